Background: an optimization exercise with open tools, aiming at small area. Do not read the settings as production practice. Where RTL was checked, it was by simulation tests only, not by an equivalence proof against the original. The runs stand in the order in which they began. Some may have run side by side, so a run need not build on the results above it, and the first need not be the original design. Not every run is shown, and edits may drop behaviour that the tests do not exercise. For run 6, only the layout was checked, not whether the RTL still works. The clock cells of runs 7 to 12 come from the design's own scripts or RTL, not from TritonCTS. No driver is modelled on the clock port, so clock power and skew are understated where the tree is cut down; a real chip needs a root buffer or a tree. No activity file was given, so power comes from the tool's default toggle rates.

<file path="design/flow/run.sh">
#!/bin/bash
# synth_recipe.tcl (not shown) runs the flow's synth.tcl, then flattens the netlist and writes it again
# the make line also repeats each setting of config.mk as NAME=value (left out here)
make -C /OpenROAD-flow-scripts/flow DESIGN_CONFIG=/design/flow/config.mk WORK_HOME=/design/flow/orfs CLKGATE_MAP_FILE= SYNTH_SCRIPT=/design/flow/synth_recipe.tcl finish
</file>
<file path="design/flow/config.mk">
export PLATFORM = sky130hd
export DESIGN_NAME = memory_game
export DESIGN_NICKNAME = memory_game
export VERILOG_FILES = /design/flow/design.v
export SDC_FILE = /design/flow/constraint.sdc
export NUM_CORES = 4
export LEC_CHECK = 0
export CAP_MARGIN = 20
export CORE_MARGIN = 2
export CORE_UTILIZATION = 40
export SLEW_MARGIN = 20
</file>
<file path="design/flow/constraint.sdc">
create_clock -name core_clock -period 10.0 [get_ports {clk}]
set_input_delay 2.0000 -clock core_clock [delete_from_list [all_inputs] [get_ports {clk}]]
set_output_delay 2.0000 -clock core_clock [all_outputs]
set_load 0.01 [all_outputs]
</file>
<file path="design/flow/design.v">
`timescale 1ns / 1ps
module clk_gen #(
	parameter W = 28
)(
	input clock,
	input reset,
	input [W-1:0] counter,
	output reg clk_out,
	output rise
	);
reg [W-1:0] count_to;
assign rise = (~reset) & (count_to == counter) & (~clk_out);
always @ (posedge clock)
begin
	if (reset)
	begin
		clk_out <= 1'b0;
		count_to <= {W{1'b0}};
	end
	else if (count_to == counter)
	begin
		clk_out <= ~clk_out;
		count_to <= {W{1'b0}};
	end
	else
	begin
		count_to <= count_to + 1'b1;
	end
end
endmodule
`timescale 1ns / 1ps
module game_speed(
	input clock,
	input reset,
	input [7:0] p_score,
	output reg [9:0] count_value
	);
always @ (posedge clock)
begin
	if (reset)
		count_value <= 10'd1023;
	else
	count_value <= (
		(p_score < 1 ) ? 10'd1023 :  
		(p_score < 2 ) ? 10'd946  :  
		(p_score < 3 ) ? 10'd839  :  
		(p_score < 4 ) ? 10'd762  :  
		(p_score < 5 ) ? 10'd648  :  
		(p_score < 6 ) ? 10'd572  :  
		(p_score < 7 ) ? 10'd457  :  
		(p_score < 8 ) ? 10'd381  :  
		(p_score < 9 ) ? 10'd286  :  
		(p_score < 10) ? 10'd190  :  
		                 10'd95);    
end
endmodule
`timescale 1ns / 1ps
module lfsr(
clock,    
reset,    
out       
);
output [7:0] out;
input clock, reset;
reg [7:0] out;
wire linear_feedback;
assign linear_feedback = ~(out[7] ^ out[3] ^ out[2]);
always @(posedge clock)
begin
	if (reset)
	begin
		out <= 8'b0 ;
	end
	else
	begin
		out <= {out[6],out[5],
				out[4],out[3],
				out[2],out[1],
				out[0], linear_feedback};
	end
end
endmodule
`timescale 1ns / 1ps
module pulse(
	input clock,
	input set,
	input clear,
	output reg out
	);
always @ (posedge clock)
begin
	if (set)
		out <= 1'b1;
	else if (clear)
		out <= 1'b0;
end
endmodule
`timescale 1ns / 1ps
module PushButton_Debouncer(
	input clock,
	input reset,
	input tick,  
	input PB,   
	output reg PB_state   
);
reg PB_sync_0;
reg PB_sync_1;
reg [3:0] PB_cnt;
wire PB_idle = (PB_state==PB_sync_1);
wire PB_cnt_max = &PB_cnt;	 
always @(posedge clock)
if (reset)
begin
	PB_sync_0 <= 1'b0;
	PB_sync_1 <= 1'b0;
	PB_cnt <= 4'd0;
	PB_state <= 1'b0;
end
else if (tick)
begin
	PB_sync_0 <= ~PB;   
	PB_sync_1 <= PB_sync_0;
	if(PB_idle)
		PB_cnt <= 4'd0;   
	else
	begin
		PB_cnt <= PB_cnt + 4'd1;   
		if(PB_cnt_max) PB_state <= ~PB_state;   
	end
end
endmodule
`timescale 1ns / 1ps
module scoreCounter(
		input clock,
		input reset,
		input inc,
		output reg [7:0] count
	);
reg inc_prev;
always @ (posedge clock)
begin
		inc_prev <= inc;
		if (reset)
		begin
			count <= 8'b0;
			inc_prev <= 1'b0;
		end
		else if (inc & ~inc_prev)
		begin
			count <= (count + 1'b1);
		end
end
endmodule
`timescale 1ns / 1ps
module BCDconverter(
	input [7:0] binary,
	output reg [3:0] Hundreds,
	output reg [3:0] Tens,
	output reg [3:0] Ones
    );
reg [19:0] a;
integer i;
always @ (binary)
begin
a[19:8] = 0;
a[7:0] = binary;
for(i=0; i<8; i = i+1)
begin
if(a[19:16] >= 5)
	a[19:16] = a[19:16] + 4'b0011;
if(a[15:12] >= 5)
	a[15:12] = a[15:12] + 4'b0011;
if(a[11:8] >=5)
	a[11:8] = a[11:8] + 4'b0011;
a = a << 1;
end
Hundreds = a[19:16];
Tens = a[15:12];
Ones = a[11:8];
end
endmodule
`timescale 1ns / 1ps
module seven_segment(input [1:0] select,
	input [3:0] digit_val,
	input dp,
	input src_clk,
	input reset,
	input en,
	output reg [3:0]anode,
	output reg [7:0]segment
	);
	always @ (posedge src_clk)
	begin
		if (reset)
		begin
			anode <= 4'b1111;
			segment <= 8'b11111111;
		end
		else if (en)
		begin
		case(select)
			0:	anode <= 4'b1110;
			1: anode <= 4'b1101;
			2: anode <= 4'b1011;
			default: anode <= 4'b0111;
		endcase
		case(digit_val)
			0:	segment <= 8'b11000000; 
			1:	segment <= 8'b11111001;
			2:	segment <= 8'b10100100;
			3:	segment <= 8'b10110000;
			4:	segment <= 8'b10011001;
			5:	segment <= 8'b10010010;
			6:	segment <= 8'b10000010;
			7:	segment <= 8'b11111000;
			8:	segment <= 8'b10000000;
			default: segment <= 8'b10011000;
		endcase
		segment[7] <= ~dp;
		end
	end
endmodule
`timescale 1ns / 1ps
module memory_game(
	input clk,
	input reset,
	input rst,
	input btnTM,
	input [7:0] sw,
	output reg [7:0] LED,
	output reg [7:0] seg,
	output reg [2:0] an
	);
wire [9:0] game_speed;    
reg  [7:0] gen_level;     
reg  inc_score;           
reg  [1:0] digPos;        
reg  enter;               
wire [7:0] score;         
wire [3:0] units;         
wire [3:0] tens;          
wire [3:0] hnds;          
wire [7:0] rng_val;       
wire pulse;               
wire rng_pulse;           
wire speed_rise;          
wire mux_rise;            
wire deb_rise;            
wire rst_db;
wire btnTM_db;
game_speed game_clock_setter(
	.clock(clk),
	.reset(reset),
	.p_score(score),
	.count_value(game_speed)
);
lfsr level_generation(
	.clock(clk),
	.reset(reset),
	.out(rng_val)
);
clk_gen #(.W(10)) generate_clock(
	.clock(clk),
	.reset(reset | enter),
	.counter(game_speed),
	.clk_out(),
	.rise(speed_rise)
);
clk_gen #(.W(4)) generate_clock_mux(
	.clock(clk),
	.reset(reset),
	.counter(4'd15),
	.clk_out(),
	.rise(mux_rise)
);
pulse genLEDs(
	.clock(clk),
	.set(reset | enter),
	.clear(speed_rise),
	.out(pulse)
);
pulse rngPulse(
	.clock(clk),
	.set(reset | enter),
	.clear(1'b1),
	.out(rng_pulse)
);
clk_gen #(.W(4)) generate_debck(
	.clock(clk),
	.reset(reset),
	.counter(4'd10),
	.clk_out(),
	.rise(deb_rise)
);
PushButton_Debouncer debRst(
	.clock(clk),
	.reset(reset),
	.tick(deb_rise),
	.PB(rst),
	.PB_state(rst_db)
);
PushButton_Debouncer debBtnTM(
	.clock(clk),
	.reset(reset),
	.tick(deb_rise),
	.PB(btnTM),
	.PB_state(btnTM_db)
);
scoreCounter sct(
	.clock(clk),
	.reset(reset | rst_db),
	.inc(inc_score),
	.count(score)
);
always @ (posedge clk)
begin
	if (reset)
		gen_level <= 8'b0;
	else
		gen_level <= (rng_pulse) ? rng_val : gen_level;
end
always @ ( posedge clk )
begin
	if (reset)
		LED <= 8'b00000000;
	else if (pulse)
	begin
		LED[0] <= (~rng_pulse) & (gen_level[0]);
		LED[1] <= (~rng_pulse) & (gen_level[1]);
		LED[2] <= (~rng_pulse) & (gen_level[2]);
		LED[3] <= (~rng_pulse) & (gen_level[3]);
		LED[4] <= (~rng_pulse) & (gen_level[4]);
		LED[5] <= (~rng_pulse) & (gen_level[5]);
		LED[6] <= (~rng_pulse) & (gen_level[6]);
		LED[7] <= (~rng_pulse) & (gen_level[7]);
	end
	else
	begin
		LED <= 8'b00000000;
	end
end
always @ (posedge clk)
begin
	if (reset | rst_db)
	begin
		enter <= 1'b1;
		inc_score <= 1'b0;
	end
	else if(btnTM_db)
	begin
		inc_score <= ((gen_level == sw) & (~pulse)) ? 1'b1:1'b0;
		enter <= 1'b1;
	end
	else
	begin
		inc_score <= 1'b0;
		enter <= 1'b0;
	end
end
BCDconverter bcd(
	.binary(score),
	.Hundreds(hnds),
	.Tens(tens),
	.Ones(units)
);
reg [3:0] digit_value [0:3];
always @ (posedge clk)
begin
	if(reset | rst_db)
	begin
		digit_value[0] <= 4'd0;
		digit_value[1] <= 4'd0;
		digit_value[2] <= 4'd0;
	end
	else
	begin
		digit_value[0] <= units;
		digit_value[1] <= tens;
		digit_value[2] <= hnds;
	end
	digit_value[3] <= 4'd0;
end
wire [3:0]an_val;
wire [7:0]seg_val;
always @ (posedge clk)
begin
	if (reset)
		digPos <= 2'b00;
	else if (mux_rise)
		digPos <= digPos + 2'b01;
end
seven_segment dispDig(
	.select(digPos),
	.dp(1'b0),
	.digit_val(digit_value[digPos]),
	.src_clk(clk),
	.reset(reset),
	.en(mux_rise),
	.anode(an_val),
	.segment(seg_val)
);
always @ (posedge clk)
begin
	if (reset)
	begin
		an[2:0] <= 3'b111;
		seg[7:0] <= 8'b11111111;
	end
	else if (mux_rise)
	begin
		an[2:0] <= an_val[2:0];
		seg[7:0] <= seg_val;
	end
end
endmodule
</file>
==> qor.csv, run 1 <==
metric,value,unit
most frequent CP cell,ha_1,
HP Start,debRst.PB_sync_0,
largest net degree at the start of global routing,74,
top cell type's share of synthesized area,0.422,
most common cell in the synthesized netlist,dfxtp_1,
Layout Skew,0.00997,ns
Period minus WS final,4.90,ns
Setup crit start kind,register,
TritonCTS Buffers,17,
Die Y,120,um
Post-Route WL,10.5,mm
Nets,674,
Final WS setup,5.10,ns
slowest CP cell,dfxtp_1,
Rows,42,
worst-path cell chain,inv_1 -> ha_1 -> o21ai_0 -> xnor2_1 -> inv_1 -> ha_1 -> nand2b_1 -> a32oi_2 -> xnor2_2 -> ha_1 -> nor2b_1 -> nand2b_1 -> mux2i_1 -> or2_2 -> ha_1 -> a21oi_1 -> mux2_2 -> or2_2 -> mux2i_1,
r2r setup slk,5.10,ns
Avg WL per Cell,12.7,um
Slew HR,0.452,
Reg2Reg Launch Point,sct.count[6],
mux contribution to synthesized area,0.0458,
die area,14500,um2
sequential fraction of design power,0.408,
internal power,921,uW
hold slack,0.454,ns
htree depth,4,
Crit path largest cell delay,0.55,ns
Clock transition at path regs,0.06,ns
RSZ-0062 raised after global routing,false,
synth top area cells,"dfxtp_1 42%, nor2_1 6.8%, ha_1 5.8%, xnor2_1 5.2%, a21oi_1 3.8%",
drt drc,0,
CTS tree,built,
first-pass GRT wire length,18.0,mm
CTS Root Cell,clkbuf_16,
WP data required,10.33,ns
CTS Sinks,114,
FMAX,204,MHz
Final setup violation count,0,
Total GRT Usage,0.153,
leakage power,2.44,nW
Resized Gates After CTS,0,
ys flop type,dfxtp_1,
TritonRoute pass-1 iters,5,
placed inst area,5800,um2
final hold vios,0,
Sw Ratio,0.192,
CP Class,reg -> reg,
number of synthesized flops with an enable pin,0,
CP Launch Point,sct.count[6],
Core ar.,13200,um2
vias in the first global route,3915,
Async SR Flop Fraction,0,
Yosys warnings,12,
CP Buf/Inv Count,2,
GPL Wtd Cong,0.880,
Cells after Synth,618,
Post-CTS Setup Bufs,0,
"CP delay by family, top",simple AND/OR/NAND/NOR gates,
complex-gate fraction of the synthesized area,0.142,
worst hold path class,reg -> reg,
Synth Area in Adders,0.0579,
Design Power,1.14,mW
Pins Over Slew Limit,0,
Post-Syn Area,5410,um2
fraction of layout cells with a size suffix above 1,0.0800,
Critical Path AT,5.23,ns
# IOs,31,
Clock power frac,0.572,
part of the cycle the worst path needs,0.490,
total grt overflow,0,
IO Port Bufs,29,
Synth top cells by count,"114 x dfxtp_1, 98 x nor2_1, 41 x a21oi_1",
DR vias,4156,
Antenna Violating Nets Remaining,0,
P_sw,219,uW
crit path capture type,register,
via/cell ratio,5.03,
Post-CTS Hold Buffers,0,
HPWL Detailed,7.19,mm
status,"complete, no violations",
starting density of the core,0.408,
#FFs+latches synth,114,
Synth cell types,65,
largest family of logic cells by synthesized area,simple AND/OR/NAND/NOR gates,
number of diodes,0,
post-synthesis simple-gate area fraction,0.211,
Final TNS setup,0,ns
FILL cells,1234,
peak fanout along the critical path,11,
clock latency on the worst-skew pair,0.40,ns
Comb pwr share,0.021,
Synth Area per Inst,8.75,um2
post-synth top area cell,dfxtp_1,
Power per Cell Area,177,nW/um2
initial antenna violation count,0,
initial DRC count,338,
XOR/XNOR share of the synthesized area,0.0824,
"Seq/Total Area, Yosys",0.422,
pre-CTS setup slack,5.13,ns
peak supply drop,0.145,mV
CTS max path bufs,2,
die width,120,um
"Design Area, Final",6450,um2
maxcap violations,0,
Slew @ Worst Pin,0.822,ns
area grow syn2layout,19.3,%
post-synth net total,655,
sequential cells by signal (all words and copies together) (netlist names), 7 cells and up:
| name | flops |
|---|---|
| digit_value | 10 |
| game_clock_setter.count_value | 10 |
| generate_clock.count_to | 10 |
| LED | 8 |
| gen_level | 8 |
| level_generation.out | 8 |
| sct.count | 8 |
| dispDig.segment | 7 |
| seg | 7 |
cells by family (layout without fill, tap and decap cells):
family,Yosys count,in the layout
buf+inv,51,83
xor+xnor,50,50
mux,23,23
compound gates,121,121
flops,114,114
fa+ha+maj,25,25
other cells,1,1
simple gates,233,233
metrics by stage:
stage / util / instances
final: 0.487 / 826
after global routing: 0.487 / 826
after CTS: 0.487 / 826
after detailed placement: 0.438 / 794
after global placement: 0.438 / 794
after floorplan: - / 618
worst reg2reg max path, delay by kind of cell, from the launching register on:
kind | cells | cell delay [ns]
and+or+nand+nor | 5 | 1.22
DFF | 1 | 0.55
adders and majority gates | 4 | 1.03
AOI/OAI and AO/OA | 3 | 0.61
buffers and inverters | 2 | 0.22
xor gates and xnor gates | 2 | 0.56
muxes | 3 | 0.66
worst paths after layout:
path	to	cells after the start
hold reg to reg	debRst.PB_sync_1	2
setup / recovery	digit_value[1][3]	19
setup reg to reg	digit_value[1][3]	19
hold / removal	debRst.PB_sync_1	2
final cells by class:
| type | instances | area [um2] | area share |
|---|---|---|---|
| sequential | 114 | 2280 | 0.354 |
| multi-input combinational | 453 | 2920 | 0.453 |
| timing repair buffer | 31 | 300 | 0.0466 |
| clock buffer | 24 | 502 | 0.0778 |
| inverter | 20 | 75.1 | 0.0116 |
| clock inverter | 8 | 148 | 0.0229 |
| tap | 176 | 220 | 0.0342 |
cells in the final DEF (no fill, tap or decap), drive strengths merged, types with 12 or more instances in the layout:
cell type	Yosys	final
nand2	32	32
dfxtp	114	114
nor2b	12	12
xnor2	33	33
o21ai	35	35
nand3	22	22
a21oi	41	41
xor2	17	17
ha	25	25
clkdlybuf4s50	0	28
mux2i	19	19
nor2	98	98
inv	19	19
clkbuf	27	24
power groups by stage:
stage	clock [mW]	sequential, mW	combinational [mW]
floorplan	0	0.472	0.0168
global placement	0	0.474	0.0233
detailed placement	0	0.474	0.0237
CTS	0.664	0.464	0.0241
global route	0.685	0.465	0.0268
finish	0.652	0.464	0.0236
routing by layer:
metal	GRT usage	vias up	part of all wire
met4	0.0603	0	0.011
met5	0	-	0
li1	-	2159	-
met2	0.254	61	0.48
met1	0.190	1927	0.48
met3	0.0420	9	0.032
==> run 2: changes to the inputs <==
==> design/flow/design.v (replaced) <==
`timescale 1ns / 1ps
module memory_game(
	input clk,
	input reset,
	input rst,
	input btnTM,
	input [7:0] sw,
	output [7:0] LED,
	output [7:0] seg,
	output [2:0] an
	);
reg [3:0] dcnt;
reg dhalf;
wire dwrap = (dcnt == 4'd10);
wire tick = dwrap & ~dhalf;
always @(posedge clk)
	if (reset) begin
		dcnt <= 4'd0;
		dhalf <= 1'b0;
	end else if (dwrap) begin
		dcnt <= 4'd0;
		dhalf <= ~dhalf;
	end else
		dcnt <= dcnt + 4'd1;
reg r_s0, r_s1, r_st;
reg [3:0] r_cnt;
always @(posedge clk)
	if (reset) begin
		r_s0 <= 1'b0; r_s1 <= 1'b0; r_cnt <= 4'd0; r_st <= 1'b0;
	end else if (tick) begin
		r_s0 <= ~rst;
		r_s1 <= r_s0;
		if (r_st == r_s1)
			r_cnt <= 4'd0;
		else begin
			r_cnt <= r_cnt + 4'd1;
			if (&r_cnt) r_st <= ~r_st;
		end
	end
reg b_s0, b_s1, b_st;
reg [3:0] b_cnt;
always @(posedge clk)
	if (reset) begin
		b_s0 <= 1'b0; b_s1 <= 1'b0; b_cnt <= 4'd0; b_st <= 1'b0;
	end else if (tick) begin
		b_s0 <= ~btnTM;
		b_s1 <= b_s0;
		if (b_st == b_s1)
			b_cnt <= 4'd0;
		else begin
			b_cnt <= b_cnt + 4'd1;
			if (&b_cnt) b_st <= ~b_st;
		end
	end
wire rr = reset | r_st;    
reg [7:0] lfsr;
always @(posedge clk)
	if (reset)
		lfsr <= 8'd0;
	else
		lfsr <= {lfsr[6:0], ~(lfsr[7] ^ lfsr[3] ^ lfsr[2])};
reg enter;        
reg rng_pulse;    
reg pulse;        
reg show;         
reg [7:0] gen_level;
always @(posedge clk)
	if (rng_pulse)
		gen_level <= lfsr;
assign LED = show ? gen_level : 8'd0;
reg inc, inc_prev, inc_d;
reg [1:0] s_h;
reg [3:0] s_t, s_o;
always @(posedge clk) begin
	enter <= rr | b_st;
	inc <= ~rr & b_st & (gen_level == sw) & ~pulse;
	inc_prev <= inc;
	inc_d <= ~rr & inc & ~inc_prev;
end
always @(posedge clk)
	if (rr) begin
		s_h <= 2'd0; s_t <= 4'd0; s_o <= 4'd0;
	end else if (inc_d) begin
		if (s_h == 2'd2 && s_t == 4'd5 && s_o == 4'd5) begin
			s_h <= 2'd0; s_t <= 4'd0; s_o <= 4'd0;
		end else if (s_o == 4'd9) begin
			s_o <= 4'd0;
			if (s_t == 4'd9) begin
				s_t <= 4'd0;
				s_h <= s_h + 2'd1;
			end else
				s_t <= s_t + 4'd1;
		end else
			s_o <= s_o + 4'd1;
	end
reg [9:0] nval;
always @(*)
	if (s_h != 2'd0 || s_t != 4'd0)
		nval = 10'd95;
	else case (s_o)
		4'd0: nval = 10'd1023;
		4'd1: nval = 10'd946;
		4'd2: nval = 10'd839;
		4'd3: nval = 10'd762;
		4'd4: nval = 10'd648;
		4'd5: nval = 10'd572;
		4'd6: nval = 10'd457;
		4'd7: nval = 10'd381;
		4'd8: nval = 10'd286;
		4'd9: nval = 10'd190;
		default: nval = 10'd95;
	endcase
reg [9:0] lcnt;
wire ldone = &lcnt;
always @(posedge clk) begin
	if (reset | enter)
		lcnt <= ~nval;
	else
		lcnt <= lcnt + 10'd1;
	rng_pulse <= reset | enter;
	pulse <= reset | enter | (pulse & ~ldone);
	show <= ~reset & pulse & ~rng_pulse;
end
reg [6:0] dpc;
reg dinit;                
reg [3:0] dig1, dig2;     
wire mstep = &dpc[4:0];
wire [1:0] pos = dpc[6:5];
reg [3:0] dsel;
always @(*)
	case (pos)
		2'd0: dsel = s_o;
		2'd1: dsel = s_t;
		2'd2: dsel = {2'b00, s_h};
		default: dsel = 4'd0;
	endcase
always @(posedge clk) begin
	if (reset)
		dpc <= 7'd16;
	else
		dpc <= dpc + 7'd1;
	if (reset)
		dinit <= 1'b1;
	else if (mstep && pos == 2'd1)
		dinit <= 1'b0;
	if (mstep) begin
		dig1 <= dsel;
		dig2 <= dig1;
	end
end
reg [6:0] sev;
always @(*)
	case (dig2)
		4'd0: sev = 7'b1000000;
		4'd1: sev = 7'b1111001;
		4'd2: sev = 7'b0100100;
		4'd3: sev = 7'b0110000;
		4'd4: sev = 7'b0011001;
		4'd5: sev = 7'b0010010;
		4'd6: sev = 7'b0000010;
		4'd7: sev = 7'b1111000;
		4'd8: sev = 7'b0000000;
		default: sev = 7'b0011000;
	endcase
assign seg = {1'b1, sev | {7{dinit}}};
assign an = {~(~dinit & pos == 2'd0), ~(~dinit & pos == 2'd3), ~(~dinit & pos == 2'd2)};
endmodule
==> run 2 against run 1 <==
Effect of this change:
- still clean
- die area decreased by 24%
- hold slack got worse by 0.094 ns
- routed wire length decreased by 29%
- largest power group is now sequential cells
==> qor.csv, run 2 <==
metric,value,unit,change
Power per Cell Area,140,nW/um2,-21%
Yosys warnings,1,,-11
TritonRoute pass-1 iters,4,,-1
Clock power frac,0.348,,-0.224
Pins Over Slew Limit,0,,unchanged
Post-Route WL,7.45,mm,-29%
post-synth net total,441,,-33%
# IOs,31,,unchanged
fraction of layout cells with a size suffix above 1,0.0799,,-0.0000913
Final TNS setup,0,ns,unchanged
peak supply drop,0.0606,mV,-58%
FMAX,248,MHz,+21%
IO Port Bufs,29,,unchanged
Comb pwr share,0.037,,+0.016
synth top area cells,"dfxtp_1 39%, edfxtp_1 12%, ha_1 6.4%, xnor2_1 3.9%, xor2_1 3.2%",,
Avg WL per Cell,13.0,um,+2.7%
number of diodes,0,,unchanged
P_sw,147,uW,-33%
final hold vios,0,,unchanged
area grow syn2layout,14.0,%,
slowest CP cell,clkdlybuf4s50_1,,
peak fanout along the critical path,39,,+28
starting density of the core,0.415,,+0.00688
initial antenna violation count,0,,unchanged
Setup crit start kind,input port,,
part of the cycle the worst path needs,0.403,,-0.0864
initial DRC count,67,,-80%
CP Class,in -> reg,,
CTS tree,built,,
die area,11000,um2,-24%
Post-CTS Setup Bufs,0,,unchanged
CTS Sinks,95,,-17%
Post-CTS Hold Buffers,0,,unchanged
die width,105,um,-13%
first-pass GRT wire length,12.8,mm,-29%
drt drc,0,,unchanged
Crit path largest cell delay,0.39,ns,-0.16 ns
leakage power,1.69,nW,-31%
worst hold path class,reg -> reg,,
CTS Root Cell,clkbuf_8,,
Final WS setup,5.97,ns,+0.864 ns
GPL Wtd Cong,0.836,,-5.0%
htree depth,3,,-1
top cell type's share of synthesized area,0.388,,-0.0342
internal power,504,uW,-45%
vias in the first global route,2749,,-30%
via/cell ratio,4.88,,-3.1%
Die Y,105,um,-13%
Antenna Violating Nets Remaining,0,,unchanged
Core ar.,9820,um2,-26%
DR vias,2785,,-33%
Slew @ Worst Pin,0.676,ns,-0.146 ns
Resized Gates After CTS,0,,unchanged
Critical Path AT,4.28,ns,-0.95 ns
Cells after Synth,408,,-34%
Nets,466,,-31%
HPWL Detailed,5.37,mm,-25%
status,"complete, no violations",,
Synth cell types,51,,-22%
maxcap violations,0,,unchanged
Synth Area per Inst,9.99,um2,+14%
number of synthesized flops with an enable pin,16,,+16
WP data required,10.25,ns,-0.08 ns
clock latency on the worst-skew pair,0.35,ns,-0.05 ns
most common cell in the synthesized netlist,dfxtp_1,,
post-synth top area cell,dfxtp_1,,
crit path capture type,register,,
ys flop type,dfxtp_1,,
sequential fraction of design power,0.616,,+0.208
Synth top cells by count,"79 x dfxtp_1, 33 x nor2_1, 31 x nand2_1",,
pre-CTS setup slack,5.49,ns,+0.357 ns
largest net degree at the start of global routing,40,,-46%
Total GRT Usage,0.144,,-0.00972
"most common cell after layout, fill and taps aside",dfxtp_1,,
TritonCTS Buffers,9,,-8
"Seq/Total Area, Yosys",0.506,,+0.0837
Post-Syn Area,4080,um2,-25%
CTS max path bufs,2,,unchanged
Slew HR,0.548,,+0.0954
Async SR Flop Fraction,0,,unchanged
Layout Skew,0.00634,ns,-0.00363 ns
Period minus WS final,4.03,ns,-0.864 ns
Clock transition at path regs,0.08,ns,+0.02 ns
Final setup violation count,0,,unchanged
Design Power,650,uW,-43%
Rows,36,,-14%
RSZ-0062 raised after global routing,false,,
#FFs+latches synth,95,,-17%
total grt overflow,0,,unchanged
"commonest non-fill, non-tap cells in the layout","79 x dfxtp_1, 33 x nor2_1, 31 x nand2_1",,
worst-path cell chain,clkdlybuf4s50_1 -> buf_4 -> nor2_1 -> o21ai_1 -> a21oi_1 -> inv_1 -> ha_1 -> or3_1 -> a21o_1,,
Sw Ratio,0.225,,+0.0334
run 2: final cells by class:
class                      instances  area (um2)
fill                             957        5170
sequential                        95        2060
multi-input combinational        285        1900
timing repair buffer              31         305
tap                              133         166
clock buffer                      10         138
inverter                          11        41.3
clock inverter                     6        35.0
run 2: worst paths after layout:
path,startpoint,depth (start not counted),slack [ns],to
setup reg to reg,dpc[0],9,7.26,sev[3]
setup / recovery,reset,9,5.97,register
hold / removal,inc,0,0.36,inc_prev
hold reg to reg,inc,0,0.36,inc_prev
run 2: cell families after synthesis:
logic type / share of synthesized area
mux: 0.0353
fa+ha+maj: 0.0645
flops: 0.506
other cells: 0.000920
xor+xnor: 0.0709
compound gates: 0.0823
simple gates: 0.211
buf+inv: 0.0295
run 2: layer usage:
metal	up-vias	share of wire	global-route usage
met4	0	0.011	0.0514
met1	1298	0.48	0.185
met5	-	0	0
met2	35	0.47	0.238
li1	1445	-	-
met3	7	0.034	0.0306
run 2: through the flow:
stage,instances,area [um2],utilization,hold slack [ns]
final,571,4650,0.473,0.360
after global routing,571,4650,0.473,0.383
after CTS,571,4640,0.473,0.366
after detailed placement,555,4470,0.455,0.351
after global placement,555,4470,0.455,0.339
after floorplan,408,4080,-,0.323
run 2: power groups by stage:
stage | sequential (mW) | clock [mW] | combinational (mW)
CTS | 0.401 | 0.236 | 0.0241
finish | 0.401 | 0.226 | 0.0238
global placement | 0.409 | 0 | 0.0237
floorplan | 0.408 | 0 | 0.0154
detailed placement | 0.410 | 0 | 0.0239
global route | 0.402 | 0.251 | 0.0269
run 2: worst max-delay path: cells and delay by family:
kind / cells / cell delay (ns)
AOI/OAI and AO/OA: 3 / 0.68
buffers and inverters: 3 / 0.78
adders and majority gates: 1 / 0.24
and+or+nand+nor: 2 / 0.59
==> run 3: changes to the inputs <==
--- a/design/flow/design.v
+++ b/design/flow/design.v
@@ -93,23 +93,19 @@
 		end else
 			s_o <= s_o + 4'd1;
 	end
-reg [9:0] nval;
-always @(*)
-	if (s_h != 2'd0 || s_t != 4'd0)
-		nval = 10'd95;
-	else case (s_o)
-		4'd0: nval = 10'd1023;
-		4'd1: nval = 10'd946;
-		4'd2: nval = 10'd839;
-		4'd3: nval = 10'd762;
-		4'd4: nval = 10'd648;
-		4'd5: nval = 10'd572;
-		4'd6: nval = 10'd457;
-		4'd7: nval = 10'd381;
-		4'd8: nval = 10'd286;
-		4'd9: nval = 10'd190;
-		default: nval = 10'd95;
-	endcase
+wire big = (s_h != 2'd0) | (s_t != 4'd0);
+wire [9:0] nval =
+	big             ? 10'd95   :
+	(s_o == 4'd0)   ? 10'd1023 :
+	(s_o == 4'd1)   ? 10'd946  :
+	(s_o == 4'd2)   ? 10'd839  :
+	(s_o == 4'd3)   ? 10'd762  :
+	(s_o == 4'd4)   ? 10'd648  :
+	(s_o == 4'd5)   ? 10'd572  :
+	(s_o == 4'd6)   ? 10'd457  :
+	(s_o == 4'd7)   ? 10'd381  :
+	(s_o == 4'd8)   ? 10'd286  :
+	                  10'd190;
 reg [9:0] lcnt;
 wire ldone = &lcnt;
 always @(posedge clk) begin
@@ -148,20 +144,15 @@
 		dig2 <= dig1;
 	end
 end
-reg [6:0] sev;
-always @(*)
-	case (dig2)
-		4'd0: sev = 7'b1000000;
-		4'd1: sev = 7'b1111001;
-		4'd2: sev = 7'b0100100;
-		4'd3: sev = 7'b0110000;
-		4'd4: sev = 7'b0011001;
-		4'd5: sev = 7'b0010010;
-		4'd6: sev = 7'b0000010;
-		4'd7: sev = 7'b1111000;
-		4'd8: sev = 7'b0000000;
-		default: sev = 7'b0011000;
-	endcase
+wire x3 = dig2[3], x2 = dig2[2], x1 = dig2[1], x0 = dig2[0];
+wire [6:0] sev;
+assign sev[0] = (~x3 & ~x2 & ~x1 & x0) | (x2 & ~x1 & ~x0);
+assign sev[1] = x2 & (x1 ^ x0);
+assign sev[2] = ~x2 & x1 & ~x0;
+assign sev[3] = (~x2 & ~x1 & x0) | (x2 & ~x1 & ~x0) | (x2 & x1 & x0);
+assign sev[4] = x0 | (x2 & ~x1);
+assign sev[5] = (~x3 & ~x2 & (x1 | x0)) | (x1 & x0);
+assign sev[6] = (~x3 & ~x2 & ~x1) | (x2 & x1 & x0);
 assign seg = {1'b1, sev | {7{dinit}}};
 assign an = {~(~dinit & pos == 2'd0), ~(~dinit & pos == 2'd3), ~(~dinit & pos == 2'd2)};
 endmodule
==> run 3 against run 2 <==
Effect of this change:
- sequential power decreased by 17%
- fmax grew 1.7%
- total power decreased by 5.3%
- non-clock buffer count fell by 1
- final cell count is 12% lower
- hold slack worse by 0.0060 ns
- combinational power up 2%
- clock power rose by 15%
- routed wire length fell by 13%
- first-iteration DRC count increased by 36%
- largest cell class unchanged
- largest power group unchanged
==> qor.csv, run 3 <==
metric,value,unit,change
Finished Layout Cells,504,,-12%
Post-CTS Setup Bufs,0,,unchanged
met3 usage,0.0367,,+0.00612
WP depth,5,,-4
Slew @ Worst Pin,0.672,ns,-0.00379 ns
Comb pwr share,0.039,,+0.002
Rows,34,,-5.6%
worst hold path class,reg -> reg,,
Synth top cells by count,"62 x dfxtp_1, 42 x nor2_1, 28 x nand2_1",,
CP Class,reg -> out,,
Antenna Violating Nets Remaining,0,,unchanged
crit path capture type,output pin,,
met1 Use GR,0.202,,+0.0166
Total GRT Usage,0.148,,+0.00452
#FFs+latches synth,78,,-18%
CTS max path bufs,2,,unchanged
CTS Root Cell,clkbuf_8,,
P_sw,127,uW,-13%
grt met2 use,0.220,,-0.0183
Power per Cell Area,151,nW/um2,+8.0%
Die Y,97.6,um,-7.0%
Final TNS setup,0,ns,unchanged
Resized Gates After CTS,0,,unchanged
starting density of the core,0.408,,-0.00760
leakage power,1.41,nW,-17%
internal power,489,uW,-3.0%
FMAX,252,MHz,+1.7%
CP Buf/Inv Count,2,,-1
sequential fraction of design power,0.541,,-0.075
Nets,414,,-11%
DR vias,2556,,-8.2%
first-pass GRT wire length,11.4,mm,-11%
initial antenna violation count,0,,unchanged
Crit path largest cell delay,0.48,ns,+0.09 ns
Reg2Reg Depth,3,,-6
Period minus WS final,3.97,ns,-0.0655 ns
via/cell ratio,5.07,,+4.0%
CTS tree,built,,
most common cell in the synthesized netlist,dfxtp_1,,
Avg WL per Cell,12.8,um,-1.9%
utilization after layout,0.474,,+0.00113
Post-CTS Hold Buffers,0,,unchanged
number of diodes,0,,unchanged
"commonest non-fill, non-tap cells in the layout","62 x dfxtp_1, 42 x nor2_1, 29 x clkdlybuf4s50_1",,
TritonCTS Buffers,9,,unchanged
TritonRoute pass-1 iters,4,,unchanged
vias in the first global route,2428,,-12%
ys flop type,dfxtp_1,,
top cell type's share of synthesized area,0.354,,-0.0336
largest register by flop count,lcnt,,
Synth Area per Inst,9.52,um2,-4.8%
Setup crit start kind,register,,
Cells after Synth,368,,-9.8%
"Most Used Layer, Global Route",met2,,
die width,97.6,um,-7.0%
Synth cell types,53,,+3.9%
GPL Wtd Cong,0.792,,-5.3%
Final setup violation count,0,,unchanged
biggest regs,"lcnt (10), gen_level (8), lfsr (8)",,
Clock power frac,0.420,,+0.072
peak fanout along the critical path,6,,-85%
HPWL Detailed,4.52,mm,-16%
part of the cycle the worst path needs,0.397,,-0.00655
clock latency on the worst-skew pair,0.35,ns,about the same
Async SR Flop Fraction,0,,unchanged
Critical Path AT,1.97,ns,-2.31 ns
slowest CP cell,clkdlybuf4s50_1,,
placed cell count,488,,-12%
"Seq/Total Area, Yosys",0.492,,-0.0142
number of flip-flops in the largest register,10,,
Yosys warnings,1,,unchanged
"most common cell after layout, fill and taps aside",dfxtp_1,,
initial DRC count,91,,+36%
status,"complete, no violations",,
WP data required,8.00,ns,-2.25 ns
largest net degree at the start of global routing,42,,+5.0%
Post-Route WL,6.45,mm,-13%
worst-path cell chain,inv_1 -> ha_1 -> nor3_1 -> or3_1 -> clkdlybuf4s50_1,,
Post-Syn Area,3500,um2,-14%
htree depth,3,,unchanged
maxcap violations,0,,unchanged
CTS Sinks,78,,-18%
Sw Ratio,0.207,,-0.0187
number of synthesized flops with an enable pin,16,,unchanged
RSZ-0062 raised after global routing,false,,
die area,9520,um2,-14%
r2r setup slk,8.03,ns,+0.77 ns
Clock transition at path regs,0.08,ns,about the same
# IOs,31,,unchanged
IO Port Bufs,29,,unchanged
Layout Skew,0.0119,ns,+0.00559 ns
hold depth,0,,unchanged
post-synth net total,391,,-11%
drt drc,0,,unchanged
Pins Over Slew Limit,0,,unchanged
final hold vios,0,,unchanged
post-synth top area cell,dfxtp_1,,
"CP delay by family, top",buffers and inverters,,
synth top area cells,"dfxtp_1 35%, edfxtp_1 14%, xnor2_1 6.5%, nor2_1 4.5%, ha_1 3.9%",,
FILL cells,830,,-13%
Core ar.,8590,um2,-12%
Slew HR,0.551,,+0.00358
peak supply drop,0.0799,mV,+32%
area grow syn2layout,16.4,%,
fraction of layout cells with a size suffix above 1,0.0581,,-0.0218
total grt overflow,0,,unchanged
==> run 3: cell types whose count changed in the layout (fill, tap and decap cells not counted), moves of 9 or more <==
cell and delta:
xor2_1 -9, or2_2 -9, ha_1 -10, dfxtp_1 -17, nor2_1 +9
==> run 3: logic make-up (layout without fill, tap and decap cells) <==
logic type      Yosys count  after routing  synth area share
simple gates            152            152             0.225
other cells               1              1           0.00107
buf+inv                  29             57            0.0336
flops                    78             78             0.492
mux                       8              8            0.0229
compound gates           57             57             0.106
fa+ha+maj                11             11            0.0393
xor+xnor                 32             32            0.0800
==> run 3: through the flow <==
| stage | setup WS [ns] | cell area (um2) | power [mW] | hold WS [ns] |
|---|---|---|---|---|
| final | 6.03 | 4080 | 0.616 | 0.354 |
| after global placement | 5.97 | 3860 | 0.365 | 0.340 |
| after detailed placement | 5.85 | 3860 | 0.365 | 0.338 |
| after floorplan | 6.91 | 3500 | 0.355 | 0.323 |
| after global routing | 5.88 | 4080 | 0.644 | 0.365 |
| after CTS | 6.02 | 4080 | 0.625 | 0.358 |
==> run 3: worst register-to-register path: stages, from the launching register on <==
cell and delay (ns):
dfxtp_1 0.76, or4b_4 0.57, o31ai_4 0.43, o22ai_2 0.10
==> run 3: area by class of cell <==
| cell class | count | area (um2) | share of cell area |
|---|---|---|---|
| well taps | 108 | 135 | 0.0331 |
| multi-input cells | 261 | 1660 | 0.408 |
| flip-flops and latches | 78 | 1720 | 0.422 |
| clock buffers | 13 | 149 | 0.0365 |
| repair buffers | 30 | 298 | 0.0731 |
| inverters | 11 | 41.3 | 0.0101 |
| clock inverters | 3 | 68.8 | 0.0169 |
==> run 3: path summary, 6_finish.rpt <==
| path | startpoint | endpoint |
|---|---|---|
| worst max-delay path | dig2[0] | seg[5] |
| worst min register to register | inc | inc_prev |
| worst min-delay path | inc | inc_prev |
| worst max register to register | s_o[2] | s_h[1] |
==> run 3: per-layer routing <==
metal / up-vias / share of wire
li1: 1322 / -
met1: 1195 / 0.51
met2: 28 / 0.44
met3: 11 / 0.027
met4: 0 / 0.021
met5: - / 0
==> run 3: power groups by stage <==
stage          logic [mW]  clock network, mW  registers [mW]
4_1_cts            0.0249              0.267           0.333
3_3_place_gp       0.0243                  0           0.341
2_1_floorplan      0.0158                  0           0.339
6_report           0.0243              0.259           0.333
3_5_place_dp       0.0247                  0           0.341
5_1_grt            0.0276              0.282           0.334
==> run 4: changes to the inputs <==
--- a/design/flow/config.mk
+++ b/design/flow/config.mk
@@ -8,4 +8,7 @@
 export CAP_MARGIN = 20
 export CORE_MARGIN = 2
 export CORE_UTILIZATION = 40
+export CTS_BUF_LIST = sky130_fd_sc_hd__clkbuf_16
+export CTS_CLUSTER_DIAMETER = 500
+export CTS_CLUSTER_SIZE = 100
 export SLEW_MARGIN = 20
==> run 4 against run 3 <==
Effect of this change:
- still clean
- sequential share of layout area down 0.93 points
- combinational power about the same
- first-iteration DRC count fell by 13%
- highest routed layer unchanged
==> qor.csv, run 4 <==
metric,value,unit,change
status,"complete, no violations",,
part of the cycle the worst path needs,0.394,,-0.00253
Nets,414,,unchanged
Synth Area per Inst,9.52,um2,unchanged
CTS Root Cell,clkbuf_16,,
CTS Sinks,78,,unchanged
peak supply drop,0.0970,mV,+22%
Core ar.,8590,um2,unchanged
worst-path cell chain,inv_1 -> ha_1 -> nor3_1 -> or3_1 -> clkdlybuf4s50_1,,
number of diodes,0,,unchanged
first-pass GRT wire length,11.6,mm,+1.5%
Final TNS setup,0,ns,unchanged
Total GRT Usage,0.150,,+0.00151
area grow syn2layout,19.0,%,
Async SR Flop Fraction,0,,unchanged
GPL Wtd Cong,0.792,,unchanged
FILL cells,812,,-2.2%
largest net degree at the start of global routing,42,,unchanged
ys flop type,dfxtp_1,,
# IOs,31,,unchanged
most common cell in the synthesized netlist,dfxtp_1,,
number of flip-flops in the largest register,10,,unchanged
Resized Gates After CTS,0,,unchanged
leakage power,1.46,nW,+3.8%
peak fanout along the critical path,6,,unchanged
FMAX,254,MHz,+0.64%
drt drc,0,,unchanged
largest register by flop count,lcnt,,
Pins Over Slew Limit,0,,unchanged
Post-CTS Setup Bufs,0,,unchanged
Crit path largest cell delay,0.48,ns,about the same
initial DRC count,79,,-13%
"most common cell after layout, fill and taps aside",dfxtp_1,,
Avg WL per Cell,13.0,um,+1.4%
post-synth top area cell,dfxtp_1,,
Setup crit start kind,register,,
htree depth,3,,unchanged
initial antenna violation count,0,,unchanged
final hold vios,0,,unchanged
Synth cell types,53,,unchanged
Antenna Violating Nets Remaining,0,,unchanged
worst hold path class,reg -> reg,,
Post-Syn Area,3500,um2,unchanged
"Seq/Total Area, Yosys",0.492,,unchanged
total grt overflow,0,,unchanged
CTS tree,built,,
placed cell count,488,,unchanged
number of synthesized flops with an enable pin,16,,unchanged
Clock transition at path regs,0.06,ns,-0.02 ns
die area,9520,um2,unchanged
synth top area cells,"dfxtp_1 35%, edfxtp_1 14%, xnor2_1 6.5%, nor2_1 4.5%, ha_1 3.9%",,
TritonRoute pass-1 iters,4,,unchanged
Yosys warnings,1,,unchanged
Post-Route WL,6.54,mm,+1.4%
HPWL Detailed,4.52,mm,unchanged
maxcap violations,0,,unchanged
Slew @ Worst Pin,0.674,ns,+0.00166 ns
"commonest non-fill, non-tap cells in the layout","62 x dfxtp_1, 42 x nor2_1, 29 x clkdlybuf4s50_1",,
Post-CTS Hold Buffers,0,,unchanged
DR vias,2564,,+0.31%
IO Port Bufs,29,,unchanged
Final setup violation count,0,,unchanged
slowest CP cell,clkdlybuf4s50_1,,
Synth top cells by count,"62 x dfxtp_1, 42 x nor2_1, 28 x nand2_1",,
Finished Layout Cells,504,,unchanged
CP Buf/Inv Count,2,,unchanged
Power per Cell Area,166,nW/um2,+10%
"CP delay by family, top",buffers and inverters,,
Critical Path AT,1.94,ns,-0.03 ns
#FFs+latches synth,78,,unchanged
crit path capture type,output pin,,
via/cell ratio,5.09,,+0.31%
CP Class,reg -> out,,
top cell type's share of synthesized area,0.354,,unchanged
TritonCTS Buffers,9,,unchanged
Period minus WS final,3.94,ns,-0.0253 ns
Rows,34,,unchanged
Layout Skew,0.00710,ns,-0.00483 ns
starting density of the core,0.408,,unchanged
Die Y,97.6,um,unchanged
WP data required,8.00,ns,about the same
fraction of layout cells with a size suffix above 1,0.0556,,-0.00253
CTS max path bufs,2,,unchanged
biggest regs,"lcnt (10), gen_level (8), lfsr (8)",,
post-synth net total,391,,unchanged
Cells after Synth,368,,unchanged
Slew HR,0.550,,-0.00111
vias in the first global route,2428,,unchanged
clock latency on the worst-skew pair,0.33,ns,-0.02 ns
die width,97.6,um,unchanged
RSZ-0062 raised after global routing,false,,
run 4: cell types whose count changed in the layout (fill, tap and decap cells not counted):
cell,before,now
clkbuf_8,10,0
clkinv_1,0,1
inv_1,10,13
clkbuf_1,3,0
clkbuf_16,0,9
run 4: metrics by stage:
step	power [mW]	hold slack [ns]	cell area, um2	worst slack (ns)	utilization
after floorplan	0.355	0.323	3500	6.91	-
after global placement	0.365	0.340	3860	5.97	0.449
after detailed placement	0.365	0.338	3860	5.85	0.449
after CTS	0.703	0.355	4170	6.06	0.485
after global routing	0.722	0.366	4170	5.92	0.485
final	0.693	0.348	4170	6.06	0.485
run 4: cell type report:
type                            instances  area, um2  area share
Multi-Input combinational cell        261       1660       0.399
Timing Repair Buffer                   30        298      0.0715
Clock buffer                            9        225      0.0540
Tap cell                              108        135      0.0324
Sequential cell                        78       1720       0.413
Clock inverter                          7       83.8      0.0201
Inverter                               11       41.3     0.00991
run 4: metal layers:
layer | vias up | GRT usage | wire, um
met5 | - | 0 | 0
met4 | 0 | 0.0630 | 110
met3 | 10 | 0.0367 | 236
met2 | 35 | 0.227 | 3030
met1 | 1196 | 0.204 | 3160
li1 | 1323 | - | -
run 4: report_power, final:
group	switching [mW]	internal (mW)
sequential	0.00599	0.328
combinational	0.0112	0.0133
clock	0.120	0.215
run 4: cell families after synthesis:
kind of cell	synth area share
adders and majority gates	0.0393
other	0.00107
and+or+nand+nor	0.225
DFF	0.492
muxes	0.0229
buffers and inverters	0.0336
AOI/OAI and AO/OA	0.106
xor gates and xnor gates	0.0800
run 4: worst paths after layout:
kind	start	end	slack, ns	cells past startpoint
worst min register to register	inc	inc_prev	0.35	0
worst min-delay path	inc	inc_prev	0.35	0
worst max-delay path	dig2[0]	seg[5]	6.06	5
worst max register to register	s_o[2]	s_h[1]	8.02	3
==> run 5: changes to the inputs <==
--- a/design/flow/config.mk
+++ b/design/flow/config.mk
@@ -8,7 +8,6 @@
 export CAP_MARGIN = 20
 export CORE_MARGIN = 2
 export CORE_UTILIZATION = 40
-export CTS_BUF_LIST = sky130_fd_sc_hd__clkbuf_16
 export CTS_CLUSTER_DIAMETER = 500
 export CTS_CLUSTER_SIZE = 100
 export SLEW_MARGIN = 20
==> run 5 against run 4 <==
Effect of this change:
- flip-flop and latch count stayed put
- synthesized cell count did not move
- critical endpoint unchanged
- fmax shrank 0.64%
- largest cell class unchanged
- global-route usage fell by 0.15 points
- largest power group is now sequential cells
- via count decreased by 0.31%
- routed wire length down 1.4%
- sequential power hardly changed
- utilization fell by 1.1 points
- die area stayed put
==> qor.csv, run 5 <==
metric,value,unit,change
status,"complete, no violations",,
htree depth,3,,unchanged
"commonest non-fill, non-tap cells in the layout","62 x dfxtp_1, 42 x nor2_1, 29 x clkdlybuf4s50_1",,
WP data required,8.00,ns,about the same
Synth Area per Inst,9.52,um2,unchanged
Final WS setup,6.03,ns,-0.0253 ns
Synth cell types,53,,unchanged
largest family of logic cells by synthesized area,simple AND/OR/NAND/NOR gates,,
Hold Crit Endpoint,inc_prev,,
GPL Wtd Cong,0.792,,unchanged
post-synth top area cell,dfxtp_1,,
Post-Route WL,6.45,mm,-1.4%
Period minus WS final,3.97,ns,+0.0253 ns
CTS tree,built,,
Yosys warnings,1,,unchanged
die area,9520,um2,unchanged
TritonRoute pass-1 iters,4,,unchanged
pre-CTS setup slack,5.85,ns,unchanged
ys flop type,dfxtp_1,,
"Design Area, Final",4080,um2,-2.2%
initial DRC count,91,,+15%
worst hold path class,reg -> reg,,
post-synthesis simple-gate area fraction,0.225,,unchanged
via/cell ratio,5.07,,-0.31%
FILL cells,830,,+2.2%
peak supply drop,0.0799,mV,-18%
leakage power,1.41,nW,-3.6%
drt drc,0,,unchanged
part of the cycle the worst path needs,0.397,,+0.00253
Post-CTS Hold Buffers,0,,unchanged
number of synthesized flops with an enable pin,16,,unchanged
synth top area cells,"dfxtp_1 35%, edfxtp_1 14%, xnor2_1 6.5%, nor2_1 4.5%, ha_1 3.9%",,
"Seq/Total Area, Yosys",0.492,,unchanged
Cells after Synth,368,,unchanged
DR vias,2556,,-0.31%
area grow syn2layout,16.4,%,
first-pass GRT wire length,11.4,mm,-1.4%
Final TNS setup,0,ns,unchanged
Final setup violation count,0,,unchanged
Nets,414,,unchanged
most common cell in the synthesized netlist,dfxtp_1,,
Post-Syn Area,3500,um2,unchanged
largest register by flop count,lcnt,,
IO Port Bufs,29,,unchanged
Power per Cell Area,151,nW/um2,-9.2%
Async SR Flop Fraction,0,,unchanged
clock latency on the worst-skew pair,0.35,ns,+0.02 ns
CTS Sinks,78,,unchanged
starting density of the core,0.408,,unchanged
Reg2Reg Launch Point,s_o[2],,
Clock transition at path regs,0.08,ns,+0.02 ns
utilization after layout,0.474,,-0.0106
Pins Over Slew Limit,0,,unchanged
CP Class,reg -> out,,
Layout Skew,0.0119,ns,+0.00483 ns
complex-gate fraction of the synthesized area,0.106,,unchanged
TritonCTS Buffers,9,,unchanged
Slew @ Worst Pin,0.672,ns,-0.00166 ns
number of diodes,0,,unchanged
top cell type's share of synthesized area,0.354,,unchanged
CTS Root Cell,clkbuf_8,,
Setup crit start kind,register,,
hold slack,0.354,ns,+0.00541 ns
Resized Gates After CTS,0,,unchanged
Total GRT Usage,0.148,,-0.00151
XOR/XNOR share of the synthesized area,0.0800,,unchanged
hold depth,0,,unchanged
"most common cell after layout, fill and taps aside",dfxtp_1,,
r2r setup slk,8.03,ns,about the same
vias in the first global route,2428,,unchanged
die width,97.6,um,unchanged
Antenna Violating Nets Remaining,0,,unchanged
peak fanout along the critical path,6,,unchanged
fraction of layout cells with a size suffix above 1,0.0581,,+0.00253
Synth Area in Adders,0.0393,,unchanged
CTS max path bufs,2,,unchanged
Slew HR,0.551,,+0.00111
number of flip-flops in the largest register,10,,unchanged
placed inst area,3860,um2,unchanged
biggest regs,"lcnt (10), gen_level (8), lfsr (8)",,
HP Start,inc,,
largest net degree at the start of global routing,42,,unchanged
total grt overflow,0,,unchanged
# IOs,31,,unchanged
maxcap violations,0,,unchanged
Critical Path AT,1.97,ns,+0.03 ns
Post-CTS Setup Bufs,0,,unchanged
#FFs+latches synth,78,,unchanged
post-synth net total,391,,unchanged
crit path capture type,output pin,,
Reg2Reg Depth,3,,unchanged
RSZ-0062 raised after global routing,false,,
initial antenna violation count,0,,unchanged
Synth top cells by count,"62 x dfxtp_1, 42 x nor2_1, 28 x nand2_1",,
Avg WL per Cell,12.8,um,-1.4%
final hold vios,0,,unchanged
Rows,34,,unchanged
FMAX,252,MHz,-0.64%
Die Y,97.6,um,unchanged
FF-to-FF End,s_h[1],,
Core ar.,8590,um2,unchanged
mux contribution to synthesized area,0.0229,,unchanged
HPWL Detailed,4.52,mm,unchanged
[run 5: cell counts after synthesis]
Identical to the previous run, type by type.
[run 5: kinds of logic (layout without fill, tap and decap cells)]
| kind of cell | count (synthesis) | in the layout |
|---|---|---|
| other cells | 1 | 1 |
| mux | 8 | 8 |
| xor+xnor | 32 | 32 |
| flops | 78 | 78 |
| fa+ha+maj | 11 | 11 |
| simple gates | 152 | 152 |
| buf+inv | 29 | 57 |
| compound gates | 57 | 57 |
[run 5: worst max path at each step]
stage                 start  endpoint  slack, ns
CTS                 dig2[0]    seg[5]       6.02
floorplan           dig2[2]    seg[6]       6.91
global route        dig2[0]    seg[5]       5.88
detailed placement    reset   lcnt[4]       5.85
global placement      reset   lcnt[3]       5.97
finish              dig2[0]    seg[5]       6.03
[run 5: cell type report]
class	count	area (um2)	area share
clock buffer	13	149	0.0365
inverter	11	41.3	0.0101
clock inverter	3	68.8	0.0169
timing repair buffer	30	298	0.0731
sequential	78	1720	0.422
tap	108	135	0.0331
multi-input combinational	261	1660	0.408
[run 5: layer usage]
layer	share of wire	vias to the layer above	global-route usage
met2	0.44	28	0.220
met5	0	-	0
met1	0.51	1195	0.202
met3	0.027	11	0.0367
met4	0.021	0	0.0726
li1	-	1322	-
[run 5: worst max-delay path: stages (launching register included)]
cell and delay, ns:
edfxtp_1 0.47, inv_1 0.15, ha_1 0.16, nor3_1 0.04, or3_1 0.31, clkdlybuf4s50_1 0.48
[run 5: power breakdown]
part	switching, mW	internal [mW]
Sequential	0.00597	0.327
Clock	0.110	0.148
Combinational	0.0111	0.0132
[run 5: through the flow]
stage / total power [mW] / cells
3_5_place_dp: 0.365 / 488
5_1_grt: 0.644 / 504
2_1_floorplan: 0.355 / 368
3_3_place_gp: 0.365 / 488
4_1_cts: 0.625 / 504
6_report: 0.616 / 504
==> run 6: changes to the inputs <==
--- a/design/flow/design.v
+++ b/design/flow/design.v
@@ -68,14 +68,13 @@
 	if (rng_pulse)
 		gen_level <= lfsr;
 assign LED = show ? gen_level : 8'd0;
-reg inc, inc_prev, inc_d;
+reg inc, inc_d;
 reg [1:0] s_h;
 reg [3:0] s_t, s_o;
 always @(posedge clk) begin
 	enter <= rr | b_st;
-	inc <= ~rr & b_st & (gen_level == sw) & ~pulse;
-	inc_prev <= inc;
-	inc_d <= ~rr & inc & ~inc_prev;
+	inc <= ~rr & b_st & (gen_level == sw) & ~pulse & ~inc;
+	inc_d <= ~rr & inc;
 end
 always @(posedge clk)
 	if (rr) begin
@@ -94,25 +93,25 @@
 			s_o <= s_o + 4'd1;
 	end
 wire big = (s_h != 2'd0) | (s_t != 4'd0);
-wire [9:0] nval =
-	big             ? 10'd95   :
-	(s_o == 4'd0)   ? 10'd1023 :
-	(s_o == 4'd1)   ? 10'd946  :
-	(s_o == 4'd2)   ? 10'd839  :
-	(s_o == 4'd3)   ? 10'd762  :
-	(s_o == 4'd4)   ? 10'd648  :
-	(s_o == 4'd5)   ? 10'd572  :
-	(s_o == 4'd6)   ? 10'd457  :
-	(s_o == 4'd7)   ? 10'd381  :
-	(s_o == 4'd8)   ? 10'd286  :
-	                  10'd190;
+wire [9:0] lval =
+	big           ? 10'b0100101110 :
+	(s_o == 4'd0) ? 10'b1111111111 :
+	(s_o == 4'd1) ? 10'b0000000001 :
+	(s_o == 4'd2) ? 10'b1011010111 :
+	(s_o == 4'd3) ? 10'b1101111001 :
+	(s_o == 4'd4) ? 10'b1011011001 :
+	(s_o == 4'd5) ? 10'b1110110101 :
+	(s_o == 4'd6) ? 10'b0100011101 :
+	(s_o == 4'd7) ? 10'b1110010011 :
+	(s_o == 4'd8) ? 10'b1001101001 :
+	                10'b1000100110;
 reg [9:0] lcnt;
-wire ldone = &lcnt;
+wire ldone = (&lcnt) & ~rng_pulse;
 always @(posedge clk) begin
 	if (reset | enter)
-		lcnt <= ~nval;
+		lcnt <= lval;
 	else
-		lcnt <= lcnt + 10'd1;
+		lcnt <= {lcnt[8:0], lcnt[9] ^ lcnt[6]};
 	rng_pulse <= reset | enter;
 	pulse <= reset | enter | (pulse & ~ldone);
 	show <= ~reset & pulse & ~rng_pulse;
==> design/flow/flow/run.sh (new file) <==
#!/bin/bash
export BUFFER_PORTS_ARGS="-buffer_cell sky130_fd_sc_hd__buf_1"
export CTS_ARGS="-sink_clustering_enable -repair_clock_nets -dont_use_dummy_load -buf_list sky130_fd_sc_hd__clkbuf_4 -root_buf sky130_fd_sc_hd__clkbuf_4"
bash standard.sh finish > flow.log 2>&1
==> design/flow/standard.sh (new file) <==
#!/bin/bash
# synth_recipe.tcl (not shown) runs the flow's synth.tcl, then flattens the netlist and writes it again
# the make line also repeats each setting of config.mk as NAME=value (left out here)
make -C /OpenROAD-flow-scripts/flow DESIGN_CONFIG=/design/flow/config.mk WORK_HOME=/design/flow/orfs CLKGATE_MAP_FILE= SYNTH_SCRIPT=/design/flow/synth_recipe.tcl "${@:-finish}"
--- a/design/flow/config.mk
+++ b/design/flow/config.mk
@@ -8,6 +8,4 @@
 export CAP_MARGIN = 20
 export CORE_MARGIN = 2
 export CORE_UTILIZATION = 40
-export CTS_CLUSTER_DIAMETER = 500
-export CTS_CLUSTER_SIZE = 100
 export SLEW_MARGIN = 20
removed: design/flow/run.sh
==> run 6 against run 5 <==
Effect of this change:
- synthesized cell count decreased by 1.9%
- total power fell by 22%
- hold slack better by 0.072 ns
- sequential power barely moved
- first-iteration DRC count grew 14%
- critical endpoint unchanged
- largest power group unchanged
==> qor.csv, run 6 <==
metric,value,unit,change
leakage power,1.26,nW,-11%
CP Class,reg -> out,,
Post-Syn Area,3430,um2,-2.1%
P_sw,104,uW,-19%
HPWL Detailed,4.36,mm,-3.5%
Antenna Violating Nets Remaining,0,,unchanged
Synth top cells by count,"61 x dfxtp_1, 38 x nor2_1, 32 x nand2_1",,
drt drc,0,,unchanged
die width,96.6,um,-1.0%
Critical Path AT,1.70,ns,-0.27 ns
# IOs,31,,unchanged
utilization after layout,0.443,,-0.0313
Total GRT Usage,0.146,,-0.00193
vias in the first global route,2259,,-7.0%
largest net degree at the start of global routing,43,,+2.4%
"Seq/Total Area, Yosys",0.497,,+0.00493
Setup crit start kind,register,,
Rows,33,,-2.9%
met3 routed WL,218,um,+23%
die area,9320,um2,-2.1%
htree depth,3,,unchanged
number of diodes,0,,unchanged
TritonRoute pass-1 iters,4,,unchanged
via/cell ratio,5.09,,+0.37%
Sw Ratio,0.216,,+0.00946
CTS Sinks,77,,-1.3%
worst hold path class,reg -> reg,,
final hold vios,0,,unchanged
top cell type's share of synthesized area,0.356,,+0.00192
internal power,375,uW,-23%
number of synthesized flops with an enable pin,16,,unchanged
biggest regs,"lcnt (10), gen_level (8), lfsr (8)",,
number of flip-flops in the largest register,10,,unchanged
post-synth net total,383,,-2.0%
highest metal used,met4,,
Final TNS setup,0,ns,unchanged
Period minus WS final,3.70,ns,-0.270 ns
RSZ-0062 raised after global routing,false,,
Layout Skew,0.0318,ns,+0.0198 ns
crit path capture type,output pin,,
Final setup violation count,0,,unchanged
Core ar.,8260,um2,-3.9%
IO Port Bufs,29,,unchanged
Yosys warnings,1,,unchanged
metal1 wirelength,2.93,mm,-11%
met2 wire length,2.78,mm,-3.0%
Post-CTS Hold Buffers,0,,unchanged
CTS Root Cell,clkbuf_4,,
peak fanout along the critical path,6,,unchanged
initial DRC count,104,,+14%
Die Y,96.6,um,-1.0%
GPL Wtd Cong,0.903,,+14%
Synth cell types,51,,-3.8%
WP data required,8.00,ns,about the same
#FFs+latches synth,77,,-1.3%
Crit path largest cell delay,0.49,ns,about the same
"most common cell after layout, fill and taps aside",dfxtp_1,,
Cells after Synth,361,,-1.9%
clock latency on the worst-skew pair,0.42,ns,+0.07 ns
sequential fraction of design power,0.689,,+0.148
CTS max path bufs,2,,unchanged
Comb pwr share,0.043,,+0.004
Clock power frac,0.268,,-0.152
Slew HR,0.589,,+0.0373
Nets,406,,-1.9%
slowest CP cell,edfxtp_1,,
maxcap violations,0,,unchanged
largest register by flop count,lcnt,,
ys flop type,dfxtp_1,,
Reg2Reg Launch Point,s_o[0],,
synth top area cells,"dfxtp_1 36%, edfxtp_1 14%, xnor2_1 4.3%, nor2_1 4.2%, mux2i_1 3.8%",,
fraction of layout cells with a size suffix above 1,0.0471,,-0.0110
HP Start,dig1[0],,
Async SR Flop Fraction,0,,unchanged
area grow syn2layout,6.75,%,
part of the cycle the worst path needs,0.370,,-0.0270
CTS tree,built,,
Pins Over Slew Limit,0,,unchanged
peak supply drop,0.100,mV,+26%
worst-path cell chain,inv_1 -> ha_1 -> nor3_1 -> or3_1 -> buf_1,,
Synth Area per Inst,9.49,um2,-0.25%
Post-CTS Setup Bufs,0,,unchanged
Design Power,479,uW,-22%
Power per Cell Area,131,nW/um2,-13%
FMAX,270,MHz,+7.3%
DR vias,2479,,-3.0%
Slew @ Worst Pin,0.615,ns,-0.0574 ns
"commonest non-fill, non-tap cells in the layout","61 x dfxtp_1, 38 x nor2_1, 32 x nand2_1",,
Resized Gates After CTS,0,,unchanged
"Design Area, Final",3660,um2,-10%
most common cell in the synthesized netlist,dfxtp_1,,
total grt overflow,0,,unchanged
status,"complete, no violations",,
first-pass GRT wire length,10.4,mm,-9.0%
post-synth top area cell,dfxtp_1,,
Post-Route WL,6.00,mm,-7.0%
placed inst area,3590,um2,-6.9%
TritonCTS Buffers,9,,unchanged
Avg WL per Cell,12.3,um,-3.8%
Clock transition at path regs,0.08,ns,about the same
CP Launch Point,dig2[0],,
starting density of the core,0.415,,+0.00746
initial antenna violation count,0,,unchanged
## run 6: cell types whose count changed after synthesis, sizes merged, moves of 3 or more
cell,delta
a31oi,+4
buf,-3
clkbuf,+4
inv,-4
mux2i,+5
nand2,+4
nand3,-4
nor2,-4
o21ai,+5
xnor2,-9
## run 6: worst paths after layout
check                               end  slack [ns]  cells after the start
worst max-delay path             seg[5]        6.30                      5
worst max register to register   s_t[2]        7.97                      4
worst min register to register  dig2[0]        0.43                      0
worst min-delay path            dig2[0]        0.43                      0
## run 6: area by class of cell
cell class / instances / area, um2
multi-input cells: 257 / 1600
inverters: 8 / 30.0
fillers: 822 / 4600
flip-flops and latches: 77 / 1700
well taps: 105 / 131
clock buffers: 9 / 67.6
repair buffers: 31 / 125
## run 6: power by group through the flow
stage | Combinational [mW] | Clock [mW] | Sequential (mW)
2_1_floorplan | 0.0160 | 0 | 0.335
3_3_place_gp | 0.0204 | 0 | 0.337
3_5_place_dp | 0.0209 | 0 | 0.337
4_1_cts | 0.0210 | 0.137 | 0.330
5_1_grt | 0.0233 | 0.152 | 0.332
6_report | 0.0206 | 0.128 | 0.330
## run 6: worst max-delay path, delay by kind of cell (launching register included)
| family | cells | cell delay [ns] |
|---|---|---|
| flops | 1 | 0.49 |
| simple gates | 2 | 0.34 |
| fa+ha+maj | 1 | 0.18 |
| buf+inv | 2 | 0.30 |
## run 6: metrics by stage
| stage | std cells | hold WS [ns] | worst slack [ns] |
|---|---|---|---|
| detailed placement | 478 | 0.407 | 6.36 |
| CTS | 487 | 0.427 | 6.27 |
| finish | 487 | 0.426 | 6.30 |
| global route | 487 | 0.437 | 6.17 |
| global placement | 478 | 0.404 | 6.44 |
| floorplan | 361 | 0.400 | 6.86 |
## run 6: logic make-up after synthesis
| kind of cell | count (synthesis) | synth area share |
|---|---|---|
| XOR/XNOR | 24 | 0.0613 |
| buffers and inverters | 27 | 0.0358 |
| other | 1 | 0.00109 |
| flip-flops | 77 | 0.497 |
| multiplexers | 13 | 0.0380 |
| AO/OA/AOI/OAI | 62 | 0.111 |
| AND/OR/NAND/NOR | 147 | 0.220 |
| adder cells (fa/ha/maj) | 10 | 0.0365 |
## run 6: routing by layer
layer / track usage / vias up
met5: 0 / -
li1: - / 1298
met3: 0.0489 / 7
met1: 0.187 / 1134
met2: 0.231 / 40
met4: 0.0528 / 0
==> run 7: changes to the inputs <==
--- a/design/flow/design.v
+++ b/design/flow/design.v
@@ -9,19 +9,13 @@
 	output [7:0] seg,
 	output [2:0] an
 	);
-reg [3:0] dcnt;
-reg dhalf;
-wire dwrap = (dcnt == 4'd10);
-wire tick = dwrap & ~dhalf;
+reg [4:0] tks;
+wire tick = tks[0] & ~tks[3] & ~tks[4];
 always @(posedge clk)
-	if (reset) begin
-		dcnt <= 4'd0;
-		dhalf <= 1'b0;
-	end else if (dwrap) begin
-		dcnt <= 4'd0;
-		dhalf <= ~dhalf;
-	end else
-		dcnt <= dcnt + 4'd1;
+	if (reset)
+		tks <= 5'd4;
+	else
+		tks <= {tks[3:0], tks[4] ^ ~(tks[2] & ~tks[1] & tks[0])};
 reg r_s0, r_s1, r_st;
 reg [3:0] r_cnt;
 always @(posedge clk)
@@ -69,29 +63,41 @@
 		gen_level <= lfsr;
 assign LED = show ? gen_level : 8'd0;
 reg inc, inc_d;
+reg n_rst, n_inc, o_rst, o_inc;
 reg [1:0] s_h;
 reg [3:0] s_t, s_o;
+wire mstep;
 always @(posedge clk) begin
 	enter <= rr | b_st;
 	inc <= ~rr & b_st & (gen_level == sw) & ~pulse & ~inc;
 	inc_d <= ~rr & inc;
 end
 always @(posedge clk)
-	if (rr) begin
-		s_h <= 2'd0; s_t <= 4'd0; s_o <= 4'd0;
-	end else if (inc_d) begin
-		if (s_h == 2'd2 && s_t == 4'd5 && s_o == 4'd5) begin
-			s_h <= 2'd0; s_t <= 4'd0; s_o <= 4'd0;
-		end else if (s_o == 4'd9) begin
-			s_o <= 4'd0;
-			if (s_t == 4'd9) begin
-				s_t <= 4'd0;
-				s_h <= s_h + 2'd1;
-			end else
-				s_t <= s_t + 4'd1;
-		end else
-			s_o <= s_o + 4'd1;
+	if (reset) begin
+		n_rst <= 1'b0; n_inc <= 1'b0; o_rst <= 1'b0; o_inc <= 1'b0;
+	end else if (mstep) begin
+		o_rst <= n_rst; o_inc <= n_inc;
+		n_rst <= r_st; n_inc <= inc_d;
+	end else begin
+		n_rst <= n_rst | r_st; n_inc <= n_inc | inc_d;
 	end
+wire c_o = mstep & o_inc;
+wire c_t = c_o & s_o[0] & s_o[3];
+wire c_h = c_t & s_t[0] & s_t[3];
+wire s_clr = reset | (mstep & o_rst) |
+	(c_o & s_h[1] & s_t[2] & ~s_t[1] & s_t[0] & s_o[2] & ~s_o[1] & s_o[0]);
+always @(posedge clk) begin
+	s_o[0] <= ~s_clr & (s_o[0] ^ c_o);
+	s_o[1] <= ~s_clr & (s_o[1] ^ (c_o & s_o[0] & ~s_o[3]));
+	s_o[2] <= ~s_clr & (s_o[2] ^ (c_o & s_o[0] & s_o[1]));
+	s_o[3] <= ~s_clr & (s_o[3] ^ (c_o & s_o[0] & (s_o[3] | (s_o[1] & s_o[2]))));
+	s_t[0] <= ~s_clr & (s_t[0] ^ c_t);
+	s_t[1] <= ~s_clr & (s_t[1] ^ (c_t & s_t[0] & ~s_t[3]));
+	s_t[2] <= ~s_clr & (s_t[2] ^ (c_t & s_t[0] & s_t[1]));
+	s_t[3] <= ~s_clr & (s_t[3] ^ (c_t & s_t[0] & (s_t[3] | (s_t[1] & s_t[2]))));
+	s_h[0] <= ~s_clr & (s_h[0] ^ c_h);
+	s_h[1] <= ~s_clr & (s_h[1] ^ (c_h & s_h[0]));
+end
 wire big = (s_h != 2'd0) | (s_t != 4'd0);
 wire [9:0] lval =
 	big           ? 10'b0100101110 :
@@ -116,33 +122,32 @@
 	pulse <= reset | enter | (pulse & ~ldone);
 	show <= ~reset & pulse & ~rng_pulse;
 end
-reg [6:0] dpc;
+reg [4:0] dps;
+reg [1:0] g;
 reg dinit;                
-reg [3:0] dig1, dig2;     
-wire mstep = &dpc[4:0];
-wire [1:0] pos = dpc[6:5];
-reg [3:0] dsel;
-always @(*)
-	case (pos)
-		2'd0: dsel = s_o;
-		2'd1: dsel = s_t;
-		2'd2: dsel = {2'b00, s_h};
-		default: dsel = 4'd0;
-	endcase
+assign mstep = (dps == 5'd30);
 always @(posedge clk) begin
 	if (reset)
-		dpc <= 7'd16;
+		dps <= 5'd0;
 	else
-		dpc <= dpc + 7'd1;
+		dps <= {dps[3:0], dps[4] ^ dps[2] ^ (dps[3:0] == 4'd0)};
+	if (reset)
+		g <= 2'b00;
+	else if (mstep)
+		g <= {g[0], ~g[1]};
 	if (reset)
 		dinit <= 1'b1;
-	else if (mstep && pos == 2'd1)
+	else if (mstep && g == 2'b01)
 		dinit <= 1'b0;
-	if (mstep) begin
-		dig1 <= dsel;
-		dig2 <= dig1;
-	end
 end
+reg [3:0] dig2;
+always @(*)
+	case (g)
+		2'b11: dig2 = s_o;
+		2'b10: dig2 = s_t;
+		2'b00: dig2 = {2'b00, s_h};
+		default: dig2 = 4'd0;
+	endcase
 wire x3 = dig2[3], x2 = dig2[2], x1 = dig2[1], x0 = dig2[0];
 wire [6:0] sev;
 assign sev[0] = (~x3 & ~x2 & ~x1 & x0) | (x2 & ~x1 & ~x0);
@@ -153,5 +158,5 @@
 assign sev[5] = (~x3 & ~x2 & (x1 | x0)) | (x1 & x0);
 assign sev[6] = (~x3 & ~x2 & ~x1) | (x2 & x1 & x0);
 assign seg = {1'b1, sev | {7{dinit}}};
-assign an = {~(~dinit & pos == 2'd0), ~(~dinit & pos == 2'd3), ~(~dinit & pos == 2'd2)};
+assign an = {~(~dinit & g == 2'b00), ~(~dinit & g == 2'b10), ~(~dinit & g == 2'b11)};
 endmodule
==> design/flow/flow/run.sh (replaced) <==
#!/bin/bash
export BUFFER_PORTS_ARGS="-buffer_cell sky130_fd_sc_hd__buf_1"
export PRE_CTS_TCL="$PWD/flow/pre_cts.tcl"
export CUSTOM_CLKBUF=sky130_fd_sc_hd__clkbuf_16
export CUSTOM_CLK_GROUPS=3
bash standard.sh finish > flow.log 2>&1
==> design/flow/flow/pre_cts.tcl (new file) <==
set sinks {}
foreach inst [[ord::get_db_block] getInsts] {
  foreach it [$inst getITerms] {
    if {[$it isInputSignal] && [[$it getMTerm] getSigType] == "CLOCK"} {
      set b [$inst getBBox]
      lappend sinks [list $it [expr ([$b xMin] + [$b xMax]) / 2.0] [expr ([$b yMin] + [$b yMax]) / 2.0]]
    }
  }
}
set k $::env(CUSTOM_CLK_GROUPS)
set n [llength $sinks]
# initial centres: spread along the sink list sorted by x
set sorted [lsort -real -index 1 $sinks]
set centres {}
for {set g 0} {$g < $k} {incr g} {
  set s [lindex $sorted [expr int(($g + 0.5) * $n / $k)]]
  lappend centres [list [lindex $s 1] [lindex $s 2]]
}
for {set iter 0} {$iter < 30} {incr iter} {
  set assign {}
  for {set g 0} {$g < $k} {incr g} { set sx($g) 0.0; set sy($g) 0.0; set cnt($g) 0 }
  foreach s $sinks {
    set best 0; set bd 1e30
    for {set g 0} {$g < $k} {incr g} {
      set c [lindex $centres $g]
      set d [expr abs([lindex $s 1] - [lindex $c 0]) + abs([lindex $s 2] - [lindex $c 1])]
      if {$d < $bd} { set bd $d; set best $g }
    }
    lappend assign $best
    set sx($best) [expr $sx($best) + [lindex $s 1]]
    set sy($best) [expr $sy($best) + [lindex $s 2]]
    incr cnt($best)
  }
  set centres {}
  for {set g 0} {$g < $k} {incr g} {
    if {$cnt($g) > 0} { lappend centres [list [expr $sx($g) / $cnt($g)] [expr $sy($g) / $cnt($g)]] } else { lappend centres [list 0 0] }
  }
}
set dbu [[ord::get_db_tech] getDbUnitsPerMicron]
for {set g 0} {$g < $k} {incr g} {
  set pins {}
  foreach s $sinks a $assign {
    if {$a == $g} {
      set it [lindex $s 0]
      lappend pins [get_pins -of_objects [get_cells [[$it getInst] getName]] -filter "name == [[$it getMTerm] getName]"]
    }
  }
  if {[llength $pins] == 0} continue
  set c [lindex $centres $g]
  set cx [expr [lindex $c 0] / $dbu]; set cy [expr [lindex $c 1] / $dbu]
  puts "clock group $g: [llength $pins] sinks, buffer at ($cx, $cy)"
  insert_buffer -buffer_cell $::env(CUSTOM_CLKBUF) -net clk -load_pins $pins -buffer_name clkbuf_g$g -net_name clk_g$g -location [list $cx $cy]
}
proc clock_tree_synthesis {args} { puts "custom clock buffers in place of clock_tree_synthesis $args" }
==> run 7 against run 6 <==
Effect of this change:
- global-route usage is 2.5 points lower
- via count is 7.9% lower
- synthesized cell count is 5.0% lower
- final cell count is 5.7% lower
- sequential power is 5% lower
- flip-flop and latch count is 4 lower
- critical path type unchanged
==> qor.csv, run 7 <==
metric,value,unit,change
first-pass GRT wire length,9.15,mm,-12%
peak supply drop,0.0939,mV,-6.4%
worst hold path class,reg -> reg,,
Antenna Violating Nets Remaining,0,,unchanged
WP data required,8.00,ns,about the same
peak fanout along the critical path,17,,+11
Pins Over Slew Limit,0,,unchanged
initial antenna violation count,0,,unchanged
vias in the first global route,2064,,-8.6%
GPL Wtd Cong,0.814,,-9.9%
top cell type's share of synthesized area,0.406,,+0.0493
CP Class,reg -> out,,
Yosys warnings,1,,unchanged
largest register by flop count,lcnt,,
initial DRC count,75,,-28%
final hold vios,0,,unchanged
Rows,32,,-3.0%
"CP delay by family, top",flip-flops,,
P_sw,91.2,uW,-12%
area grow syn2layout,6.47,%,
Synth cell types,57,,+12%
Final WS setup,6.15,ns,-0.148 ns
IO Port Bufs,29,,unchanged
largest net degree at the start of global routing,46,,+7.0%
"most common cell after layout, fill and taps aside",dfxtp_1,,
Clock transition at path regs,0.12,ns,+0.04 ns
CP Buf/Inv Count,1,,-1
HPWL Detailed,3.81,mm,-13%
Comb pwr share,0.054,,+0.011
total grt overflow,0,,unchanged
TritonRoute pass-1 iters,4,,unchanged
Clock power frac,0.272,,+0.004
Core ar.,7770,um2,-5.9%
die area,8750,um2,-6.1%
Post-Syn Area,3210,um2,-6.4%
# IOs,31,,unchanged
number of diodes,0,,unchanged
RSZ-0062 raised after global routing,false,,
"commonest non-fill, non-tap cells in the layout","65 x dfxtp_1, 45 x nor2_1, 28 x buf_1",,
"Design Area, Final",3420,um2,-6.6%
DR vias,2282,,-7.9%
Design Power,463,uW,-3.4%
Post-Route WL,5.30,mm,-12%
Resized Gates After CTS,0,,unchanged
crit path capture type,output pin,,
footprint of the multi-input gates,1530,um2,-4.7%
Avg WL per Cell,11.5,um,-6.3%
FF+latch area,1540,um2,-9.4%
synth top area cells,"dfxtp_1 41%, edfxtp_1 7.5%, nor2_1 5.3%, xnor2_1 5.2%, nor2b_1 3.5%",,
die width,93.6,um,-3.1%
number of flip-flops in the largest register,10,,unchanged
FILL cells,782,,-4.9%
Synth Area per Inst,9.35,um2,-1.5%
Post-CTS Setup Bufs,0,,unchanged
slowest CP cell,dfxtp_1,,
most frequent CP cell,nor2_1,,
status,"complete, no violations",,
leakage power,1.22,nW,-3.4%
internal power,371,uW,-1.0%
biggest regs,"lcnt (10), gen_level (8), lfsr (8)",,
drt drc,0,,unchanged
Synth top cells by count,"65 x dfxtp_1, 45 x nor2_1, 23 x nand2_1",,
Cells after Synth,343,,-5.0%
most common cell in the synthesized netlist,dfxtp_1,,
Slew @ Worst Pin,0.851,ns,+0.236 ns
Total GRT Usage,0.121,,-0.0254
hold slack,0.438,ns,+0.0114 ns
Final setup violation count,0,,unchanged
Final TNS setup,0,ns,unchanged
Nets,378,,-6.9%
FMAX,260,MHz,-3.8%
placed inst area,3340,um2,-7.0%
sequential fraction of design power,0.674,,-0.015
Async SR Flop Fraction,0,,unchanged
Post-CTS Hold Buffers,0,,unchanged
Layout Skew,0.0378,ns,+0.00606 ns
Sw Ratio,0.197,,-0.0190
part of the cycle the worst path needs,0.385,,+0.0148
maxcap violations,0,,unchanged
Slew HR,0.433,,-0.156
starting density of the core,0.413,,-0.00198
Critical Path AT,1.85,ns,+0.15 ns
fraction of layout cells with a size suffix above 1,0.0476,,+0.000499
Setup crit start kind,register,,
Crit path largest cell delay,0.69,ns,+0.20 ns
Die Y,93.6,um,-3.1%
post-synth top area cell,dfxtp_1,,
clock latency on the worst-skew pair,0.18,ns,-0.24 ns
pre-CTS setup slack,6.32,ns,-0.0456 ns
#FFs+latches synth,73,,-5.2%
post-synth net total,362,,-5.5%
"Seq/Total Area, Yosys",0.480,,-0.0160
ys flop type,dfxtp_1,,
via/cell ratio,4.97,,-2.3%
Power per Cell Area,135,nW/um2,+3.5%
number of synthesized flops with an enable pin,8,,-8
worst-path cell chain,nor2_1 -> a211oi_2 -> nor2_1 -> a311o_1 -> buf_1,,
Period minus WS final,3.85,ns,+0.148 ns
run 7: final cells by class, without the clock buffers:
| class | instances | area share |
|---|---|---|
| multi-input combinational | 243 | 0.447 |
| tap | 102 | 0.0374 |
| inverter | 9 | 0.00989 |
| timing repair buffer | 29 | 0.0322 |
| sequential | 73 | 0.451 |
run 7: kinds of logic after synthesis:
kind of cell / share of synthesized area
adder cells (fa/ha/maj): 0.0273
buffers and inverters: 0.0433
other: 0.00117
AND/OR/NAND/NOR: 0.231
AO/OA/AOI/OAI: 0.128
flip-flops: 0.480
multiplexers: 0.0254
XOR/XNOR: 0.0628
run 7: final timing paths:
path                              start            to  slack (ns)  depth (start not counted)
worst max-delay path             s_o[2]        seg[6]        6.15                          5
worst min-delay path            lfsr[0]  gen_level[0]        0.44                          0
worst max register to register   dps[4]        s_h[0]        7.91                          9
worst min register to register  lfsr[0]  gen_level[0]        0.44                          0
run 7: power by group through the flow:
stage,combinational [mW],clock (mW),sequential [mW]
after CTS,0.0254,0.0981,0.319
after global placement,0.0250,0,0.319
after detailed placement,0.0253,0,0.319
after global routing,0.0286,0.141,0.314
after floorplan,0.0210,0,0.317
final,0.0250,0.126,0.312
run 7: metal layers:
metal,track usage,wire length (um),part of all wire,vias up
met5,0,0,0,-
met4,0.0217,113,0.021,0
met3,0.00806,135,0.025,8
met2,0.207,2380,0.45,23
met1,0.170,2670,0.50,1049
li1,-,-,-,1202
run 7: through the flow:
step	utilization	cells
floorplan	-	343
global placement	0.430	456
detailed placement	0.430	456
CTS	0.440	459
global route	0.440	459
finish	0.440	459
run 7: worst register-to-register path, stage by stage, from the launching register on:
cell and delay (ns):
dfxtp_1 0.36, nand4_1 0.14, nor3b_1 0.41, ha_1 0.28
and2_1 0.14, ha_1 0.19, and2_1 0.14, ha_1 0.22
inv_1 0.06, nor2_1 0.04
==> run 8: changes to the inputs <==
--- a/design/flow/design.v
+++ b/design/flow/design.v
@@ -27,8 +27,8 @@
 		if (r_st == r_s1)
 			r_cnt <= 4'd0;
 		else begin
-			r_cnt <= r_cnt + 4'd1;
-			if (&r_cnt) r_st <= ~r_st;
+			r_cnt <= {r_cnt[2:0], r_cnt[3] ^ r_cnt[2] ^ (r_cnt[2:0] == 3'd0)};
+			if (r_cnt == 4'd8) r_st <= ~r_st;
 		end
 	end
 reg b_s0, b_s1, b_st;
@@ -42,8 +42,8 @@
 		if (b_st == b_s1)
 			b_cnt <= 4'd0;
 		else begin
-			b_cnt <= b_cnt + 4'd1;
-			if (&b_cnt) b_st <= ~b_st;
+			b_cnt <= {b_cnt[2:0], b_cnt[3] ^ b_cnt[2] ^ (b_cnt[2:0] == 3'd0)};
+			if (b_cnt == 4'd8) b_st <= ~b_st;
 		end
 	end
 wire rr = reset | r_st;    
==> design/flow/flow/run.sh (replaced) <==
#!/bin/bash
# The standard layout (standard.sh) with three changes:
#  - synthesis (flow/synth.tcl) is synth_recipe.tcl with ABC's mapping step
#    run with flow/abc_area.script and a 10 ns delay target instead of
#    ORFS's speed script; every other step, and so every register, is as in
#    the standard synthesis;
#  - port buffers use the smallest buffer (buf_1);
#  - the clk port drives three clkbuf_16, each placed at the centroid of a
#    group of flip-flops and driving that group (flow/pre_cts.tcl, run as
#    the PRE_CTS hook), in place of TritonCTS's H-tree.
# The full output of the flow goes to flow.log in this folder.
export MY_ABC_SCRIPT="$PWD/flow/abc_area.script"
export MY_ABC_D=10000
export BUFFER_PORTS_ARGS="-buffer_cell sky130_fd_sc_hd__buf_1"
export PRE_CTS_TCL="$PWD/flow/pre_cts.tcl"
export CUSTOM_CLKBUF=sky130_fd_sc_hd__clkbuf_16
export CUSTOM_CLK_GROUPS=3
bash standard.sh SYNTH_SCRIPT="$PWD/flow/synth.tcl" finish > flow.log 2>&1
==> design/flow/flow/abc_area.script (new file) <==
strash
ifraig
scorr
dc2
dretime
strash
&get -n
&dch -f
&nf -R 1000
&put
==> design/flow/flow/synth.tcl (new file) <==
proc synth {args} { yosys synth -nofsm -noshare {*}$args }
# Technology mapping with yosys's own ABC script (area-oriented at the
# relaxed clock) instead of ORFS's speed script; everything else unchanged.
proc abc {args} {
  set i [lsearch -exact $args -script]
  if {$i >= 0} { set args [lreplace $args $i [expr {$i + 1}]] }
  if {[info exists ::env(MY_ABC_D)] && $::env(MY_ABC_D) ne ""} {
    set j [lsearch -exact $args -D]
    if {$j >= 0} { set args [lreplace $args $j [expr {$j + 1}]] }
    if {$::env(MY_ABC_D) ne "none"} { lappend args -D $::env(MY_ABC_D) }
  }
  if {[info exists ::env(MY_ABC_SCRIPT)] && $::env(MY_ABC_SCRIPT) ne ""} { set args [concat [list -script $::env(MY_ABC_SCRIPT)] $args] }
  yosys abc {*}$args
}
source $::env(SCRIPTS_DIR)/synth.tcl
# left out here: clear keep_hierarchy, flatten, clean up, hide names made inside functions, write 1_2_yosys.v
==> run 8 against run 7 <==
Effect of this change:
- still clean on timing, DRC and antenna
- cell area down 4.3%
- via count down 1.5%
- die area down 7.4%
- register-to-register slack worse by 0.21 ns
- area after synthesis down 7.7%
- final cell count down 2.2%
- total power down 1.1%
- clock power about the same
- critical path type unchanged
==> qor.csv, run 8 <==
metric,value,unit,change
status,"complete, no violations",,
die width,90.0,um,-3.8%
number of diodes,0,,unchanged
number of flip-flops in the largest register,10,,unchanged
# IOs,31,,unchanged
Final TNS setup,0,ns,unchanged
complex-gate fraction of the synthesized area,0.168,,+0.0395
Pins Over Slew Limit,0,,unchanged
mux contribution to synthesized area,0,,-0.0254
fraction of layout cells with a size suffix above 1,0.0143,,-0.0333
initial antenna violation count,0,,unchanged
Sw Ratio,0.193,,-0.00438
first-pass GRT wire length,9.03,mm,-1.4%
drt drc,0,,unchanged
Post-CTS Setup Bufs,0,,unchanged
Synth top cells by count,"65 x dfxtp_1, 42 x nor2_1, 24 x a21oi_1",,
post-synthesis simple-gate area fraction,0.228,,-0.00305
peak supply drop,0.105,mV,+11%
WP data required,8.00,ns,about the same
Nets,371,,-1.9%
worst-path cell chain,and2_0 -> a22o_1 -> a21oi_1 -> clkinv_1 -> ha_1 -> nor2_1 -> o21ai_0 -> buf_1,,
FMAX,252,MHz,-3.1%
starting density of the core,0.410,,-0.00268
Synth Area per Inst,9.31,um2,-0.47%
Cells after Synth,318,,-7.3%
leakage power,1.16,nW,-4.6%
Final setup violation count,0,,unchanged
Clock transition at path regs,0.10,ns,-0.02 ns
IO Port Bufs,29,,unchanged
post-synth top area cell,dfxtp_1,,
DR vias,2248,,-1.5%
largest net degree at the start of global routing,46,,unchanged
Slew HR,0.515,,+0.0826
Setup crit start kind,register,,
GPL Wtd Cong,0.776,,-4.7%
worst hold path class,reg -> reg,,
largest family of logic cells by synthesized area,simple AND/OR/NAND/NOR gates,,
FF+latch area,1540,um2,unchanged
sequential fraction of design power,0.680,,+0.006
Comb pwr share,0.050,,-0.004
synth top area cells,"dfxtp_1 44%, edfxtp_1 8.1%, nor2_1 5.3%, a21oi_1 4.1%, nor2b_1 3.8%",,
Resized Gates After CTS,0,,unchanged
Synth Area in Adders,0.0296,,+0.00228
Total GRT Usage,0.124,,+0.00293
Period minus WS final,3.97,ns,+0.124 ns
footprint of the multi-input gates,1350,um2,-12%
"most common cell after layout, fill and taps aside",dfxtp_1,,
TritonRoute pass-1 iters,4,,unchanged
FILL cells,727,,-7.0%
XOR/XNOR share of the synthesized area,0.0296,,-0.0332
Layout Skew,0.0147,ns,-0.0231 ns
part of the cycle the worst path needs,0.397,,+0.0124
most common cell in the synthesized netlist,dfxtp_1,,
hold slack,0.432,ns,-0.00525 ns
P_sw,88.2,uW,-3.3%
initial DRC count,75,,unchanged
Synth cell types,46,,-19%
die area,8110,um2,-7.4%
clock latency on the worst-skew pair,0.15,ns,-0.03 ns
RSZ-0062 raised after global routing,false,,
HPWL Detailed,3.61,mm,-5.1%
Yosys warnings,1,,unchanged
Post-CTS Hold Buffers,0,,unchanged
Avg WL per Cell,11.3,um,-2.4%
post-synth net total,337,,-6.9%
Critical Path AT,1.97,ns,+0.12 ns
maxcap violations,0,,unchanged
Rows,31,,-3.1%
Crit path largest cell delay,0.36,ns,-0.33 ns
area grow syn2layout,10.4,%,
#FFs+latches synth,73,,unchanged
Core ar.,7210,um2,-7.1%
Power per Cell Area,140,nW/um2,+3.3%
final hold vios,0,,unchanged
ys flop type,dfxtp_1,,
top cell type's share of synthesized area,0.440,,+0.0339
Antenna Violating Nets Remaining,0,,unchanged
"Seq/Total Area, Yosys",0.521,,+0.0402
largest register by flop count,lcnt,,
via/cell ratio,5.01,,+0.70%
Die Y,90.0,um,-3.8%
vias in the first global route,2009,,-2.7%
internal power,369,uW,-0.60%
Post-Syn Area,2960,um2,-7.7%
Clock power frac,0.270,,-0.002
Post-Route WL,5.06,mm,-4.5%
crit path capture type,output pin,,
Slew @ Worst Pin,0.726,ns,-0.125 ns
CP Class,reg -> out,,
biggest regs,"lcnt (10), gen_level (8), lfsr (8)",,
peak fanout along the critical path,7,,-10
number of synthesized flops with an enable pin,8,,unchanged
slowest CP cell,dfxtp_1,,
Async SR Flop Fraction,0,,unchanged
total grt overflow,0,,unchanged
"commonest non-fill, non-tap cells in the layout","65 x dfxtp_1, 42 x nor2_1, 28 x buf_1",,
==> run 8: cell count changes after synthesis, moves of 9 or more <==
cell | previous run | this run
xnor2_1 | 19 | 7
clkinv_1 | 0 | 16
nor3_1 | 3 | 13
and2_1 | 10 | 0
and2_0 | 0 | 13
buf_2 | 9 | 0
==> run 8: cells by family after synthesis <==
family,count (synthesis)
DFF,73
buffers and inverters,17
and+or+nand+nor,136
AOI/OAI and AO/OA,74
adders and majority gates,7
xor gates and xnor gates,10
other,1
==> run 8: layout make-up, without the clock buffers <==
cell class | instances | share of cell area
Tap cell | 99 | 0.0379
Timing Repair Buffer | 30 | 0.0360
Sequential cell | 73 | 0.471
Inverter | 16 | 0.0184
Multi-Input combinational cell | 228 | 0.413
==> run 8: per-stage QoR <==
stage	setup slack (ns)	cell area [um2]	cells	util	total power [mW]
floorplan	6.44	2960	318	-	0.332
global placement	6.26	3190	446	0.443	0.341
detailed placement	6.20	3190	446	0.443	0.341
CTS	6.20	3270	449	0.453	0.439
global route	5.81	3270	449	0.453	0.479
finish	6.03	3270	449	0.453	0.457
==> run 8: path summary, 6_finish.rpt <==
path	endpoint	slack, ns	cells after the start	startpoint
max	seg[5]	6.03	8	g[1]
min	gen_level[5]	0.43	0	lfsr[5]
max reg2reg	s_h[1]	7.70	11	dps[2]
min reg2reg	gen_level[5]	0.43	0	lfsr[5]
==> run 8: power by group through the flow <==
stage / logic [mW] / registers [mW] / clock network (mW)
global route: 0.0259 / 0.313 / 0.140
CTS: 0.0232 / 0.318 / 0.0981
detailed placement: 0.0230 / 0.318 / 0
finish: 0.0227 / 0.311 / 0.124
floorplan: 0.0155 / 0.316 / 0
global placement: 0.0227 / 0.318 / 0
==> run 8: routing by layer <==
metal	track usage	routed length [um]	vias up
met3	0.00754	121	3
met1	0.171	2520	1039
met2	0.225	2380	20
li1	-	-	1186
met5	0	0	-
met4	0.00641	34	0
==> run 8: critical path: cells and delay by family, from the launching register on <==
kind	cells	cell delay, ns
adder cells (fa/ha/maj)	1	0.22
flip-flops	1	0.36
AO/OA/AOI/OAI	3	0.64
AND/OR/NAND/NOR	2	0.31
buffers and inverters	2	0.30
==> run 9: changes to the inputs <==
--- a/design/flow/design.v
+++ b/design/flow/design.v
@@ -100,24 +100,24 @@
 end
 wire big = (s_h != 2'd0) | (s_t != 4'd0);
 wire [9:0] lval =
-	big           ? 10'b0100101110 :
-	(s_o == 4'd0) ? 10'b1111111111 :
-	(s_o == 4'd1) ? 10'b0000000001 :
-	(s_o == 4'd2) ? 10'b1011010111 :
-	(s_o == 4'd3) ? 10'b1101111001 :
-	(s_o == 4'd4) ? 10'b1011011001 :
-	(s_o == 4'd5) ? 10'b1110110101 :
-	(s_o == 4'd6) ? 10'b0100011101 :
-	(s_o == 4'd7) ? 10'b1110010011 :
-	(s_o == 4'd8) ? 10'b1001101001 :
-	                10'b1000100110;
+	big           ? 10'b0000100010 :
+	(s_o == 4'd0) ? 10'b1010011011 :
+	(s_o == 4'd1) ? 10'b0001010010 :
+	(s_o == 4'd2) ? 10'b0010101011 :
+	(s_o == 4'd3) ? 10'b1000000011 :
+	(s_o == 4'd4) ? 10'b0000101011 :
+	(s_o == 4'd5) ? 10'b1111000001 :
+	(s_o == 4'd6) ? 10'b1110111001 :
+	(s_o == 4'd7) ? 10'b1110011010 :
+	(s_o == 4'd8) ? 10'b1000110011 :
+	                10'b1001110010;
 reg [9:0] lcnt;
-wire ldone = (&lcnt) & ~rng_pulse;
+wire ldone = (lcnt == 10'b1010011011) & ~rng_pulse;
 always @(posedge clk) begin
 	if (reset | enter)
 		lcnt <= lval;
 	else
-		lcnt <= {lcnt[8:0], lcnt[9] ^ lcnt[6]};
+		lcnt <= {lcnt[8:0], ~(lcnt[9] ^ lcnt[6])};
 	rng_pulse <= reset | enter;
 	pulse <= reset | enter | (pulse & ~ldone);
 	show <= ~reset & pulse & ~rng_pulse;
==> run 9 against run 8 <==
Effect of this change:
- global-route usage grew 0.66 points
- clock skew rose by 0.014 ns
- fmax is 1.4% higher
- critical path depth is the same
- sequential power about the same
- combinational power up 4%
- final cell count down 2.0%
- critical path type unchanged
- largest cell class unchanged
- largest power group unchanged
- highest routed layer unchanged
==> qor.csv, run 9 <==
metric,value,unit,change
Post-Syn Area,2930,um2,-1.1%
ys flop type,dfxtp_1,,
initial antenna violation count,0,,unchanged
Antenna Violating Nets Remaining,0,,unchanged
hold depth,0,,unchanged
final hold vios,0,,unchanged
HP Start,lfsr[0],,
Post-Route WL,4.98,mm,-1.6%
peak fanout along the critical path,7,,unchanged
fraction of layout cells with a size suffix above 1,0.0117,,-0.00256
Clock transition at path regs,0.09,ns,about the same
CP Class,reg -> out,,
part of the cycle the worst path needs,0.391,,-0.00567
GPL Wtd Cong,0.828,,+6.7%
total grt overflow,0,,unchanged
#FFs+latches synth,73,,unchanged
"Seq/Total Area, Yosys",0.527,,+0.00601
area grow syn2layout,10.5,%,about the same
Setup crit start kind,register,,
Cells after Synth,309,,-2.8%
status,"complete, no violations",,
post-synth net total,328,,-2.7%
Slew @ Worst Pin,0.745,ns,+0.0194 ns
HPWL Detailed,3.62,mm,about the same
Final TNS setup,0,ns,unchanged
synth top area cells,"dfxtp_1 44%, edfxtp_1 8.2%, nor2_1 5.3%, nor2b_1 3.8%, and2_0 3.4%",,
number of flip-flops in the largest register,10,,unchanged
Hold Crit Endpoint,gen_level[0],,
Rows,31,,unchanged
Post-CTS Setup Bufs,0,,unchanged
most common cell in the synthesized netlist,dfxtp_1,,
Post-CTS Hold Buffers,0,,unchanged
placed inst area,3160,um2,-1.1%
RSZ-0062 raised after global routing,false,,
vias in the first global route,2006,,-0.15%
via/cell ratio,4.95,,-1.1%
post-synth top area cell,dfxtp_1,,
Critical Path AT,1.91,ns,-0.06 ns
"commonest non-fill, non-tap cells in the layout","65 x dfxtp_1, 41 x nor2_1, 29 x buf_1",,
leakage power,1.17,nW,+0.44%
Synth Area per Inst,9.47,um2,+1.7%
Avg WL per Cell,11.3,um,+0.37%
clock latency on the worst-skew pair,0.17,ns,+0.02 ns
die area,8020,um2,-1.1%
IO Port Bufs,29,,unchanged
Pins Over Slew Limit,0,,unchanged
Slew HR,0.502,,-0.0130
FMAX,256,MHz,+1.4%
Total GRT Usage,0.131,,+0.00664
DR vias,2179,,-3.1%
first-pass GRT wire length,8.81,mm,-2.4%
Reg2Reg Depth,10,,-1
worst hold path class,reg -> reg,,
"most common cell after layout, fill and taps aside",dfxtp_1,,
drt drc,0,,unchanged
Synth top cells by count,"65 x dfxtp_1, 41 x nor2_1, 22 x nand2_1",,
WP data required,8.00,ns,about the same
largest net degree at the start of global routing,44,,-4.3%
Synth cell types,44,,-4.3%
die width,89.5,um,-0.55%
initial DRC count,116,,+55%
TritonRoute pass-1 iters,4,,unchanged
Reg2Reg Launch Point,dps[1],,
Layout Skew,0.0287,ns,+0.0140 ns
crit path capture type,output pin,,
Power per Cell Area,142,nW/um2,+1.7%
# IOs,31,,unchanged
Die Y,89.5,um,-0.55%
Period minus WS final,3.91,ns,-0.0567 ns
maxcap violations,0,,unchanged
Nets,362,,-2.4%
top cell type's share of synthesized area,0.445,,+0.00507
Yosys warnings,1,,unchanged
number of diodes,0,,unchanged
Core ar.,7180,um2,-0.54%
Resized Gates After CTS,0,,unchanged
placed cell count,437,,-2.0%
starting density of the core,0.408,,-0.00249
number of synthesized flops with an enable pin,8,,unchanged
Finished Layout Cells,440,,-2.0%
FF-to-FF End,s_h[1],,
Final setup violation count,0,,unchanged
r2r setup slk,7.75,ns,+0.05 ns
hold slack,0.433,ns,+0.000898 ns
biggest regs,"lcnt (10), gen_level (8), lfsr (8)",,
largest register by flop count,lcnt,,
Design Power,460,uW,+0.57%
FILL cells,691,,-5.0%
"Design Area, Final",3230,um2,-1.1%
Async SR Flop Fraction,0,,unchanged
peak supply drop,0.0965,mV,-7.7%
run 9: per-stage QoR:
| step | util | setup slack (ns) |
|---|---|---|
| floorplan | - | 6.49 |
| global placement | 0.440 | 6.32 |
| detailed placement | 0.440 | 6.26 |
| CTS | 0.451 | 6.25 |
| global route | 0.451 | 5.89 |
| finish | 0.451 | 6.09 |
run 9: how the worst max path moves through the flow:
stage	start	to	slack (ns)	cells past startpoint
CTS	g[1]	seg[5]	6.25	8
global route	g[1]	seg[5]	5.89	8
global placement	g[1]	seg[5]	6.32	8
finish	g[1]	seg[5]	6.09	8
detailed placement	g[1]	seg[5]	6.26	8
floorplan	g[1]	seg[5]	6.49	7
run 9: critical path: stages (launching register included):
cell	delay (ns)
dfxtp_1	0.35
nor2b_1	0.20
a22o_1	0.19
a21oi_1	0.36
clkinv_1	0.17
ha_1	0.22
nor2_1	0.07
o21ai_0	0.09
buf_1	0.13
run 9: report_power, final:
group / internal [mW] / leakage (nW) / switching (mW)
Combinational: 0.0103 / 0.513 / 0.0134
Clock: 0.0549 / 0.0370 / 0.0692
Sequential: 0.305 / 0.618 / 0.00684
Total: 0.371 / 1.17 / 0.0894
run 9: per-layer routing:
| metal | up-vias | GRT usage | wire (um) |
|---|---|---|---|
| li1 | 1146 | - | - |
| met1 | 1014 | 0.182 | 2500 |
| met2 | 15 | 0.231 | 2330 |
| met3 | 4 | 0.00831 | 94 |
| met4 | 0 | 0.0136 | 57 |
| met5 | - | 0 | 0 |
run 9: final cells by class, without the clock buffers:
class | count | area (um2) | area share
inverters | 18 | 67.6 | 0.0209
multi-input cells | 217 | 1310 | 0.405
repair buffers | 30 | 116 | 0.0360
flip-flops and latches | 73 | 1540 | 0.477
well taps | 99 | 124 | 0.0383
run 9: logic make-up (layout without fill, tap and decap cells):
kind of cell / after synthesis / in the layout / synth area share
simple gates: 133 / 133 / 0.229
compound gates: 65 / 65 / 0.155
flops: 73 / 73 / 0.527
fa+ha+maj: 7 / 7 / 0.0299
buf+inv: 19 / 51 / 0.0257
other cells: 1 / 1 / 0.00128
xor+xnor: 11 / 11 / 0.0329
==> run 10: changes to the inputs <==
--- a/design/flow/flow/run.sh
+++ b/design/flow/flow/run.sh
@@ -5,7 +5,7 @@
 #    ORFS's speed script; every other step, and so every register, is as in
 #    the standard synthesis;
 #  - port buffers use the smallest buffer (buf_1);
-#  - the clk port drives three clkbuf_16, each placed at the centroid of a
+#  - the clk port drives three buf_12 clock buffers, each placed at the centroid of a
 #    group of flip-flops and driving that group (flow/pre_cts.tcl, run as
 #    the PRE_CTS hook), in place of TritonCTS's H-tree.
 # The full output of the flow goes to flow.log in this folder.
@@ -13,6 +13,6 @@
 export MY_ABC_D=10000
 export BUFFER_PORTS_ARGS="-buffer_cell sky130_fd_sc_hd__buf_1"
 export PRE_CTS_TCL="$PWD/flow/pre_cts.tcl"
-export CUSTOM_CLKBUF=sky130_fd_sc_hd__clkbuf_16
+export CUSTOM_CLKBUF=sky130_fd_sc_hd__buf_12
 export CUSTOM_CLK_GROUPS=3
 bash standard.sh SYNTH_SCRIPT="$PWD/flow/synth.tcl" finish > flow.log 2>&1
==> design/flow/flow/abc_area.script (replaced) <==
strash
ifraig
scorr
dc2
dretime
strash
&get -n
&syn2
&dch -f
&nf -R 1000 -a
&put
strash
&get -n
&syn2
&dch -f
&nf -R 1000 -a
&put
==> run 10 against run 9 <==
Effect of this change:
- critical endpoint is now lcnt[7]
- total power fell by 0.84%
- flip-flop and latch count did not move
- via count decreased by 1.0%
- clock power down 4%
==> qor.csv, run 10 <==
metric,value,unit,change
final hold vios,0,,unchanged
Design Power,456,uW,-0.84%
GPL Wtd Cong,0.792,,-4.3%
largest net degree at the start of global routing,45,,+2.3%
TritonRoute pass-1 iters,4,,unchanged
number of diodes,0,,unchanged
fraction of layout cells with a size suffix above 1,0.0116,,-0.000102
largest register by flop count,lcnt,,
synth top area cells,"dfxtp_1 44%, edfxtp_1 8.2%, nor2_1 5.7%, nor2b_1 4.5%, nand2_1 3.6%",,
Final WS setup,5.79,ns,-0.298 ns
DR vias,2157,,-1.0%
Synth Area per Inst,9.39,um2,-0.90%
met2 wire length,2.34,mm,+0.47%
drt drc,0,,unchanged
Slew HR,0.447,,-0.0553
Post-CTS Setup Bufs,0,,unchanged
Power per Cell Area,141,nW/um2,-0.53%
Synth top cells by count,"65 x dfxtp_1, 45 x nor2_1, 28 x nand2_1",,
ys flop type,dfxtp_1,,
total grt overflow,0,,unchanged
peak fanout along the critical path,44,,+37
"commonest non-fill, non-tap cells in the layout","65 x dfxtp_1, 45 x nor2_1, 28 x nand2_1, 28 x buf_1, 21 x nor2b_1",,
Layout Skew,0.0137,ns,-0.0150 ns
IO Port Bufs,29,,unchanged
Yosys warnings,1,,unchanged
Pins Over Slew Limit,0,,unchanged
Post-Route WL,5.09,mm,+2.2%
Slew @ Worst Pin,0.830,ns,+0.0845 ns
Clock transition at path regs,0.09,ns,about the same
Post-Syn Area,2940,um2,+0.38%
Synth cell types,44,,unchanged
highest metal used,met4,,
maxcap violations,0,,unchanged
Avg WL per Cell,11.5,um,+1.5%
FILL cells,695,,+0.58%
HPWL Detailed,3.59,mm,-0.82%
top cell type's share of synthesized area,0.443,,-0.00170
Die Y,89.7,um,+0.18%
number of synthesized flops with an enable pin,8,,unchanged
starting density of the core,0.409,,+0.00157
# IOs,31,,unchanged
initial DRC count,67,,-42%
Post-CTS Hold Buffers,0,,unchanged
Crit path largest cell delay,0.62,ns,+0.26 ns
crit path capture type,register,,
post-synth top area cell,dfxtp_1,,
status,"complete, no violations",,
Final TNS setup,0,ns,unchanged
biggest regs,"lcnt (10), gen_level (8), lfsr (8)",,
Core ar.,7180,um2,unchanged
CP Buf/Inv Count,1,,-1
area grow syn2layout,9.75,%,
Nets,365,,+0.83%
met3 routed WL,121,um,+29%
Period minus WS final,4.21,ns,+0.298 ns
number of flip-flops in the largest register,10,,unchanged
metal1 wirelength,2.58,mm,+3.2%
slowest CP cell,clkbuf_2,,
Critical Path AT,4.29,ns,+2.38 ns
leakage power,1.17,nW,+0.36%
Resized Gates After CTS,0,,unchanged
Async SR Flop Fraction,0,,unchanged
utilization after layout,0.449,,-0.00139
worst hold path class,reg -> reg,,
peak supply drop,0.0976,mV,+1.1%
CP Class,in -> reg,,
FMAX,237,MHz,-7.1%
vias in the first global route,1866,,-7.0%
die area,8050,um2,+0.37%
Antenna Violating Nets Remaining,0,,unchanged
die width,89.7,um,+0.18%
Final setup violation count,0,,unchanged
initial antenna violation count,0,,unchanged
WP data required,10.08,ns,+2.08 ns
"Seq/Total Area, Yosys",0.525,,-0.00202
worst-path cell chain,clkbuf_2 -> nor2_1 -> nor4_1 -> nor2b_1 -> o21ai_0 -> a21oi_1 -> a21o_1,,
via/cell ratio,4.87,,-1.7%
first-pass GRT wire length,8.51,mm,-3.5%
clock latency on the worst-skew pair,0.14,ns,-0.03 ns
"most common cell after layout, fill and taps aside",dfxtp_1,,
pre-CTS setup slack,5.66,ns,-0.593 ns
post-synth net total,332,,+1.2%
"CP delay by family, top",simple AND/OR/NAND/NOR gates,,
Setup crit start kind,input port,,
part of the cycle the worst path needs,0.421,,+0.0298
Cells after Synth,313,,+1.3%
#FFs+latches synth,73,,unchanged
RSZ-0062 raised after global routing,false,,
Total GRT Usage,0.120,,-0.0109
most common cell in the synthesized netlist,dfxtp_1,,
Rows,31,,unchanged
==> run 10: cell count changes after synthesis, moves of 3 or more <==
cell      change
nand2_1       +6
a21oi_1       -5
nor3_1        -5
clkinv_1      -4
nand3_1       +4
nor2_1        +4
o21ai_0       +4
nor2b_1       +3
==> run 10: cell type report, without the clock buffers <==
class	instances	area [um2]	area share
flip-flops and latches	73	1540	0.478
multi-input cells	225	1340	0.414
well taps	99	124	0.0384
repair buffers	29	110	0.0341
inverters	14	52.6	0.0163
==> run 10: worst paths after layout <==
path              startpoint            to  slack, ns  depth (start not counted)
setup / recovery       reset       lcnt[7]       5.79                          7
hold / removal       lfsr[1]  gen_level[1]       0.43                          0
setup reg to reg      dps[1]        s_h[1]       7.76                         10
hold reg to reg      lfsr[1]  gen_level[1]       0.43                          0
==> run 10: power breakdown <==
group | internal (mW) | leakage [nW] | switching (mW)
combinational | 0.0107 | 0.526 | 0.0140
clock | 0.0489 | 0.0282 | 0.0701
sequential | 0.306 | 0.618 | 0.00674
==> run 10: metrics by stage <==
stage	std cells	hold WS (ns)	area, um2
finish	443	0.430	3220
global route	443	0.439	3220
CTS	443	0.411	3220
detailed placement	440	0.408	3160
global placement	440	0.410	3160
floorplan	313	0.401	2940
==> run 10: cells by family after synthesis <==
| group | count (synthesis) | synth area share |
|---|---|---|
| fa+ha+maj | 7 | 0.0298 |
| simple gates | 143 | 0.242 |
| xor+xnor | 15 | 0.0447 |
| other cells | 1 | 0.00128 |
| mux | 2 | 0.00681 |
| flops | 73 | 0.525 |
| buf+inv | 15 | 0.0204 |
| compound gates | 57 | 0.130 |
==> run 10: metal layers <==
metal | track usage | up-vias
met3 | 0.00754 | 4
met4 | 0.0115 | 0
met1 | 0.172 | 990
met5 | 0 | -
li1 | - | 1139
met2 | 0.208 | 24
==> run 11: changes to the inputs <==
--- a/design/flow/design.v
+++ b/design/flow/design.v
@@ -63,7 +63,9 @@
 		gen_level <= lfsr;
 assign LED = show ? gen_level : 8'd0;
 reg inc, inc_d;
-reg n_rst, n_inc, o_rst, o_inc;
+reg pa, pb, pc;
+wire o_rst = pa & ~pb;
+wire o_inc = ~pa & pb;
 reg [1:0] s_h;
 reg [3:0] s_t, s_o;
 wire mstep;
@@ -74,12 +76,15 @@
 end
 always @(posedge clk)
 	if (reset) begin
-		n_rst <= 1'b0; n_inc <= 1'b0; o_rst <= 1'b0; o_inc <= 1'b0;
+		pa <= 1'b0; pb <= 1'b0; pc <= 1'b0;
 	end else if (mstep) begin
-		o_rst <= n_rst; o_inc <= n_inc;
-		n_rst <= r_st; n_inc <= inc_d;
+		pa <= pc | inc_d;
+		pb <= (pa & pb & ~pc) | inc_d;
+		pc <= r_st;
 	end else begin
-		n_rst <= n_rst | r_st; n_inc <= n_inc | inc_d;
+		pa <= pa | inc_d;
+		pb <= pb | inc_d;
+		pc <= pc | r_st;
 	end
 wire c_o = mstep & o_inc;
 wire c_t = c_o & s_o[0] & s_o[3];
@@ -158,5 +163,5 @@
 assign sev[5] = (~x3 & ~x2 & (x1 | x0)) | (x1 & x0);
 assign sev[6] = (~x3 & ~x2 & ~x1) | (x2 & x1 & x0);
 assign seg = {1'b1, sev | {7{dinit}}};
-assign an = {~(~dinit & g == 2'b00), ~(~dinit & g == 2'b10), ~(~dinit & g == 2'b11)};
+assign an = {~(~dinit & g == 2'b00), ~(g == 2'b10), ~(g == 2'b11)};
 endmodule
==> run 11 against run 10 <==
Effect of this change:
- clock power is 3% lower
- sequential share of layout area decreased by 0.16 points
- synthesized cell count fell by 0.64%
- final cell count is 0.23% lower
- fmax increased by 9.0%
- area after synthesis is 1.3% lower
- largest power group unchanged
- critical path type is now reg -> out
- combinational power is essentially flat
- register-to-register slack better by 0.03 ns
- cell area down 0.97%
- largest cell class unchanged
- first-iteration DRC count rose by 18%
- routed wire length fell by 3.9%
==> qor.csv, run 11 <==
metric,value,unit,change
slowest CP cell,dfxtp_1,,
HP Start,lfsr[1],,
clock latency on the worst-skew pair,0.14,ns,about the same
post-synth net total,330,,-0.60%
peak supply drop,0.0736,mV,-25%
"most common cell after layout, fill and taps aside",dfxtp_1,,
Slew @ Worst Pin,0.594,ns,-0.235 ns
WP data required,8.00,ns,-2.08 ns
Setup crit start kind,register,,
biggest regs,"lcnt (10), gen_level (8), lfsr (8)",,
Post-Route WL,4.89,mm,-3.9%
starting density of the core,0.406,,-0.00321
"Design Area, Final",3190,um2,-0.97%
number of synthesized flops with an enable pin,8,,unchanged
GPL Wtd Cong,0.797,,+0.59%
Resized Gates After CTS,0,,unchanged
complex-gate fraction of the synthesized area,0.136,,+0.00649
part of the cycle the worst path needs,0.386,,-0.0348
Period minus WS final,3.86,ns,-0.348 ns
TritonRoute pass-1 iters,4,,unchanged
Synth cell types,41,,-6.8%
Clock transition at path regs,0.11,ns,+0.02 ns
number of flip-flops in the largest register,10,,unchanged
Avg WL per Cell,11.1,um,-3.7%
Crit path largest cell delay,0.47,ns,-0.15 ns
maxcap violations,0,,unchanged
largest family of logic cells by synthesized area,simple AND/OR/NAND/NOR gates,,
Reg2Reg Launch Point,dps[1],,
CP Launch Point,g[1],,
top cell type's share of synthesized area,0.442,,-0.000979
Pins Over Slew Limit,0,,unchanged
peak fanout along the critical path,10,,-77%
vias in the first global route,1932,,+3.5%
drt drc,0,,unchanged
Final setup violation count,0,,unchanged
synth top area cells,"dfxtp_1 44%, edfxtp_1 8.3%, nor2_1 6.2%, nor2b_1 4.3%, nand2_1 3.2%",,
total grt overflow,0,,unchanged
Final TNS setup,0,ns,unchanged
IO Port Bufs,29,,unchanged
CP Buf/Inv Count,2,,+1
largest register by flop count,lcnt,,
hold depth,0,,unchanged
"Seq/Total Area, Yosys",0.525,,about the same
Rows,31,,unchanged
"CP delay by family, top",compound AO/OA/AOI/OAI gates,,
Antenna Violating Nets Remaining,0,,unchanged
via/cell ratio,4.95,,+1.7%
DR vias,2189,,+1.5%
Nets,364,,-0.27%
Yosys warnings,1,,unchanged
crit path capture type,output pin,,
Critical Path AT,1.86,ns,-2.43 ns
number of diodes,0,,unchanged
FMAX,259,MHz,+9.0%
most common cell in the synthesized netlist,dfxtp_1,,
"commonest non-fill, non-tap cells in the layout","64 x dfxtp_1, 48 x nor2_1, 28 x buf_1",,
WP depth,6,,-1
Post-CTS Hold Buffers,0,,unchanged
Synth top cells by count,"64 x dfxtp_1, 48 x nor2_1, 25 x nand2_1",,
worst hold path class,reg -> reg,,
Post-CTS Setup Bufs,0,,unchanged
Synth Area in Adders,0.0302,,+0.000399
post-synth top area cell,dfxtp_1,,
Cells after Synth,311,,-0.64%
Power per Cell Area,141,nW/um2,-0.68%
Synth Area per Inst,9.32,um2,-0.69%
Die Y,89.1,um,-0.64%
Layout Skew,0.0261,ns,+0.0124 ns
die area,7940,um2,-1.3%
status,"complete, no violations",,
largest net degree at the start of global routing,45,,unchanged
ys flop type,dfxtp_1,,
worst-path cell chain,nor2b_1 -> a221o_1 -> clkinv_1 -> ha_1 -> a21o_1 -> buf_1,,
#FFs+latches synth,72,,-1.4%
Slew HR,0.602,,+0.155
initial DRC count,79,,+18%
RSZ-0062 raised after global routing,false,,
Total GRT Usage,0.123,,+0.00297
# IOs,31,,unchanged
XOR/XNOR share of the synthesized area,0.0393,,-0.00544
HPWL Detailed,3.57,mm,-0.63%
Core ar.,7140,um2,-0.54%
placed inst area,3130,um2,-0.99%
final hold vios,0,,unchanged
Async SR Flop Fraction,0,,unchanged
post-synthesis simple-gate area fraction,0.234,,-0.00841
area grow syn2layout,10.1,%,
Reg2Reg Depth,10,,unchanged
mux contribution to synthesized area,0.00691,,+0.0000912
first-pass GRT wire length,8.32,mm,-2.2%
Post-Syn Area,2900,um2,-1.3%
initial antenna violation count,0,,unchanged
leakage power,1.16,nW,-0.88%
CP Class,reg -> out,,
fraction of layout cells with a size suffix above 1,0.0146,,+0.00295
die width,89.1,um,-0.64%
==> run 11: metrics by stage <==
step / instances / hold WS (ns) / setup slack [ns] / utilization / power (mW)
after floorplan: 311 / 0.401 / 6.49 / - / 0.330
after global placement: 439 / 0.405 / 6.33 / 0.439 / 0.340
after detailed placement: 439 / 0.409 / 6.20 / 0.439 / 0.340
after CTS: 442 / 0.412 / 6.20 / 0.447 / 0.432
after global routing: 442 / 0.450 / 5.92 / 0.447 / 0.469
final: 442 / 0.436 / 6.14 / 0.447 / 0.449
==> run 11: layout make-up, without the clock buffers <==
type | instances | area, um2
flip-flops and latches | 72 | 1520
well taps | 99 | 124
multi-input cells | 219 | 1300
fillers | 727 | 3940
inverters | 19 | 71.3
repair buffers | 30 | 118
==> run 11: report_power, final <==
| group | total, mW | switching [mW] | leakage (nW) | internal [mW] |
|---|---|---|---|---|
| sequential | 0.308 | 0.00663 | 0.610 | 0.302 |
| combinational | 0.0249 | 0.0147 | 0.523 | 0.0102 |
| clock | 0.115 | 0.0665 | 0.0282 | 0.0488 |
| total | 0.449 | 0.0878 | 1.16 | 0.361 |
==> run 11: logic make-up after synthesis <==
kind of cell | count (synthesis)
adders and majority gates | 7
xor gates and xnor gates | 13
DFF | 72
buffers and inverters | 20
AOI/OAI and AO/OA | 58
and+or+nand+nor | 138
other | 1
muxes | 2
==> run 11: path summary, 6_finish.rpt <==
path / endpoint / slack, ns
setup / recovery: seg[1] / 6.14
hold / removal: gen_level[1] / 0.44
setup reg to reg: s_h[1] / 7.79
hold reg to reg: gen_level[1] / 0.44
==> run 11: metal layers <==
layer / GRT usage / vias up / part of all wire / routed length [um]
met5: 0 / - / 0 / 0
met1: 0.175 / 1009 / 0.49 / 2400
met3: 0.00923 / 7 / 0.032 / 156
li1: - / 1140 / - / -
met4: 0.0136 / 0 / 0.013 / 62
met2: 0.211 / 33 / 0.47 / 2270
==> run 12: changes to the inputs <==
--- a/design/flow/design.v
+++ b/design/flow/design.v
@@ -53,7 +53,6 @@
 		lfsr <= 8'd0;
 	else
 		lfsr <= {lfsr[6:0], ~(lfsr[7] ^ lfsr[3] ^ lfsr[2])};
-reg enter;        
 reg rng_pulse;    
 reg pulse;        
 reg show;         
@@ -62,7 +61,11 @@
 	if (rng_pulse)
 		gen_level <= lfsr;
 assign LED = show ? gen_level : 8'd0;
-reg inc, inc_d;
+reg eu, ev;
+wire enter = eu | ev;
+wire inc = eu & ~ev;
+wire inc_d = eu & ev;
+wire inc_n = ~rr & b_st & (gen_level == sw) & ~pulse & ~inc;
 reg pa, pb, pc;
 wire o_rst = pa & ~pb;
 wire o_inc = ~pa & pb;
@@ -70,9 +73,8 @@
 reg [3:0] s_t, s_o;
 wire mstep;
 always @(posedge clk) begin
-	enter <= rr | b_st;
-	inc <= ~rr & b_st & (gen_level == sw) & ~pulse & ~inc;
-	inc_d <= ~rr & inc;
+	eu <= inc_n | (~rr & inc);
+	ev <= (rr | b_st) & ~inc_n;
 end
 always @(posedge clk)
 	if (reset) begin
==> run 12 against run 11 <==
Effect of this change:
- worst setup slack got worse by 0.30 ns
- sequential share of layout area hardly changed
- critical path depth rose by 1
- highest routed layer unchanged
- final cell count shrank 2.0%
- critical path type is now in -> reg
==> qor.csv, run 12 <==
metric,value,unit,change
initial DRC count,63,,-20%
Die Y,88.7,um,-0.45%
Setup crit start kind,input port,,
CP Class,in -> reg,,
Power per Cell Area,142,nW/um2,+0.72%
number of flip-flops in the largest register,10,,unchanged
worst hold path class,reg -> reg,,
maxcap violations,0,,unchanged
biggest regs,"lcnt (10), gen_level (8), lfsr (8)",,
fraction of layout cells with a size suffix above 1,0.0119,,-0.00271
Post-CTS Setup Bufs,0,,unchanged
TritonRoute pass-1 iters,5,,+1
crit path capture type,register,,
via/cell ratio,4.96,,+0.12%
synth top area cells,"dfxtp_1 44%, edfxtp_1 8.4%, nor2_1 5.6%, nor2b_1 4.6%, xnor2_1 4.3%",,
FMAX,240,MHz,-7.2%
DR vias,2147,,-1.9%
Layout Skew,0.0172,ns,-0.00893 ns
Synth top cells by count,"63 x dfxtp_1, 43 x nor2_1, 25 x nand2_1",,
number of diodes,0,,unchanged
Synth cell types,39,,-4.9%
Core ar.,6870,um2,-3.8%
Post-Syn Area,2870,um2,-0.95%
die width,88.7,um,-0.45%
status,"complete, no violations",,
"most common cell after layout, fill and taps aside",dfxtp_1,,
initial antenna violation count,0,,unchanged
Antenna Violating Nets Remaining,0,,unchanged
"commonest non-fill, non-tap cells in the layout","63 x dfxtp_1, 43 x nor2_1, 28 x buf_1",,
Critical Path AT,4.24,ns,+2.38 ns
largest register by flop count,lcnt,,
hold slack,0.445,ns,+0.00894 ns
Synth Area per Inst,9.38,um2,+0.67%
Async SR Flop Fraction,0,,unchanged
Final TNS setup,0,ns,unchanged
ys flop type,dfxtp_1,,
area grow syn2layout,9.85,%,
Final setup violation count,0,,unchanged
Avg WL per Cell,11.8,um,+6.7%
clock latency on the worst-skew pair,0.13,ns,about the same
most common cell in the synthesized netlist,dfxtp_1,,
# IOs,31,,unchanged
top cell type's share of synthesized area,0.439,,-0.00274
first-pass GRT wire length,8.60,mm,+3.4%
IO Port Bufs,29,,unchanged
starting density of the core,0.418,,+0.0118
RSZ-0062 raised after global routing,false,,
WP data required,10.08,ns,+2.08 ns
placed cell count,430,,-2.1%
Resized Gates After CTS,0,,unchanged
HPWL Detailed,3.63,mm,+1.7%
post-synth net total,325,,-1.5%
largest net degree at the start of global routing,44,,-2.2%
part of the cycle the worst path needs,0.416,,+0.0299
Pins Over Slew Limit,0,,unchanged
drt drc,0,,unchanged
leakage power,1.13,nW,-2.6%
final hold vios,0,,unchanged
pre-CTS setup slack,5.66,ns,-0.538 ns
Slew @ Worst Pin,0.836,ns,+0.242 ns
die area,7870,um2,-0.91%
Total GRT Usage,0.129,,+0.00685
peak fanout along the critical path,43,,+33
Nets,358,,-1.6%
vias in the first global route,1866,,-3.4%
post-synth top area cell,dfxtp_1,,
Finished Layout Cells,433,,-2.0%
#FFs+latches synth,71,,-1.4%
Clock transition at path regs,0.10,ns,about the same
number of synthesized flops with an enable pin,8,,unchanged
Yosys warnings,1,,unchanged
peak supply drop,0.132,mV,+80%
total grt overflow,0,,unchanged
r2r setup slk,7.75,ns,-0.04 ns
Period minus WS final,4.16,ns,+0.299 ns
Cells after Synth,306,,-1.6%
"Seq/Total Area, Yosys",0.523,,-0.00194
Post-Route WL,5.11,mm,+4.5%
Post-CTS Hold Buffers,0,,unchanged
Slew HR,0.438,,-0.164
GPL Wtd Cong,0.804,,+0.80%
Rows,30,,-3.2%
Final WS setup,5.84,ns,-0.299 ns
[run 12: cell types whose count changed after synthesis, moves of 3 or more]
cell	previous run	this run
xnor2_1	9	14
nor2_1	48	43
clkinv_1	19	15
o2bb2ai_1	3	0
[run 12: cell type report, without the clock buffers]
| class | count | area, um2 |
|---|---|---|
| fillers | 669 | 3710 |
| flip-flops and latches | 71 | 1500 |
| multi-input cells | 219 | 1310 |
| well taps | 96 | 120 |
| repair buffers | 29 | 110 |
| inverters | 15 | 56.3 |
[run 12: kinds of logic (layout without fill, tap and decap cells)]
logic type / Yosys count / count (layout) / share of synthesized area
simple gates: 133 / 133 / 0.230
compound gates: 59 / 59 / 0.135
buf+inv: 16 / 47 / 0.0222
flops: 71 / 71 / 0.523
fa+ha+maj: 7 / 7 / 0.0305
xor+xnor: 18 / 18 / 0.0549
mux: 1 / 1 / 0.00349
other cells: 1 / 1 / 0.00131
[run 12: per-layer routing]
| layer | vias up | GRT usage | wire length [um] |
|---|---|---|---|
| met5 | - | 0 | 0 |
| met4 | 0 | 0.0110 | 53 |
| met3 | 4 | 0.00840 | 113 |
| met2 | 19 | 0.210 | 2320 |
| met1 | 996 | 0.197 | 2620 |
| li1 | 1128 | - | - |
[run 12: worst max-delay path, stage by stage]
cell	delay [ns]
clkbuf_2	0.44
nor3_1	0.82
clkinv_1	0.33
nand3_1	0.30
or3_1	0.19
a21oi_1	0.05
nor2_1	0.09
[run 12: metrics by stage]
step	power, mW	util	area [um2]
after floorplan	0.327	-	2870
after global placement	0.336	0.450	3090
after detailed placement	0.336	0.450	3090
after CTS	0.428	0.459	3150
after global routing	0.467	0.459	3150
final	0.446	0.459	3150
[run 12: final timing paths]
kind | depth (start not counted) | from | to
max | 7 | reset | lcnt[1]
min | 0 | lfsr[1] | gen_level[1]
max reg2reg | 10 | dps[1] | s_h[1]
min reg2reg | 0 | lfsr[1] | gen_level[1]
[run 12: power by group]
| part | internal [mW] | leakage, nW | switching, mW |
|---|---|---|---|
| registers | 0.298 | 0.602 | 0.00686 |
| clock network | 0.0488 | 0.0282 | 0.0680 |
| logic | 0.0107 | 0.501 | 0.0141 |
| total | 0.357 | 1.13 | 0.0889 |

static timing again, ports no longer ideal:
The flow's constraints put no driver on any port. The routed layouts listed below were extracted and timed again, unchanged, in two steps.
Step 1: set_driving_cell puts a clkbuf_16 on clk and a buf_2 on each other input, an assumption about the parent block.
Step 2 times the ports against the registers' clock, not the clock port: input delays grow and output delays shrink by t, the midpoint of the rising clock arrivals with the driver on.
Slacks: ideal ports / drivers / drivers and shift; pairs: ideal ports / drivers.
| run | t (ns) | setup WS [ns] | worst setup path at the end | latest minus earliest clock arrival (ns) |
|---|---|---|---|---|
| run 1 | 0.442 | 5.103 / 5.103 / 5.103 | register to register | 0.012 / 0.013 |
| run 2 | 0.377 | 5.967 / 5.978 / 5.601 | input to register | 0.006 / 0.007 |
| run 3 | 0.374 | 6.032 / 6.004 / 5.874 | input to register | 0.012 / 0.012 |
| run 4 | 0.359 | 6.058 / 6.024 / 5.872 | input to register | 0.008 / 0.007 |
| run 5 | 0.374 | 6.032 / 6.004 / 5.874 | input to register | 0.012 / 0.012 |
| run 6 | 0.424 | 6.302 / 6.274 / 6.378 | input to register | 0.041 / 0.042 |
| run 7 | 0.220 | 6.154 / 6.092 / 6.312 | register to output | 0.038 / 0.038 |
| run 8 | 0.208 | 6.030 / 5.972 / 6.179 | register to output | 0.019 / 0.019 |
| run 9 | 0.214 | 6.087 / 6.027 / 6.240 | register to output | 0.033 / 0.033 |
| run 10 | 0.196 | 5.789 / 5.834 / 5.638 | input to register | 0.015 / 0.015 |
| run 11 | 0.193 | 6.137 / 6.070 / 6.207 | input to register | 0.027 / 0.027 |
| run 12 | 0.189 | 5.838 / 5.883 / 5.694 | input to register | 0.018 / 0.018 |
After both steps setup and hold are still met in every run listed. For run 2, which loses most, drivers alone change the setup slack by +0.011 ns; drivers and shift together by -0.366 ns.
